Background: an optimization exercise with open tools, aiming at small area and few clock cycles per item. Do not read the settings as production practice. Function was checked by simulation only, so behaviour that the tests miss may differ from the original. The runs stand in the order in which they began. Some may have run side by side, so a run need not build on the results above it, and the first need not be the original design. The series may have gaps, and a smaller design here may also do less where the tests do not look.

--- design/flow/design.v ---
`timescale 1ns / 1ps
module compression(
    input [31:0] Ki, Wi,
    input [31:0] ain, bin, cin, din, ein, fin, gin, hin,
    output [31:0] aout, bout, cout, dout, eout, fout, gout, hout
    );
    wire [31:0] S0, S1, T1, T2, Ch_efg, Maj_abc;
    assign S0 = ({ain[1:0],ain[31:2]}) ^ ({ain[12:0],ain[31:13]}) ^ ({ain[21:0],ain[31:22]});
    assign S1 = ({ein[5:0],ein[31:6]}) ^ ({ein[10:0],ein[31:11]}) ^ ({ein[24:0],ein[31:25]});
    assign Maj_abc = (ain & bin) ^ (ain & cin) ^ (bin & cin);
    assign Ch_efg = (ein & fin) ^ (~ein & gin);
    assign T1 = hin + S1 + Ch_efg + Ki + Wi;
    assign T2 = S0 + Maj_abc;
    assign aout = T1 + T2;
    assign bout = ain;
    assign cout = bin;
    assign dout = cin;
    assign eout = din + T1;
    assign fout = ein;
    assign gout = fin;
    assign hout = gin;
endmodule
`timescale 1ns / 1ps
module sigma0(
    input [31:0] X,
    output [31:0] Y
    );
    assign Y = {X[6:0], X[31:7]} ^ {X[17:0], X[31:18]} ^ {3'b000, X[31:3]};
endmodule
module sigma1(
    input [31:0] X,
    output [31:0] Y
    );
    assign Y = {X[16:0], X[31:17]} ^ {X[18:0], X[31:19]} ^ {10'b0000000000, X[31:10]};
endmodule
module expander(
    input [31:0] Wm16, Wm15, Wm7, Wm2,
    output [31:0] Wnext
    );
    wire [31:0] sigmaL0Out, sigmaL1Out;
    sigma0 s0(.X(Wm15), .Y(sigmaL0Out));
    sigma1 s1(.X(Wm2), .Y(sigmaL1Out));
    assign Wnext = sigmaL1Out + Wm7 + sigmaL0Out + Wm16;
endmodule
`timescale 1ns / 1ps
module sha256_core(
    input clk, rst_n,
    input start,                
    input init,                 
    input [511:0] block,        
    output reg ready,
    output reg done,
    output [255:0] hash
    );
    localparam
        H01 = 32'h6A09E667,
        H02 = 32'hBB67AE85,
        H03 = 32'h3C6EF372,
        H04 = 32'hA54FF53A,
        H05 = 32'h510E527F,
        H06 = 32'h9B05688C,
        H07 = 32'h1F83D9AB,
        H08 = 32'h5BE0CD19;
    reg [31:0] H0, H1, H2, H3, H4, H5, H6, H7;
    reg [31:0] a, b, c, d, e, f, g, h;
    reg [31:0] W [0:15];
    reg [6:0] counter;
    reg busy;
    reg [31:0] Ki;
    always @(*)
        begin
            case(counter[5:0])
            6'd0:  Ki = 32'h428a2f98; 6'd1:  Ki = 32'h71374491; 6'd2:  Ki = 32'hb5c0fbcf; 6'd3:  Ki = 32'he9b5dba5;
            6'd4:  Ki = 32'h3956c25b; 6'd5:  Ki = 32'h59f111f1; 6'd6:  Ki = 32'h923f82a4; 6'd7:  Ki = 32'hab1c5ed5;
            6'd8:  Ki = 32'hd807aa98; 6'd9:  Ki = 32'h12835b01; 6'd10: Ki = 32'h243185be; 6'd11: Ki = 32'h550c7dc3;
            6'd12: Ki = 32'h72be5d74; 6'd13: Ki = 32'h80deb1fe; 6'd14: Ki = 32'h9bdc06a7; 6'd15: Ki = 32'hc19bf174;
            6'd16: Ki = 32'he49b69c1; 6'd17: Ki = 32'hefbe4786; 6'd18: Ki = 32'h0fc19dc6; 6'd19: Ki = 32'h240ca1cc;
            6'd20: Ki = 32'h2de92c6f; 6'd21: Ki = 32'h4a7484aa; 6'd22: Ki = 32'h5cb0a9dc; 6'd23: Ki = 32'h76f988da;
            6'd24: Ki = 32'h983e5152; 6'd25: Ki = 32'ha831c66d; 6'd26: Ki = 32'hb00327c8; 6'd27: Ki = 32'hbf597fc7;
            6'd28: Ki = 32'hc6e00bf3; 6'd29: Ki = 32'hd5a79147; 6'd30: Ki = 32'h06ca6351; 6'd31: Ki = 32'h14292967;
            6'd32: Ki = 32'h27b70a85; 6'd33: Ki = 32'h2e1b2138; 6'd34: Ki = 32'h4d2c6dfc; 6'd35: Ki = 32'h53380d13;
            6'd36: Ki = 32'h650a7354; 6'd37: Ki = 32'h766a0abb; 6'd38: Ki = 32'h81c2c92e; 6'd39: Ki = 32'h92722c85;
            6'd40: Ki = 32'ha2bfe8a1; 6'd41: Ki = 32'ha81a664b; 6'd42: Ki = 32'hc24b8b70; 6'd43: Ki = 32'hc76c51a3;
            6'd44: Ki = 32'hd192e819; 6'd45: Ki = 32'hd6990624; 6'd46: Ki = 32'hf40e3585; 6'd47: Ki = 32'h106aa070;
            6'd48: Ki = 32'h19a4c116; 6'd49: Ki = 32'h1e376c08; 6'd50: Ki = 32'h2748774c; 6'd51: Ki = 32'h34b0bcb5;
            6'd52: Ki = 32'h391c0cb3; 6'd53: Ki = 32'h4ed8aa4a; 6'd54: Ki = 32'h5b9cca4f; 6'd55: Ki = 32'h682e6ff3;
            6'd56: Ki = 32'h748f82ee; 6'd57: Ki = 32'h78a5636f; 6'd58: Ki = 32'h84c87814; 6'd59: Ki = 32'h8cc70208;
            6'd60: Ki = 32'h90befffa; 6'd61: Ki = 32'ha4506ceb; 6'd62: Ki = 32'hbef9a3f7; default: Ki = 32'hc67178f2;
            endcase
        end
    wire [31:0] an, bn, cn, dn, en, fn, gn, hn;
    wire [31:0] Wnext;
    compression u_compression(
        .Ki(Ki), .Wi(W[0]),
        .ain(a), .bin(b), .cin(c), .din(d), .ein(e), .fin(f), .gin(g), .hin(h),
        .aout(an), .bout(bn), .cout(cn), .dout(dn), .eout(en), .fout(fn), .gout(gn), .hout(hn)
        );
    expander u_expander(
        .Wm16(W[0]), .Wm15(W[1]), .Wm7(W[9]), .Wm2(W[14]),
        .Wnext(Wnext)
        );
    assign hash = {H0, H1, H2, H3, H4, H5, H6, H7};
    integer i;
    always @(posedge clk)
        begin
            if (~rst_n)
                begin
                    H0 <= H01; H1 <= H02; H2 <= H03; H3 <= H04;
                    H4 <= H05; H5 <= H06; H6 <= H07; H7 <= H08;
                    counter <= 0;
                    busy <= 0;
                    ready <= 1;
                    done <= 0;
                end
            else
                begin
                    done <= 0;
                    if (ready && start)
                        begin
                            if (init)
                                begin
                                    H0 <= H01; H1 <= H02; H2 <= H03; H3 <= H04;
                                    H4 <= H05; H5 <= H06; H6 <= H07; H7 <= H08;
                                    a <= H01; b <= H02; c <= H03; d <= H04;
                                    e <= H05; f <= H06; g <= H07; h <= H08;
                                end
                            else
                                begin
                                    a <= H0; b <= H1; c <= H2; d <= H3;
                                    e <= H4; f <= H5; g <= H6; h <= H7;
                                end
                            for (i = 0; i < 16; i = i + 1)
                                W[i] <= block[511-32*i -: 32];
                            counter <= 0;
                            busy <= 1;
                            ready <= 0;
                        end
                    else if (busy)
                        begin
                            if (counter == 64)
                                begin
                                    H0 <= H0 + a; H1 <= H1 + b; H2 <= H2 + c; H3 <= H3 + d;
                                    H4 <= H4 + e; H5 <= H5 + f; H6 <= H6 + g; H7 <= H7 + h;
                                    busy <= 0;
                                    ready <= 1;
                                    done <= 1;
                                end
                            else
                                begin
                                    a <= an; b <= bn; c <= cn; d <= dn;
                                    e <= en; f <= fn; g <= gn; h <= hn;
                                    for (i = 0; i < 15; i = i + 1)
                                        W[i] <= W[i+1];
                                    W[15] <= Wnext;
                                    counter <= counter + 1;
                                end
                        end
                end
        end
endmodule
--- design/flow/run.sh ---
#!/bin/bash
# synth_recipe.tcl (not shown) runs the flow's synth.tcl, then flattens the netlist and writes it again
# the make line also repeats each setting of config.mk as NAME=value (left out here)
make -C /OpenROAD-flow-scripts/flow DESIGN_CONFIG=/design/flow/config.mk WORK_HOME=/design/flow/orfs CLKGATE_MAP_FILE= SYNTH_SCRIPT=/design/flow/synth_recipe.tcl finish
--- design/flow/config.mk ---
export PLATFORM = sky130hd
export DESIGN_NAME = sha256_core
export DESIGN_NICKNAME = sha256_core
export VERILOG_FILES = /design/flow/design.v
export SDC_FILE = /design/flow/constraint.sdc
export NUM_CORES = 4
export LEC_CHECK = 0
export CAP_MARGIN = 20
export CORE_MARGIN = 2
export CORE_UTILIZATION = 40
export PLACE_DENSITY = 0.6
export SLEW_MARGIN = 20
--- design/flow/constraint.sdc ---
create_clock -name core_clock -period 8.0 [get_ports {clk}]
set_input_delay 1.6000 -clock core_clock [delete_from_list [all_inputs] [get_ports {clk}]]
set_output_delay 1.6000 -clock core_clock [all_outputs]
set_load 0.01 [all_outputs]
==> results of run 1 <==
-- stage by stage --
stage | TNS, ns | instance area (sq um) | setup slack [ns] | instances
after floorplan | -5451.96 | 71600 | -7.10 | 8226
after global placement | 0 | 81600 | 0.432 | 11000
after global routing | 0 | 86100 | 0.00657 | 11300
final | 0 | 86100 | 0.455 | 11300
after CTS | 0 | 86000 | 0.343 | 11300
after detailed placement | 0 | 81600 | 0.335 | 11000
-- synth_stat cells, drive strengths merged, types with 10 or more instances --
cell / instances / share of area, %
nand2: 2107 / 11
o22ai: 16 / 0.14
o221ai: 17 / 0.21
a2111oi: 11 / 0.15
or3: 43 / 0.38
and3: 31 / 0.27
o21ai: 599 / 4.2
xnor2: 363 / 4.5
o211ai: 51 / 0.54
nand3b: 120 / 1.3
fa: 195 / 5.5
o21bai: 40 / 0.42
edfxtp: 768 / 32
mux2: 13 / 0.20
a211oi: 57 / 0.61
nor2: 374 / 2.0
nor3: 175 / 1.2
buf: 26 / 0.16
inv: 526 / 2.8
or2: 15 / 0.13
xor2: 198 / 2.4
ha: 390 / 6.8
a31o: 10 / 0.12
dfxtp: 298 / 8.3
nor2b: 44 / 0.39
nand4: 27 / 0.24
o41ai: 10 / 0.15
o31ai: 24 / 0.27
a31oi: 62 / 0.55
o21a: 69 / 0.72
nand3: 152 / 1.1
nand2b: 44 / 0.39
o311ai: 26 / 0.32
a21o: 194 / 2.0
and2: 23 / 0.20
clkbuf: 415 / 2.2
mux2i: 29 / 0.41
a221oi: 14 / 0.18
a21boi: 14 / 0.15
a21oi: 497 / 3.5
-- layout make-up --
class	instances	area, sq um
tap	2355	2950
antenna	16	40.0
timing repair buffer	890	8780
inverter	528	1980
fill	17200	92000
clock inverter	70	742
clock buffer	173	3630
multi-input combinational	6191	38900
sequential	1066	29000
-- sequential cells by signal, summed over array words and instances, names as in the netlist, 32 cells and up --
| name | count |
|---|---|
| u_compression.Ki | 32 |
| H6 | 32 |
| H4 | 32 |
| e | 32 |
| h | 32 |
| a | 32 |
| c | 32 |
| H0 | 32 |
| b | 32 |
| H2 | 32 |
| g | 32 |
| d | 32 |
| H3 | 32 |
| W | 512 |
| f | 32 |
| H7 | 32 |
| H1 | 32 |
| H5 | 32 |
-- routing by layer --
metal | share of wire, % | wire, um | vias up | track usage (%)
met3 | 8.7 | 27400 | 476 | 6.25
met5 | 0.018 | 57 | - | 0
met4 | 4.2 | 13100 | 10 | 12.7
li1 | - | - | 29400 | -
met1 | 43 | 137000 | 31300 | 47.7
met2 | 44 | 137000 | 3136 | 49.4
-- cells by family after synthesis --
logic type               count (synthesis)  share of synthesized area, %
flip-flops                            1066                          40.6
adder cells (fa/ha/maj)                588                          12.3
buffers and inverters                  969                          5.11
AND/OR/NAND/NOR                       3191                          19.0
multiplexers                            42                         0.611
XOR/XNOR                               561                          6.88
AO/OA/AOI/OAI                         1809                          15.5
-- worst max-delay path, delay by kind of cell (launching register included) --
kind | cells | cell delay [ns]
AO/OA/AOI/OAI | 11 | 2.11
buffers and inverters | 5 | 0.47
XOR/XNOR | 2 | 0.70
adder cells (fa/ha/maj) | 7 | 2.87
AND/OR/NAND/NOR | 2 | 0.29
flip-flops | 1 | 0.46
multiplexers | 1 | 0.34
-- how the worst min path moves through the flow --
stage	cells past startpoint	slack, ns	end
2_1_floorplan	2	0.48	counter[6]$_SDFFE_PP0P_
3_3_place_gp	2	0.49	W[6][22]$_DFFE_PP_
3_5_place_dp	2	0.50	W[7][17]$_DFFE_PP_
4_1_cts	2	0.50	W[14][17]$_DFFE_PP_
5_1_grt	2	0.53	W[1][27]$_DFFE_PP_
6_report	2	0.50	W[14][17]$_DFFE_PP_
-- what timing repair did --
action                     in CTS  in global routing
resized for setup               0                  2
setup endpoints to repair       0                  5
buffers inserted                0                  0
==> run_summary.xml, run 1 <==
<?xml version="1.0" encoding="UTF-8"?>
<metrics>
  <group name="synth">
    <metric name="synth_top_flop_cell" unit="">sky130_fd_sc_hd__edfxtp_1</metric>
    <metric name="synth-seq-cells" unit="">1066</metric>
    <metric name="postSynthNetCount" unit="">9327</metric>
    <metric name="ys_types" unit="">90</metric>
    <metric name="synth_cells" unit="">8226</metric>
    <metric name="yosys_warnings" unit="">3</metric>
    <metric name="sequential_element_share_of_the_synthesized_area" unit="%">40.6</metric>
    <metric name="share_of_synthesized_registers_carrying_an_async_set_or_reset" unit="%">0</metric>
    <metric name="synth_edf_count" unit="">768</metric>
    <metric name="netlist_area" unit="sq um">71500</metric>
    <metric name="syn_area_per_cell" unit="sq um">8.69</metric>
  </group>
  <group name="floorplan">
    <metric name="die-area" unit="sq um">182000</metric>
    <metric name="ioPinCount" unit="">774</metric>
    <metric name="die_x" unit="um">427</metric>
    <metric name="floorplan.core_area" unit="sq um">178000</metric>
    <metric name="die_height" unit="um">427</metric>
    <metric name="initial_core_util" unit="%">40.2</metric>
    <metric name="row_count" unit="">155</metric>
  </group>
  <group name="critical_path">
    <metric name="end_kind" unit="">flip-flop</metric>
    <metric name="cpMaxStageDelayCell" unit="">sky130_fd_sc_hd__xor2_1</metric>
    <metric name="slowest_delay" unit="ns">0.54</metric>
    <metric name="critPathLaunch" unit="">g[1]$_DFFE_PP_</metric>
    <metric name="worst_r2r_path_depth" unit="">28</metric>
    <metric name="rr_endpoint" unit="">a[29]$_DFFE_PP_</metric>
    <metric name="worst-r2r-setup-slack" unit="ns">0.45</metric>
    <metric name="critical-path-top-cell-by-count" unit="">sky130_fd_sc_hd__fa_1</metric>
    <metric name="timing.critical_path.arrival" unit="ns">8.06</metric>
    <metric name="classification_of_the_worst_setup_path" unit="">reg2reg</metric>
    <metric name="critical_path.max_fanout" unit="">4</metric>
    <metric name="worst_ep_required_time" unit="ns">8.51</metric>
    <metric name="worstSetupEndpoint" unit="">a[29]$_DFFE_PP_</metric>
    <metric name="regToRegStartpoint" unit="">g[1]$_DFFE_PP_</metric>
    <metric name="cp-start-kind" unit="">flip-flop</metric>
  </group>
  <group name="timing">
    <metric name="finalCritPeriodShare" unit="%">94.3</metric>
    <metric name="hold_violations" unit="">0</metric>
    <metric name="finalHoldWorstSlack" unit="ns">0.504</metric>
    <metric name="unrepaired_setup_endpoints_after_global_routing" unit="">no</metric>
    <metric name="slew_violations" unit="">0</metric>
    <metric name="finalWorstPathRequiredPeriod" unit="ns">7.55</metric>
    <metric name="timing_worst_slew_pin_value" unit="ns">1.21</metric>
    <metric name="max_clock_freq" unit="MHz">133</metric>
    <metric name="final-setup-viol-count" unit="">0</metric>
    <metric name="fin_skew" unit="ns">0.0437</metric>
    <metric name="slew_headroom" unit="%">18.2</metric>
  </group>
  <group name="global_routing">
    <metric name="antenna_found_initial" unit="">22</metric>
    <metric name="grt_max_degree" unit="">247</metric>
    <metric name="grt_pass1_wl" unit="um">436000</metric>
    <metric name="number_of_global_route_vias_before_repair" unit="">59200</metric>
    <metric name="grt.total_usage" unit="%">33.2</metric>
    <metric name="global_route.overflow_total" unit="">0</metric>
  </group>
  <group name="min_path">
    <metric name="worst_hold_startpoint" unit="">W[15][17]$_DFFE_PP_</metric>
    <metric name="holdCritPathClass" unit="">reg2reg</metric>
  </group>
  <group name="placement">
    <metric name="io_buffers" unit="">773</metric>
    <metric name="detailed_place_hpwl" unit="um">240000</metric>
    <metric name="gp_routability_congestion" unit="">0.981</metric>
  </group>
  <group name="final_layout">
    <metric name="finish.net_count" unit="">9909</metric>
    <metric name="most_common_cell_after_layout_fill_and_taps_aside" unit="">sky130_fd_sc_hd__nand2_1</metric>
    <metric name="layout_common_cells" unit="">sky130_fd_sc_hd__nand2_1 (2,103), sky130_fd_sc_hd__clkdlybuf4s50_1 (771), sky130_fd_sc_hd__edfxtp_1 (768)</metric>
    <metric name="areaGrowthSynthToFinish" unit="%">20.4</metric>
    <metric name="postLayoutCoreUtil" unit="%">48.3</metric>
    <metric name="final_layout_size_suffix_gt1_share" unit="%">4.35</metric>
  </group>
  <group name="routing">
    <metric name="post-route-drc-count" unit="">0</metric>
    <metric name="drt_pass1_iterations" unit="">6</metric>
    <metric name="detail-route-antenna-nets" unit="">0</metric>
    <metric name="routedWlPerCell" unit="um">27.9</metric>
    <metric name="drt-vias-per-instance" unit="">5.70</metric>
    <metric name="drt-total-wl" unit="um">315000</metric>
    <metric name="detail_route.iter0.violations" unit="">8585</metric>
    <metric name="dr_total_vias" unit="">64400</metric>
  </group>
  <group name="job">
    <metric name="timing.max_cap.violations" unit="">0</metric>
  </group>
  <group name="clock_tree">
    <metric name="cts.hold.buffers_added" unit="">0</metric>
    <metric name="cts.root.buffer_cell" unit="">sky130_fd_sc_hd__clkbuf_16</metric>
    <metric name="cts_tree" unit="">yes</metric>
    <metric name="cts_buffers" unit="">131</metric>
    <metric name="clk-insertion-delay-late" unit="ns">0.83</metric>
    <metric name="cts.clk_slew.worst_paths" unit="ns">0.07</metric>
    <metric name="clock_tree.buffer_depth" unit="">3</metric>
    <metric name="cts_sinks" unit="">1066</metric>
    <metric name="h-tree-depth" unit="">4</metric>
  </group>
  <group name="run_status">
    <metric name="run_status" unit="">complete, no violations</metric>
  </group>
</metrics>
Testbench counts, summed over its fixed seeds: cycles 15,378, blocks 233.
Power of run 1 is left out: the tool's default activity adds up to more than one toggle a clock period on the data nets, which glitch-free logic cannot reach.
==> run 2, diff against run 1 <==
==> design/flow/design.v (replaced) <==
`timescale 1ns / 1ps
module csa32(
    input [31:0] x, y, z,
    input cin,
    output [31:0] s, c
    );
    assign s = x ^ y ^ z;
    assign c = {(x[30:0] & y[30:0]) | (x[30:0] & z[30:0]) | (y[30:0] & z[30:0]), cin};
endmodule
module bsig0(input [31:0] x, output [31:0] y);
    assign y = {x[1:0], x[31:2]} ^ {x[12:0], x[31:13]} ^ {x[21:0], x[31:22]};
endmodule
module bsig1(input [31:0] x, output [31:0] y);
    assign y = {x[5:0], x[31:6]} ^ {x[10:0], x[31:11]} ^ {x[24:0], x[31:25]};
endmodule
module eround(
    input [31:0] p, e, f, g,
    output [31:0] y
    );
    wire [31:0] s1, ch, s, c;
    bsig1 u_s1(.x(e), .y(s1));
    assign ch = (e & f) | (~e & g);
    csa32 u_c(.x(p), .y(ch), .z(s1), .cin(1'b0), .s(s), .c(c));
    assign y = s + c;
endmodule
module around(
    input [31:0] t, a, b, c,
    output [31:0] y
    );
    wire [31:0] s0, mj, s, cy;
    bsig0 u_s0(.x(a), .y(s0));
    assign mj = (a & b) | (a & c) | (b & c);
    csa32 u_c(.x(t), .y(mj), .z(s0), .cin(1'b0), .s(s), .c(cy));
    assign y = s + cy;
endmodule
module around0(
    input [31:0] e, d, a, b, c,
    output [31:0] y
    );
    wire [31:0] s0, mj, s1, c1, s2, c2;
    bsig0 u_s0(.x(a), .y(s0));
    assign mj = (a & b) | (a & c) | (b & c);
    csa32 u_c1(.x(e), .y(~d), .z(mj), .cin(1'b1), .s(s1), .c(c1));
    csa32 u_c2(.x(s1), .y(c1), .z(s0), .cin(1'b0), .s(s2), .c(c2));
    assign y = s2 + c2;
endmodule
module compression(
    input [31:0] ain, bin, cin, din, ein, fin, gin,
    input [31:0] dd, pp, d2,
    input pro,
    input [31:0] x, y, z,
    output [31:0] a1, a2, e2, e3
    );
    wire [31:0] t1;
    around0 u_a1(.e(ein), .d(din), .a(ain), .b(bin), .c(cin), .y(a1));
    eround  u_e2(.p(dd), .e(ein), .f(fin), .g(gin), .y(e2));
    eround  u_t1(.p(pp), .e(ein), .f(fin), .g(gin), .y(t1));
    around  u_a2(.t(t1), .a(a1), .b(ain), .c(bin), .y(a2));
    wire [31:0] ex = pro ? x : e2;
    wire [31:0] ey = pro ? y : ein;
    wire [31:0] ez = pro ? z : fin;
    eround  u_e3(.p(d2), .e(ex), .f(ey), .g(ez), .y(e3));
endmodule
`timescale 1ns / 1ps
module sigma0(
    input [31:0] X,
    output [31:0] Y
    );
    assign Y = {X[6:0], X[31:7]} ^ {X[17:0], X[31:18]} ^ {3'b000, X[31:3]};
endmodule
module sigma1(
    input [31:0] X,
    output [31:0] Y
    );
    assign Y = {X[16:0], X[31:17]} ^ {X[18:0], X[31:19]} ^ {10'b0000000000, X[31:10]};
endmodule
module expander(
    input [31:0] Wm16, Wm15, Wm7, Wm2,
    output [31:0] Wnext
    );
    wire [31:0] sigmaL0Out, sigmaL1Out, s1, c1, s2, c2;
    sigma0 s0(.X(Wm15), .Y(sigmaL0Out));
    sigma1 s1m(.X(Wm2), .Y(sigmaL1Out));
    csa32 ca(.x(sigmaL1Out), .y(Wm7), .z(Wm16), .cin(1'b0), .s(s1), .c(c1));
    csa32 cb(.x(s1), .y(c1), .z(sigmaL0Out), .cin(1'b0), .s(s2), .c(c2));
    assign Wnext = s2 + c2;
endmodule
`timescale 1ns / 1ps
module sha256_core(
    input clk, rst_n,
    input start,                
    input init,                 
    input [511:0] block,        
    output ready,
    output reg done,
    output [255:0] hash
    );
    localparam
        H01 = 32'h6A09E667,
        H02 = 32'hBB67AE85,
        H03 = 32'h3C6EF372,
        H04 = 32'hA54FF53A,
        H05 = 32'h510E527F,
        H06 = 32'h9B05688C,
        H07 = 32'h1F83D9AB,
        H08 = 32'h5BE0CD19,
        K00 = 32'h428a2f98,
        K01 = 32'h71374491,
        C0  = 32'h43baf1eb;    
    reg [31:0] a, b, c, d, e, f, g;
    reg [31:0] dd, pp;
    reg [31:0] hx, hy, hu, hv, gx, gy, gu, gv;
    reg [31:0] W [0:15];
    reg [4:0] cnt;
    reg busy;
    reg hvalid;                 
    reg [31:0] KA, KB;          
    assign ready = ~busy;
    wire accept = start & ~busy;
    wire last = busy & (cnt == 5'd31);
    wire init_eff = init | ~hvalid;
    always @(*)
        case (cnt)
        5'd0: KA = 32'hb5c0fbcf;
        5'd1: KA = 32'h3956c25b;
        5'd2: KA = 32'h923f82a4;
        5'd3: KA = 32'hd807aa98;
        5'd4: KA = 32'h243185be;
        5'd5: KA = 32'h72be5d74;
        5'd6: KA = 32'h9bdc06a7;
        5'd7: KA = 32'he49b69c1;
        5'd8: KA = 32'h0fc19dc6;
        5'd9: KA = 32'h2de92c6f;
        5'd10: KA = 32'h5cb0a9dc;
        5'd11: KA = 32'h983e5152;
        5'd12: KA = 32'hb00327c8;
        5'd13: KA = 32'hc6e00bf3;
        5'd14: KA = 32'h06ca6351;
        5'd15: KA = 32'h27b70a85;
        5'd16: KA = 32'h4d2c6dfc;
        5'd17: KA = 32'h650a7354;
        5'd18: KA = 32'h81c2c92e;
        5'd19: KA = 32'ha2bfe8a1;
        5'd20: KA = 32'hc24b8b70;
        5'd21: KA = 32'hd192e819;
        5'd22: KA = 32'hf40e3585;
        5'd23: KA = 32'h19a4c116;
        5'd24: KA = 32'h2748774c;
        5'd25: KA = 32'h391c0cb3;
        5'd26: KA = 32'h5b9cca4f;
        5'd27: KA = 32'h748f82ee;
        5'd28: KA = 32'h84c87814;
        5'd29: KA = 32'h90befffa;
        5'd30: KA = 32'hbef9a3f7;
        default: KA = 32'hbef9a3f7;
        endcase
    always @(*)
        case (cnt)
        5'd0: KB = 32'he9b5dba5;
        5'd1: KB = 32'h59f111f1;
        5'd2: KB = 32'hab1c5ed5;
        5'd3: KB = 32'h12835b01;
        5'd4: KB = 32'h550c7dc3;
        5'd5: KB = 32'h80deb1fe;
        5'd6: KB = 32'hc19bf174;
        5'd7: KB = 32'hefbe4786;
        5'd8: KB = 32'h240ca1cc;
        5'd9: KB = 32'h4a7484aa;
        5'd10: KB = 32'h76f988da;
        5'd11: KB = 32'ha831c66d;
        5'd12: KB = 32'hbf597fc7;
        5'd13: KB = 32'hd5a79147;
        5'd14: KB = 32'h14292967;
        5'd15: KB = 32'h2e1b2138;
        5'd16: KB = 32'h53380d13;
        5'd17: KB = 32'h766a0abb;
        5'd18: KB = 32'h92722c85;
        5'd19: KB = 32'ha81a664b;
        5'd20: KB = 32'hc76c51a3;
        5'd21: KB = 32'hd6990624;
        5'd22: KB = 32'h106aa070;
        5'd23: KB = 32'h1e376c08;
        5'd24: KB = 32'h34b0bcb5;
        5'd25: KB = 32'h4ed8aa4a;
        5'd26: KB = 32'h682e6ff3;
        5'd27: KB = 32'h78a5636f;
        5'd28: KB = 32'h8cc70208;
        5'd29: KB = 32'ha4506ceb;
        5'd30: KB = 32'hc67178f2;
        default: KB = 32'hc67178f2;
        endcase
    wire [31:0] fa0 = hx + a, fa1 = hy + b, fe0 = gx + f, fe1 = gy + g;
    assign hash = {fa0, fa1, hu, hv, fe0, fe1, gu, gv};
    wire [31:0] n0 = init_eff ? H01 : fa0;
    wire [31:0] n1 = init_eff ? H02 : fa1;
    wire [31:0] n2 = init_eff ? H03 : hu;
    wire [31:0] n3 = init_eff ? H04 : hv;
    wire [31:0] n4 = init_eff ? H05 : fe0;
    wire [31:0] n5 = init_eff ? H06 : fe1;
    wire [31:0] n6 = init_eff ? H07 : gu;
    wire [31:0] w0 = block[511:480], w1 = block[479:448];
    wire [31:0] l1s, l1c, m1s, m1c, l2s, l2c, d2;
    csa32 c_d2a(.x(busy ? b : hv), .y(busy ? g : gv), .z(busy ? KA : K00), .cin(1'b0), .s(l1s), .c(l1c));
    assign m1s = (~busy & init_eff) ? C0 : l1s;
    assign m1c = (~busy & init_eff) ? 32'd0 : l1c;
    csa32 c_d2b(.x(m1s), .y(m1c), .z(busy ? W[2] : w0), .cin(1'b0), .s(l2s), .c(l2c));
    assign d2 = l2s + l2c;
    wire [31:0] q1s, q1c, q2s, q2c, dd_n, pp_n;
    csa32 c_pa(.x(busy ? f : n6), .y(busy ? KB : K01), .z(busy ? W[3] : w1), .cin(1'b0), .s(q1s), .c(q1c));
    csa32 c_pb(.x(q1s), .y(q1c), .z(busy ? a : n2), .cin(1'b0), .s(q2s), .c(q2c));
    assign pp_n = q1s + q1c;
    assign dd_n = q2s + q2c;
    wire [31:0] a1, a2, e2, e3;
    compression u_compression(
        .ain(a), .bin(b), .cin(c), .din(d), .ein(e), .fin(f), .gin(g),
        .dd(dd), .pp(pp), .d2(d2),
        .pro(~busy), .x(n4), .y(n5), .z(n6),
        .a1(a1), .a2(a2), .e2(e2), .e3(e3)
        );
    wire [31:0] Wn0, Wn1;
    expander u_exp0(.Wm16(W[0]), .Wm15(W[1]), .Wm7(W[9]), .Wm2(W[14]), .Wnext(Wn0));
    expander u_exp1(.Wm16(W[1]), .Wm15(W[2]), .Wm7(W[10]), .Wm2(W[15]), .Wnext(Wn1));
    integer i;
    always @(posedge clk)
        begin
            if (~rst_n)
                begin
                    cnt <= 0;
                    busy <= 0;
                    done <= 0;
                    hvalid <= 0;
                end
            else
                begin
                    done <= last;
                    if (accept)
                        begin
                            busy <= 1;
                            hvalid <= 1;
                        end
                    else if (last)
                        busy <= 0;
                    if (accept)
                        cnt <= 0;
                    else
                        cnt <= cnt + 1'b1;
                end
        end
    always @(posedge clk)
        begin
            if (accept)
                begin
                    for (i = 0; i < 16; i = i + 1)
                        W[i] <= block[511-32*i -: 32];
                end
            else
                begin
                    for (i = 0; i < 14; i = i + 1)
                        W[i] <= W[i+2];
                    W[14] <= Wn0;
                    W[15] <= Wn1;
                end
            e <= e3;
            dd <= dd_n;
            pp <= pp_n;
            if (accept)
                begin
                    a <= n0; b <= n1; c <= n2; d <= n3;
                    f <= n4; g <= n5;
                end
            else
                begin
                    c <= a; d <= b;
                    if (busy)
                        begin
                            a <= a2; b <= a1; f <= e2; g <= e;
                        end
                end
            if (accept && init_eff)
                begin
                    hx <= H03; hy <= H04; hu <= H01; hv <= H02;
                    gx <= H07; gy <= H08; gu <= H05; gv <= H06;
                end
            else if (accept || last)
                begin
                    hx <= hu; hy <= hv; hu <= fa0; hv <= fa1;
                    gx <= gu; gy <= gv; gu <= fe0; gv <= fe1;
                end
        end
endmodule
==> run 2 against run 1 <==
First-iteration DRC count down 3.0%; synthesized cell count rose by 14%; via count increased by 18%; utilization increased by 4.3 points; setup slack got worse by 0.32 ns; flip-flop and latch count grew 62; register-to-register slack worse by 0.32 ns; clock skew is 0.015 ns higher; critical path type unchanged.
==> run_summary.xml, run 2 <==
<?xml version="1.0" encoding="UTF-8"?>
<metrics>
  <group name="timing">
    <metric name="finalCritPeriodShare" unit="%">98.3</metric>
    <metric name="hold_violations" unit="">0</metric>
    <metric name="final-setup-viol-count" unit="">0</metric>
    <metric name="slew_violations" unit="">0</metric>
    <metric name="slew_headroom" unit="%">20.8</metric>
    <metric name="fin_skew" unit="ns">0.0592</metric>
    <metric name="unrepaired_setup_endpoints_after_global_routing" unit="">yes</metric>
    <metric name="finalWorstPathRequiredPeriod" unit="ns">7.86</metric>
    <metric name="timing_worst_slew_pin_value" unit="ns">1.18</metric>
    <metric name="max_clock_freq" unit="MHz">127</metric>
    <metric name="finalHoldWorstSlack" unit="ns">0.404</metric>
  </group>
  <group name="routing">
    <metric name="routedWlPerCell" unit="um">31.4</metric>
    <metric name="drt-total-wl" unit="um">431000</metric>
    <metric name="post-route-drc-count" unit="">0</metric>
    <metric name="drt-vias-per-instance" unit="">5.56</metric>
    <metric name="dr_total_vias" unit="">76300</metric>
    <metric name="detail-route-antenna-nets" unit="">0</metric>
    <metric name="detail_route.iter0.violations" unit="">8327</metric>
    <metric name="drt_pass1_iterations" unit="">8</metric>
  </group>
  <group name="placement">
    <metric name="gp_routability_congestion" unit="">1.09</metric>
    <metric name="detailed_place_hpwl" unit="um">358000</metric>
    <metric name="io_buffers" unit="">773</metric>
  </group>
  <group name="final_layout">
    <metric name="layout_common_cells" unit="">sky130_fd_sc_hd__nand2_1 (2,031), sky130_fd_sc_hd__buf_4 (1,093), sky130_fd_sc_hd__dfxtp_1 (992)</metric>
    <metric name="finish.net_count" unit="">12400</metric>
    <metric name="top_register" unit="">W</metric>
    <metric name="most_common_cell_after_layout_fill_and_taps_aside" unit="">sky130_fd_sc_hd__nand2_1</metric>
    <metric name="areaGrowthSynthToFinish" unit="%">31.2</metric>
    <metric name="final_layout_size_suffix_gt1_share" unit="%">14.9</metric>
    <metric name="largest_register_ff_count" unit="">512</metric>
  </group>
  <group name="synth">
    <metric name="netlist_top_cells_area" unit="">sky130_fd_sc_hd__dfxtp_1 (26%), sky130_fd_sc_hd__fa_1 (11%), sky130_fd_sc_hd__nand2_1 (9.8%)</metric>
    <metric name="synthDominantCellAreaShare" unit="%">25.6</metric>
    <metric name="syn_area_per_cell" unit="sq um">8.32</metric>
    <metric name="postSynthNetCount" unit="">10800</metric>
    <metric name="netlist_area" unit="sq um">78100</metric>
    <metric name="synth_xor_area_share" unit="%">10.1</metric>
    <metric name="yosys_warnings" unit="">3</metric>
    <metric name="synth_top_flop_cell" unit="">sky130_fd_sc_hd__dfxtp_1</metric>
    <metric name="ys_types" unit="">107</metric>
    <metric name="post_synth_most_frequent_cells" unit="">sky130_fd_sc_hd__nand2_1 (2,037), sky130_fd_sc_hd__dfxtp_1 (1,000), sky130_fd_sc_hd__inv_1 (830)</metric>
    <metric name="synth_compound_area_share" unit="%">15.6</metric>
    <metric name="synth-seq-cells" unit="">1128</metric>
    <metric name="post_synth_and_or_nand_nor_area_fraction" unit="%">16.3</metric>
    <metric name="yosysTopAreaCell" unit="">sky130_fd_sc_hd__dfxtp_1</metric>
    <metric name="yosysMostFrequentCell" unit="">sky130_fd_sc_hd__nand2_1</metric>
    <metric name="share_of_synthesized_registers_carrying_an_async_set_or_reset" unit="%">0</metric>
    <metric name="synth_cells" unit="">9389</metric>
    <metric name="synth.mux.area_fraction" unit="%">2.48</metric>
    <metric name="post_synth_fa_ha_maj_area_fraction" unit="%">18.9</metric>
    <metric name="sequential_element_share_of_the_synthesized_area" unit="%">30.5</metric>
    <metric name="synth_edf_count" unit="">128</metric>
    <metric name="synth_top_family_by_area" unit="">adder cells</metric>
  </group>
  <group name="clock_tree">
    <metric name="clk-insertion-delay-late" unit="ns">0.84</metric>
    <metric name="cts_buffers" unit="">138</metric>
    <metric name="cts_sinks" unit="">1128</metric>
    <metric name="clock_tree.buffer_depth" unit="">3</metric>
    <metric name="cts.clk_slew.worst_paths" unit="ns">0.06</metric>
    <metric name="h-tree-depth" unit="">4</metric>
    <metric name="cts_tree" unit="">yes</metric>
    <metric name="cts.root.buffer_cell" unit="">sky130_fd_sc_hd__clkbuf_16</metric>
  </group>
  <group name="floorplan">
    <metric name="die-area" unit="sq um">199000</metric>
    <metric name="die_x" unit="um">446</metric>
    <metric name="floorplan.core_area" unit="sq um">195000</metric>
    <metric name="row_count" unit="">162</metric>
    <metric name="die_height" unit="um">446</metric>
    <metric name="ioPinCount" unit="">774</metric>
    <metric name="initial_core_util" unit="%">40.2</metric>
  </group>
  <group name="critical_path">
    <metric name="classification_of_the_worst_setup_path" unit="">reg2reg</metric>
    <metric name="worst_ep_required_time" unit="ns">8.57</metric>
    <metric name="cpMaxStageDelayCell" unit="">sky130_fd_sc_hd__fa_1</metric>
    <metric name="end_kind" unit="">flip-flop</metric>
    <metric name="critical-path-top-cell-by-count" unit="">sky130_fd_sc_hd__buf_4</metric>
    <metric name="timing.critical_path.arrival" unit="ns">8.44</metric>
    <metric name="cp-start-kind" unit="">flip-flop</metric>
    <metric name="slowest_delay" unit="ns">0.56</metric>
    <metric name="critPathTopFamily" unit="">compound AO/OA/AOI/OAI gates</metric>
    <metric name="critical_path.max_fanout" unit="">4</metric>
    <metric name="critical_path.n_buffers_inverters" unit="">8</metric>
  </group>
  <group name="global_routing">
    <metric name="grt_max_degree" unit="">178</metric>
    <metric name="grt.total_usage" unit="%">42.1</metric>
    <metric name="grt_pass1_wl" unit="um">582000</metric>
    <metric name="global_route.overflow_total" unit="">0</metric>
    <metric name="antenna_found_initial" unit="">43</metric>
    <metric name="number_of_global_route_vias_before_repair" unit="">74100</metric>
  </group>
  <group name="job">
    <metric name="timing.max_cap.violations" unit="">0</metric>
  </group>
  <group name="run_status">
    <metric name="run_status" unit="">complete, no violations</metric>
  </group>
  <group name="min_path">
    <metric name="holdCritPathClass" unit="">reg2reg</metric>
  </group>
</metrics>
-- run 2: layer usage --
metal	global-route usage (%)	wire [um]
met5	0	107
met4	28.3	34400
met3	8.50	34600
met2	66.4	193000
met1	51.9	169000
-- run 2: worst min-delay path, cell delays in order (launching register included) --
cell and delay (ns):
sky130_fd_sc_hd__dfxtp_1 0.31, sky130_fd_sc_hd__nand2_1 0.04, sky130_fd_sc_hd__nand2_1 0.05
-- run 2: final cells by class --
class	count	area, sq um
diodes	29	72.6
well taps	2542	3180
flip-flops and latches	1128	23900
repair buffers	1918	16900
multi-input cells	6996	50400
clock buffers	197	4000
inverters	834	3130
clock inverters	60	937
fillers	18400	92000
-- run 2: logic make-up after synthesis --
group | after synthesis
and+or+nand+nor | 3053
AOI/OAI and AO/OA | 1941
buffers and inverters | 1265
DFF | 1128
adders and majority gates | 920
xor gates and xnor gates | 901
muxes | 181
-- run 2: worst paths after layout --
check | startpoint | end | slack [ns] | depth (start not counted)
max | a[14]$_DFFE_PP_ | a[27]$_DFFE_PP_ | 0.14 | 36
min | W[4][26]$_DFF_P_ | W[2][26]$_DFF_P_ | 0.40 | 2
max reg2reg | a[14]$_DFFE_PP_ | a[27]$_DFFE_PP_ | 0.14 | 36
min reg2reg | W[4][26]$_DFF_P_ | W[2][26]$_DFF_P_ | 0.40 | 2
-- run 2: what timing repair did --
action / CTS / global route
setup endpoints to repair: 16 / 22
hold buffers: 0 / 0
setup buffers: 4 / 25
endpoints found under the hold margin: 0 / 0
pin swaps: 10 / 70
resized for setup: 33 / 125
-- run 2: per-stage QoR --
step	util [%]	TNS, ns	std cells	setup WS, ns	cell area (sq um)
finish	52.7	0	13700	0.136	103000
global route	52.7	-0.394	13700	-0.103	103000
CTS	52.3	0	13700	0.000306	102000
detailed placement	49.6	-4.76	13400	-0.670	96600
global placement	49.6	-4.01	13400	-0.744	96600
floorplan	-	0	9389	0.00313	78200
Testbench counts for the RTL of run 2, summed over its fixed seeds: cycles 7,689, blocks 233.
Power of run 2 is left out for the same reason.
==> run 3, diff against run 2 <==
--- a/design/flow/design.v
+++ b/design/flow/design.v
@@ -46,7 +46,7 @@
 endmodule
 module compression(
     input [31:0] ain, bin, cin, din, ein, fin, gin,
-    input [31:0] dd, pp, d2,
+    input [31:0] dd, d2,
     input pro,
     input [31:0] x, y, z,
     output [31:0] a1, a2, e2, e3
@@ -54,13 +54,45 @@
     wire [31:0] t1;
     around0 u_a1(.e(ein), .d(din), .a(ain), .b(bin), .c(cin), .y(a1));
     eround  u_e2(.p(dd), .e(ein), .f(fin), .g(gin), .y(e2));
-    eround  u_t1(.p(pp), .e(ein), .f(fin), .g(gin), .y(t1));
+    wire [31:0] s1e, che, t1s, t1c, t2s, t2c;
+    bsig1 u_s1e(.x(ein), .y(s1e));
+    assign che = (ein & fin) | (~ein & gin);
+    csa32 u_t1a(.x(dd), .y(che), .z(s1e), .cin(1'b0), .s(t1s), .c(t1c));
+    csa32 u_t1b(.x(t1s), .y(t1c), .z(~cin), .cin(1'b1), .s(t2s), .c(t2c));
+    assign t1 = t2s + t2c;
     around  u_a2(.t(t1), .a(a1), .b(ain), .c(bin), .y(a2));
     wire [31:0] ex = pro ? x : e2;
     wire [31:0] ey = pro ? y : ein;
     wire [31:0] ez = pro ? z : fin;
     eround  u_e3(.p(d2), .e(ex), .f(ey), .g(ez), .y(e3));
 endmodule
+module add32_bk(
+    input [31:0] x, y,
+    output [31:0] s
+    );
+    wire [31:0] g0 = x & y, p0 = x ^ y;
+    reg [31:0] G, P;
+    integer l, i;
+    always @(*)
+        begin
+            G = g0; P = p0;
+            for (l = 0; l < 5; l = l + 1)
+                for (i = 0; i < 32; i = i + 1)
+                    if ((i % (2 << l)) == (2 << l) - 1)
+                        begin
+                            G[i] = G[i] | (P[i] & G[i - (1 << l)]);
+                            P[i] = P[i] & P[i - (1 << l)];
+                        end
+            for (l = 3; l >= 0; l = l - 1)
+                for (i = 0; i < 32; i = i + 1)
+                    if ((i % (2 << l)) == (1 << l) - 1 && i >= (2 << l))
+                        begin
+                            G[i] = G[i] | (P[i] & G[i - (1 << l)]);
+                            P[i] = P[i] & P[i - (1 << l)];
+                        end
+        end
+    assign s = p0 ^ {G[30:0], 1'b0};
+endmodule
 `timescale 1ns / 1ps
 module sigma0(
     input [31:0] X,
@@ -83,7 +115,7 @@
     sigma1 s1m(.X(Wm2), .Y(sigmaL1Out));
     csa32 ca(.x(sigmaL1Out), .y(Wm7), .z(Wm16), .cin(1'b0), .s(s1), .c(c1));
     csa32 cb(.x(s1), .y(c1), .z(sigmaL0Out), .cin(1'b0), .s(s2), .c(c2));
-    assign Wnext = s2 + c2;
+    add32_bk u_add(.x(s2), .y(c2), .s(Wnext));
 endmodule
 `timescale 1ns / 1ps
 module sha256_core(
@@ -108,11 +140,12 @@
         K01 = 32'h71374491,
         C0  = 32'h43baf1eb;    
     reg [31:0] a, b, c, d, e, f, g;
-    reg [31:0] dd, pp;
+    reg [31:0] dd;
     reg [31:0] hx, hy, hu, hv, gx, gy, gu, gv;
     reg [31:0] W [0:15];
     reg [4:0] cnt;
     reg busy;
+    reg idle;                   
     reg hvalid;                 
     reg [31:0] KA, KB;          
     assign ready = ~busy;
@@ -189,7 +222,11 @@
         5'd30: KB = 32'hc67178f2;
         default: KB = 32'hc67178f2;
         endcase
-    wire [31:0] fa0 = hx + a, fa1 = hy + b, fe0 = gx + f, fe1 = gy + g;
+    wire [31:0] fa0, fa1, fe0, fe1;
+    add32_bk u_fa0(.x(hx), .y(a), .s(fa0));
+    add32_bk u_fa1(.x(hy), .y(b), .s(fa1));
+    add32_bk u_fe0(.x(gx), .y(f), .s(fe0));
+    add32_bk u_fe1(.x(gy), .y(g), .s(fe1));
     assign hash = {fa0, fa1, hu, hv, fe0, fe1, gu, gv};
     wire [31:0] n0 = init_eff ? H01 : fa0;
     wire [31:0] n1 = init_eff ? H02 : fa1;
@@ -198,22 +235,22 @@
     wire [31:0] n4 = init_eff ? H05 : fe0;
     wire [31:0] n5 = init_eff ? H06 : fe1;
     wire [31:0] n6 = init_eff ? H07 : gu;
-    wire [31:0] w0 = block[511:480], w1 = block[479:448];
+    wire [31:0] Wd0 = idle ? block[511:480] : W[2];
+    wire [31:0] Wd1 = busy ? W[3] : block[479:448];
     wire [31:0] l1s, l1c, m1s, m1c, l2s, l2c, d2;
-    csa32 c_d2a(.x(busy ? b : hv), .y(busy ? g : gv), .z(busy ? KA : K00), .cin(1'b0), .s(l1s), .c(l1c));
-    assign m1s = (~busy & init_eff) ? C0 : l1s;
-    assign m1c = (~busy & init_eff) ? 32'd0 : l1c;
-    csa32 c_d2b(.x(m1s), .y(m1c), .z(busy ? W[2] : w0), .cin(1'b0), .s(l2s), .c(l2c));
+    csa32 c_d2a(.x(idle ? hv : b), .y(idle ? gv : g), .z(idle ? K00 : KA), .cin(1'b0), .s(l1s), .c(l1c));
+    assign m1s = (idle & init_eff) ? C0 : l1s;
+    assign m1c = (idle & init_eff) ? 32'd0 : l1c;
+    csa32 c_d2b(.x(m1s), .y(m1c), .z(Wd0), .cin(1'b0), .s(l2s), .c(l2c));
     assign d2 = l2s + l2c;
-    wire [31:0] q1s, q1c, q2s, q2c, dd_n, pp_n;
-    csa32 c_pa(.x(busy ? f : n6), .y(busy ? KB : K01), .z(busy ? W[3] : w1), .cin(1'b0), .s(q1s), .c(q1c));
+    wire [31:0] q1s, q1c, q2s, q2c, dd_n;
+    csa32 c_pa(.x(busy ? f : n6), .y(busy ? KB : K01), .z(Wd1), .cin(1'b0), .s(q1s), .c(q1c));
     csa32 c_pb(.x(q1s), .y(q1c), .z(busy ? a : n2), .cin(1'b0), .s(q2s), .c(q2c));
-    assign pp_n = q1s + q1c;
-    assign dd_n = q2s + q2c;
+    add32_bk u_dd(.x(q2s), .y(q2c), .s(dd_n));
     wire [31:0] a1, a2, e2, e3;
     compression u_compression(
         .ain(a), .bin(b), .cin(c), .din(d), .ein(e), .fin(f), .gin(g),
-        .dd(dd), .pp(pp), .d2(d2),
+        .dd(dd), .d2(d2),
         .pro(~busy), .x(n4), .y(n5), .z(n6),
         .a1(a1), .a2(a2), .e2(e2), .e3(e3)
         );
@@ -221,12 +258,21 @@
     expander u_exp0(.Wm16(W[0]), .Wm15(W[1]), .Wm7(W[9]), .Wm2(W[14]), .Wnext(Wn0));
     expander u_exp1(.Wm16(W[1]), .Wm15(W[2]), .Wm7(W[10]), .Wm2(W[15]), .Wnext(Wn1));
     integer i;
+    reg [31:0] Wn [2:15];     
+    always @(*)
+        begin
+            for (i = 2; i < 14; i = i + 1)
+                Wn[i] = W[i+2];
+            Wn[14] = Wn0;
+            Wn[15] = Wn1;
+        end
     always @(posedge clk)
         begin
             if (~rst_n)
                 begin
                     cnt <= 0;
                     busy <= 0;
+                    idle <= 1;
                     done <= 0;
                     hvalid <= 0;
                 end
@@ -236,10 +282,14 @@
                     if (accept)
                         begin
                             busy <= 1;
+                            idle <= 0;
                             hvalid <= 1;
                         end
                     else if (last)
-                        busy <= 0;
+                        begin
+                            busy <= 0;
+                            idle <= 1;
+                        end
                     if (accept)
                         cnt <= 0;
                     else
@@ -248,21 +298,12 @@
         end
     always @(posedge clk)
         begin
-            if (accept)
-                begin
-                    for (i = 0; i < 16; i = i + 1)
-                        W[i] <= block[511-32*i -: 32];
-                end
-            else
-                begin
-                    for (i = 0; i < 14; i = i + 1)
-                        W[i] <= W[i+2];
-                    W[14] <= Wn0;
-                    W[15] <= Wn1;
-                end
+            W[0] <= Wd0;
+            W[1] <= Wd1;
+            for (i = 2; i < 16; i = i + 1)
+                W[i] <= busy ? Wn[i] : block[511-32*i -: 32];
             e <= e3;
             dd <= dd_n;
-            pp <= pp_n;
             if (accept)
                 begin
                     a <= n0; b <= n1; c <= n2; d <= n3;
--- a/design/flow/config.mk
+++ b/design/flow/config.mk
@@ -8,5 +8,6 @@
 export CAP_MARGIN = 20
 export CORE_MARGIN = 2
 export CORE_UTILIZATION = 40
+export CTS_BUF_LIST = sky130_fd_sc_hd__clkbuf_4 sky130_fd_sc_hd__clkbuf_8
 export PLACE_DENSITY = 0.6
 export SLEW_MARGIN = 20
==> run 3 against run 2 <==
Now fails the layout checks on negative setup slack; critical endpoint is now a[31]$_DFFE_PP_; hold slack gained 0.038 ns; die area shrank 5.1%; via count fell by 9.8%; clock skew increased by 0.023 ns; utilization grew 1.5 points; largest cell class unchanged; critical path type unchanged; setup slack got worse by 0.14 ns; fmax is 1.7% lower.
==> run_summary.xml, run 3 <==
<?xml version="1.0" encoding="UTF-8"?>
<metrics>
  <group name="critical_path">
    <metric name="worst_ep_required_time" unit="ns">8.74</metric>
    <metric name="critical_path.n_buffers_inverters" unit="">6</metric>
    <metric name="worst-r2r-setup-slack" unit="ns">-0.0002</metric>
    <metric name="timing.critical_path.arrival" unit="ns">8.74</metric>
    <metric name="slowest_delay" unit="ns">0.52</metric>
    <metric name="worst_r2r_path_depth" unit="">35</metric>
    <metric name="regToRegStartpoint" unit="">e[27]$_DFF_P_</metric>
    <metric name="critical_path.max_fanout" unit="">2</metric>
    <metric name="end_kind" unit="">flip-flop</metric>
    <metric name="critical-path-top-cell-by-count" unit="">sky130_fd_sc_hd__buf_4</metric>
    <metric name="critPathTopFamily" unit="">compound AO/OA/AOI/OAI gates</metric>
    <metric name="classification_of_the_worst_setup_path" unit="">reg2reg</metric>
    <metric name="cp-start-kind" unit="">flip-flop</metric>
    <metric name="rr_endpoint" unit="">a[31]$_DFFE_PP_</metric>
    <metric name="cpMaxStageDelayCell" unit="">sky130_fd_sc_hd__fa_1</metric>
  </group>
  <group name="synth">
    <metric name="netlist_area" unit="sq um">74100</metric>
    <metric name="yosysTopAreaCell" unit="">sky130_fd_sc_hd__dfxtp_1</metric>
    <metric name="synth_xor_area_share" unit="%">9.45</metric>
    <metric name="synth_top_flop_cell" unit="">sky130_fd_sc_hd__dfxtp_1</metric>
    <metric name="synth.mux.area_fraction" unit="%">8.69</metric>
    <metric name="postSynthNetCount" unit="">9195</metric>
    <metric name="yosysMostFrequentCell" unit="">sky130_fd_sc_hd__dfxtp_1</metric>
    <metric name="post_synth_most_frequent_cells" unit="">sky130_fd_sc_hd__dfxtp_1 (969), sky130_fd_sc_hd__inv_1 (844), sky130_fd_sc_hd__nand2_1 (649)</metric>
    <metric name="netlist_top_cells_area" unit="">sky130_fd_sc_hd__dfxtp_1 (26%), sky130_fd_sc_hd__fa_1 (15%), sky130_fd_sc_hd__mux2_2 (7.5%)</metric>
    <metric name="post_synth_and_or_nand_nor_area_fraction" unit="%">8.76</metric>
    <metric name="synth-seq-cells" unit="">1097</metric>
    <metric name="syn_area_per_cell" unit="sq um">9.59</metric>
    <metric name="ys_types" unit="">87</metric>
    <metric name="post_synth_fa_ha_maj_area_fraction" unit="%">22.0</metric>
    <metric name="synth_cells" unit="">7732</metric>
    <metric name="yosys_warnings" unit="">6</metric>
    <metric name="synth_compound_area_share" unit="%">13.6</metric>
    <metric name="synthDominantCellAreaShare" unit="%">26.2</metric>
    <metric name="synth_edf_count" unit="">128</metric>
    <metric name="synth_top_family_by_area" unit="">adder cells</metric>
    <metric name="share_of_synthesized_registers_carrying_an_async_set_or_reset" unit="%">0</metric>
    <metric name="sequential_element_share_of_the_synthesized_area" unit="%">31.4</metric>
  </group>
  <group name="floorplan">
    <metric name="row_count" unit="">158</metric>
    <metric name="die_x" unit="um">435</metric>
    <metric name="floorplan.core_area" unit="sq um">185000</metric>
    <metric name="ioPinCount" unit="">774</metric>
    <metric name="die_height" unit="um">435</metric>
    <metric name="initial_core_util" unit="%">40.1</metric>
    <metric name="die-area" unit="sq um">189000</metric>
  </group>
  <group name="final_layout">
    <metric name="largest_register_ff_count" unit="">512</metric>
    <metric name="final_layout_size_suffix_gt1_share" unit="%">24.3</metric>
    <metric name="most_common_cell_after_layout_fill_and_taps_aside" unit="">sky130_fd_sc_hd__buf_4</metric>
    <metric name="finish.net_count" unit="">11100</metric>
    <metric name="final.fill_count" unit="">17100</metric>
    <metric name="areaGrowthSynthToFinish" unit="%">35.0</metric>
    <metric name="layout_common_cells" unit="">sky130_fd_sc_hd__buf_4 (1,209), sky130_fd_sc_hd__dfxtp_1 (964), sky130_fd_sc_hd__inv_1 (835)</metric>
    <metric name="top_register" unit="">W</metric>
    <metric name="fin_cells" unit="">12300</metric>
  </group>
  <group name="routing">
    <metric name="drt_pass1_iterations" unit="">7</metric>
    <metric name="dr_total_vias" unit="">68700</metric>
    <metric name="routedWlPerCell" unit="um">34.9</metric>
    <metric name="drt-total-wl" unit="um">430000</metric>
    <metric name="highest-signal-layer" unit="">met5</metric>
    <metric name="route.met3.wl" unit="um">35000</metric>
    <metric name="post-route-drc-count" unit="">0</metric>
    <metric name="detail_route.iter0.violations" unit="">7053</metric>
    <metric name="routed_length_on_met1" unit="um">149000</metric>
    <metric name="dr_wl_met2" unit="um">190000</metric>
    <metric name="detail-route-antenna-nets" unit="">0</metric>
    <metric name="drt-vias-per-instance" unit="">5.58</metric>
  </group>
  <group name="clock_tree">
    <metric name="cts.root.buffer_cell" unit="">sky130_fd_sc_hd__clkbuf_8</metric>
    <metric name="clk-insertion-delay-late" unit="ns">1.02</metric>
    <metric name="cts_sinks" unit="">1097</metric>
    <metric name="h-tree-depth" unit="">4</metric>
    <metric name="cts.clk_slew.worst_paths" unit="ns">0.06</metric>
    <metric name="cts_buffers" unit="">202</metric>
    <metric name="cts.hold.buffers_added" unit="">0</metric>
    <metric name="cts_tree" unit="">yes</metric>
    <metric name="clock_tree.buffer_depth" unit="">3</metric>
  </group>
  <group name="timing">
    <metric name="finalCritPeriodShare" unit="%">100</metric>
    <metric name="timing_worst_slew_pin_value" unit="ns">1.34</metric>
    <metric name="fin_skew" unit="ns">0.0817</metric>
    <metric name="finalWorstPathRequiredPeriod" unit="ns">8.00</metric>
    <metric name="unrepaired_setup_endpoints_after_global_routing" unit="">yes</metric>
    <metric name="max_clock_freq" unit="MHz">125</metric>
    <metric name="hold_violations" unit="">0</metric>
    <metric name="slew_headroom" unit="%">9.53</metric>
    <metric name="final-setup-viol-count" unit="">1</metric>
    <metric name="slew_violations" unit="">0</metric>
    <metric name="timing.final.ws_setup" unit="ns">-0.000208</metric>
  </group>
  <group name="run_status">
    <metric name="layout.failed_checks" unit="">negative setup slack</metric>
    <metric name="run_status" unit="">complete, but fails checks</metric>
  </group>
  <group name="placement">
    <metric name="io_buffers" unit="">773</metric>
    <metric name="gp_routability_congestion" unit="">1.12</metric>
    <metric name="detailed_place_hpwl" unit="um">358000</metric>
    <metric name="placed_cells" unit="">11900</metric>
  </group>
  <group name="global_routing">
    <metric name="grt_pass1_wl" unit="um">571000</metric>
    <metric name="number_of_global_route_vias_before_repair" unit="">68700</metric>
    <metric name="global_route.overflow_total" unit="">0</metric>
    <metric name="antenna_found_initial" unit="">60</metric>
    <metric name="grt.total_usage" unit="%">44.7</metric>
    <metric name="grt_max_degree" unit="">159</metric>
  </group>
  <group name="job">
    <metric name="timing.max_cap.violations" unit="">0</metric>
  </group>
  <group name="min_path">
    <metric name="hold_depth" unit="">1</metric>
    <metric name="holdCritPathClass" unit="">reg2reg</metric>
    <metric name="holdPathEnd" unit="">W[3][27]$_DFF_P_</metric>
    <metric name="worst_hold_startpoint" unit="">W[5][27]$_DFF_P_</metric>
  </group>
</metrics>
## run 3: cell count changes after synthesis, sizes merged, moves of 40 or more
cell and delta:
a21oi -82, fa +100, a22o -50, o21ai -213, nand2 -1388, nand3 -82
mux2 +401, xnor2 -65, xor2 -41, o22a +46, clkbuf -50, ha -40
## run 3: worst max-delay path by stage
stage / from / end / slack (ns) / cells past startpoint
floorplan: init / e[31]$_DFF_P_ / 0.09 / 33
global placement: e[28]$_DFF_P_ / e[31]$_DFF_P_ / -0.91 / 35
detailed placement: e[14]$_DFF_P_ / e[28]$_DFF_P_ / -0.95 / 37
CTS: a[7]$_DFFE_PP_ / hash[255] / 0.0006 / 20
global route: e[27]$_DFF_P_ / e[31]$_DFF_P_ / -0.14 / 36
finish: e[27]$_DFF_P_ / a[31]$_DFFE_PP_ / -0.0002 / 35
## run 3: logic make-up after synthesis
| group | Yosys count |
|---|---|
| AOI/OAI and AO/OA | 1576 |
| xor gates and xnor gates | 796 |
| adders and majority gates | 989 |
| buffers and inverters | 1211 |
| DFF | 1097 |
| muxes | 582 |
| and+or+nand+nor | 1481 |
## run 3: cell type report
type / instances / area, sq um / area share, %
flip-flops and latches: 1097 / 23300 / 23.2
multi-input cells: 5424 / 47700 / 47.7
well taps: 2480 / 3100 / 3.10
clock buffers: 304 / 3880 / 3.88
repair buffers: 2045 / 18000 / 17.9
clock inverters: 71 / 882 / 0.881
inverters: 850 / 3200 / 3.19
diodes: 44 / 110 / 0.110
## run 3: through the flow
stage	utilization, %	setup slack, ns	TNS [ns]	hold WS (ns)	cell area, sq um
3_3_place_gp	50.7	-0.914	-15.82	0.435	93600
5_1_grt	54.1	-0.140	-0.290	0.459	100000
6_report	54.2	-0.000208	-0.000208	0.442	100000
3_5_place_dp	50.7	-0.948	-17.45	0.439	93600
2_1_floorplan	-	0.0852	0	0.432	74100
4_1_cts	53.7	0.000589	0	0.451	99200
## run 3: routing by layer
| metal | track usage, % | up-vias |
|---|---|---|
| li1 | - | 29800 |
| met1 | 48.5 | 33700 |
| met2 | 69.6 | 3812 |
| met3 | 10.6 | 1427 |
| met4 | 46.7 | 32 |
| met5 | 0.538 | - |
## run 3: what timing repair did
item | in CTS | in global routing
gates cloned | 0 | 0
setup endpoints to repair | 45 | 23
pin swaps | 57 | 123
buffers inserted | 28 | 20
gates resized for setup | 105 | 129
Testbench counts for the RTL of run 3, summed over its fixed seeds: cycles 7,689, blocks 233.
Power of run 3 is left out for the same reason.
==> run 4, diff against run 3 <==
--- a/design/flow/design.v
+++ b/design/flow/design.v
@@ -33,26 +33,15 @@
     csa32 u_c(.x(t), .y(mj), .z(s0), .cin(1'b0), .s(s), .c(cy));
     assign y = s + cy;
 endmodule
-module around0(
-    input [31:0] e, d, a, b, c,
-    output [31:0] y
-    );
-    wire [31:0] s0, mj, s1, c1, s2, c2;
-    bsig0 u_s0(.x(a), .y(s0));
-    assign mj = (a & b) | (a & c) | (b & c);
-    csa32 u_c1(.x(e), .y(~d), .z(mj), .cin(1'b1), .s(s1), .c(c1));
-    csa32 u_c2(.x(s1), .y(c1), .z(s0), .cin(1'b0), .s(s2), .c(c2));
-    assign y = s2 + c2;
-endmodule
 module compression(
-    input [31:0] ain, bin, cin, din, ein, fin, gin,
-    input [31:0] dd, d2,
+    input [31:0] ain, bin, cin, ein, fin, gin, tt,
+    input [31:0] dd, d2, p2,
     input pro,
     input [31:0] x, y, z,
-    output [31:0] a1, a2, e2, e3
+    output [31:0] a1, a2, e2, e3, t3
     );
     wire [31:0] t1;
-    around0 u_a1(.e(ein), .d(din), .a(ain), .b(bin), .c(cin), .y(a1));
+    around  u_a1(.t(tt), .a(ain), .b(bin), .c(cin), .y(a1));
     eround  u_e2(.p(dd), .e(ein), .f(fin), .g(gin), .y(e2));
     wire [31:0] s1e, che, t1s, t1c, t2s, t2c;
     bsig1 u_s1e(.x(ein), .y(s1e));
@@ -65,6 +54,7 @@
     wire [31:0] ey = pro ? y : ein;
     wire [31:0] ez = pro ? z : fin;
     eround  u_e3(.p(d2), .e(ex), .f(ey), .g(ez), .y(e3));
+    eround  u_t3(.p(p2), .e(ex), .f(ey), .g(ez), .y(t3));
 endmodule
 module add32_bk(
     input [31:0] x, y,
@@ -137,10 +127,10 @@
         H07 = 32'h1F83D9AB,
         H08 = 32'h5BE0CD19,
         K00 = 32'h428a2f98,
-        K01 = 32'h71374491,
-        C0  = 32'h43baf1eb;    
-    reg [31:0] a, b, c, d, e, f, g;
+        K01 = 32'h71374491;
+    reg [31:0] a, b, c, e, f, g;
     reg [31:0] dd;
+    reg [31:0] tt;              
     reg [31:0] hx, hy, hu, hv, gx, gy, gu, gv;
     reg [31:0] W [0:15];
     reg [4:0] cnt;
@@ -235,24 +225,24 @@
     wire [31:0] n4 = init_eff ? H05 : fe0;
     wire [31:0] n5 = init_eff ? H06 : fe1;
     wire [31:0] n6 = init_eff ? H07 : gu;
+    wire [31:0] n7 = init_eff ? H08 : gv;
     wire [31:0] Wd0 = idle ? block[511:480] : W[2];
     wire [31:0] Wd1 = busy ? W[3] : block[479:448];
-    wire [31:0] l1s, l1c, m1s, m1c, l2s, l2c, d2;
-    csa32 c_d2a(.x(idle ? hv : b), .y(idle ? gv : g), .z(idle ? K00 : KA), .cin(1'b0), .s(l1s), .c(l1c));
-    assign m1s = (idle & init_eff) ? C0 : l1s;
-    assign m1c = (idle & init_eff) ? 32'd0 : l1c;
-    csa32 c_d2b(.x(m1s), .y(m1c), .z(Wd0), .cin(1'b0), .s(l2s), .c(l2c));
+    wire [31:0] l1s, l1c, l2s, l2c, p2, d2;
+    csa32 c_d2a(.x(idle ? n7 : g), .y(idle ? K00 : KA), .z(Wd0), .cin(1'b0), .s(l1s), .c(l1c));
+    csa32 c_d2b(.x(l1s), .y(l1c), .z(idle ? n3 : b), .cin(1'b0), .s(l2s), .c(l2c));
+    assign p2 = l1s + l1c;
     assign d2 = l2s + l2c;
     wire [31:0] q1s, q1c, q2s, q2c, dd_n;
     csa32 c_pa(.x(busy ? f : n6), .y(busy ? KB : K01), .z(Wd1), .cin(1'b0), .s(q1s), .c(q1c));
     csa32 c_pb(.x(q1s), .y(q1c), .z(busy ? a : n2), .cin(1'b0), .s(q2s), .c(q2c));
     add32_bk u_dd(.x(q2s), .y(q2c), .s(dd_n));
-    wire [31:0] a1, a2, e2, e3;
+    wire [31:0] a1, a2, e2, e3, t3;
     compression u_compression(
-        .ain(a), .bin(b), .cin(c), .din(d), .ein(e), .fin(f), .gin(g),
-        .dd(dd), .d2(d2),
+        .ain(a), .bin(b), .cin(c), .ein(e), .fin(f), .gin(g), .tt(tt),
+        .dd(dd), .d2(d2), .p2(p2),
         .pro(~busy), .x(n4), .y(n5), .z(n6),
-        .a1(a1), .a2(a2), .e2(e2), .e3(e3)
+        .a1(a1), .a2(a2), .e2(e2), .e3(e3), .t3(t3)
         );
     wire [31:0] Wn0, Wn1;
     expander u_exp0(.Wm16(W[0]), .Wm15(W[1]), .Wm7(W[9]), .Wm2(W[14]), .Wnext(Wn0));
@@ -303,15 +293,16 @@
             for (i = 2; i < 16; i = i + 1)
                 W[i] <= busy ? Wn[i] : block[511-32*i -: 32];
             e <= e3;
+            tt <= t3;
             dd <= dd_n;
             if (accept)
                 begin
-                    a <= n0; b <= n1; c <= n2; d <= n3;
+                    a <= n0; b <= n1; c <= n2;
                     f <= n4; g <= n5;
                 end
             else
                 begin
-                    c <= a; d <= b;
+                    c <= a;
                     if (busy)
                         begin
                             a <= a2; b <= a1; f <= e2; g <= e;
==> design/flow/flow/run.sh (new file) <==
#!/bin/bash
# The standard layout (standard.sh), with plain buf_1 cells as the port buffers
# instead of the delay buffers buffer_ports picks by default.
set -euo pipefail
bash standard.sh "BUFFER_PORTS_ARGS=-buffer_cell sky130_fd_sc_hd__buf_1" finish > flow_make.log 2>&1
==> design/flow/standard.sh (new file) <==
#!/bin/bash
# synth_recipe.tcl (not shown) runs the flow's synth.tcl, then flattens the netlist and writes it again
# the make line also repeats each setting of config.mk as NAME=value (left out here)
make -C /OpenROAD-flow-scripts/flow DESIGN_CONFIG=/design/flow/config.mk WORK_HOME=/design/flow/orfs CLKGATE_MAP_FILE= SYNTH_SCRIPT=/design/flow/synth_recipe.tcl "${@:-finish}"
--- a/design/flow/config.mk
+++ b/design/flow/config.mk
@@ -10,4 +10,5 @@
 export CORE_UTILIZATION = 40
 export CTS_BUF_LIST = sky130_fd_sc_hd__clkbuf_4 sky130_fd_sc_hd__clkbuf_8
 export PLACE_DENSITY = 0.6
+export SETUP_SLACK_MARGIN = 0.1
 export SLEW_MARGIN = 20
removed: design/flow/run.sh
==> run 4 against run 3 <==
Flip-flop and latch count unchanged; the run now finishes clean; synthesized cell count grew 4.7%; utilization fell by 3.6 points; via count rose by 4.2%; area after synthesis up 3.1%.
==> run_summary.xml, run 4 <==
<?xml version="1.0" encoding="UTF-8"?>
<metrics>
  <group name="critical_path">
    <metric name="critical_path.max_fanout" unit="">3</metric>
    <metric name="critical-path-top-cell-by-count" unit="">sky130_fd_sc_hd__a21oi_2</metric>
    <metric name="classification_of_the_worst_setup_path" unit="">reg2reg</metric>
    <metric name="slowest_delay" unit="ns">0.52</metric>
    <metric name="timing.critical_path.arrival" unit="ns">8.75</metric>
    <metric name="worst_ep_required_time" unit="ns">8.89</metric>
    <metric name="end_kind" unit="">flip-flop</metric>
    <metric name="cpMaxStageDelayCell" unit="">sky130_fd_sc_hd__fa_1</metric>
    <metric name="cp-start-kind" unit="">flip-flop</metric>
  </group>
  <group name="global_routing">
    <metric name="grt_pass1_wl" unit="um">559000</metric>
    <metric name="grt.total_usage" unit="%">41.9</metric>
    <metric name="number_of_global_route_vias_before_repair" unit="">67900</metric>
    <metric name="grt_max_degree" unit="">172</metric>
    <metric name="global_route.overflow_total" unit="">0</metric>
    <metric name="antenna_found_initial" unit="">63</metric>
  </group>
  <group name="floorplan">
    <metric name="initial_core_util" unit="%">40.2</metric>
    <metric name="ioPinCount" unit="">774</metric>
    <metric name="die_height" unit="um">441</metric>
    <metric name="die_x" unit="um">441</metric>
    <metric name="row_count" unit="">160</metric>
    <metric name="floorplan.core_area" unit="sq um">190000</metric>
    <metric name="die-area" unit="sq um">195000</metric>
  </group>
  <group name="placement">
    <metric name="io_buffers" unit="">773</metric>
    <metric name="detailed_place_hpwl" unit="um">352000</metric>
    <metric name="gp_routability_congestion" unit="">1.10</metric>
  </group>
  <group name="timing">
    <metric name="slew_violations" unit="">0</metric>
    <metric name="tns" unit="ns">0</metric>
    <metric name="fin_skew" unit="ns">0.123</metric>
    <metric name="slew_headroom" unit="%">11.8</metric>
    <metric name="finalWorstPathRequiredPeriod" unit="ns">7.86</metric>
    <metric name="finalCritPeriodShare" unit="%">98.2</metric>
    <metric name="timing_worst_slew_pin_value" unit="ns">1.31</metric>
    <metric name="hold_violations" unit="">0</metric>
    <metric name="unrepaired_setup_endpoints_after_global_routing" unit="">yes</metric>
    <metric name="max_clock_freq" unit="MHz">127</metric>
    <metric name="final-setup-viol-count" unit="">0</metric>
  </group>
  <group name="run_status">
    <metric name="run_status" unit="">complete, no violations</metric>
  </group>
  <group name="routing">
    <metric name="drt-vias-per-instance" unit="">5.72</metric>
    <metric name="detail-route-antenna-nets" unit="">0</metric>
    <metric name="dr_total_vias" unit="">71600</metric>
    <metric name="drt-total-wl" unit="um">421000</metric>
    <metric name="routedWlPerCell" unit="um">33.6</metric>
    <metric name="post-route-drc-count" unit="">0</metric>
    <metric name="detail_route.iter0.violations" unit="">8992</metric>
    <metric name="drt_pass1_iterations" unit="">6</metric>
  </group>
  <group name="synth">
    <metric name="yosysTopAreaCell" unit="">sky130_fd_sc_hd__dfxtp_1</metric>
    <metric name="ys_types" unit="">84</metric>
    <metric name="netlist_area" unit="sq um">76400</metric>
    <metric name="synth_cells" unit="">8096</metric>
    <metric name="yosys_warnings" unit="">6</metric>
    <metric name="synth-seq-cells" unit="">1097</metric>
    <metric name="syn_area_per_cell" unit="sq um">9.44</metric>
    <metric name="synthDominantCellAreaShare" unit="%">25.4</metric>
    <metric name="share_of_synthesized_registers_carrying_an_async_set_or_reset" unit="%">0</metric>
    <metric name="post_synth_most_frequent_cells" unit="">sky130_fd_sc_hd__dfxtp_1 (969), sky130_fd_sc_hd__inv_1 (798), sky130_fd_sc_hd__nand2_1 (638)</metric>
    <metric name="postSynthNetCount" unit="">9621</metric>
    <metric name="netlist_top_cells_area" unit="">sky130_fd_sc_hd__dfxtp_1 (25%), sky130_fd_sc_hd__fa_1 (14%), sky130_fd_sc_hd__ha_1 (7.6%)</metric>
    <metric name="synth_top_flop_cell" unit="">sky130_fd_sc_hd__dfxtp_1</metric>
    <metric name="sequential_element_share_of_the_synthesized_area" unit="%">30.4</metric>
    <metric name="synth_edf_count" unit="">128</metric>
    <metric name="yosysMostFrequentCell" unit="">sky130_fd_sc_hd__dfxtp_1</metric>
  </group>
  <group name="clock_tree">
    <metric name="cts_buffers" unit="">197</metric>
    <metric name="clock_tree.buffer_depth" unit="">3</metric>
    <metric name="cts_tree" unit="">yes</metric>
    <metric name="cts.root.buffer_cell" unit="">sky130_fd_sc_hd__clkbuf_8</metric>
    <metric name="cts_sinks" unit="">1097</metric>
    <metric name="clk-insertion-delay-late" unit="ns">1.06</metric>
    <metric name="h-tree-depth" unit="">4</metric>
    <metric name="cts.clk_slew.worst_paths" unit="ns">0.07</metric>
    <metric name="cts.hold.buffers_added" unit="">0</metric>
  </group>
  <group name="min_path">
    <metric name="holdCritPathClass" unit="">reg2reg</metric>
  </group>
  <group name="final_layout">
    <metric name="final_layout_size_suffix_gt1_share" unit="%">21.9</metric>
    <metric name="final.fill_count" unit="">18100</metric>
    <metric name="largest_register_ff_count" unit="">512</metric>
    <metric name="top_register" unit="">W</metric>
    <metric name="layout_common_cells" unit="">sky130_fd_sc_hd__buf_4 (1,051), sky130_fd_sc_hd__dfxtp_1 (965), sky130_fd_sc_hd__inv_1 (794)</metric>
    <metric name="most_common_cell_after_layout_fill_and_taps_aside" unit="">sky130_fd_sc_hd__buf_4</metric>
    <metric name="finish.net_count" unit="">11300</metric>
    <metric name="layout.area.seq" unit="sq um">23300</metric>
    <metric name="multi_input_area" unit="sq um">50000</metric>
    <metric name="areaGrowthSynthToFinish" unit="%">25.8</metric>
    <metric name="postLayoutCoreUtil" unit="%">50.6</metric>
  </group>
  <group name="job">
    <metric name="timing.max_cap.violations" unit="">0</metric>
  </group>
</metrics>
[run 4: timing repair]
item                                    4_1_cts  5_1_grt
setup buffers                                11       28
gates cloned                                  0        0
endpoints found under the setup margin       28       30
gates resized for setup                      41      127
pin swaps                                    16       71
[run 4: critical path: cells and delay by family (launching register included)]
family / cells / cell delay [ns]
simple gates: 5 / 0.86
compound gates: 19 / 3.23
fa+ha+maj: 5 / 1.73
buf+inv: 5 / 0.75
flops: 1 / 0.39
xor+xnor: 4 / 0.74
[run 4: layout make-up]
cell class	count	share of cell area, %
diodes	31	0.0807
flip-flops and latches	1097	24.2
repair buffers	1896	12.7
multi-input cells	5825	52.0
well taps	2511	3.27
clock inverters	56	0.729
clock buffers	308	3.97
inverters	800	3.12
[run 4: per-layer routing]
| metal | vias up | part of all wire (%) | global-route usage (%) |
|---|---|---|---|
| li1 | 30900 | - | - |
| met2 | 4249 | 42 | 61.5 |
| met3 | 955 | 11 | 12.0 |
| met4 | 40 | 7.0 | 24.5 |
| met1 | 35500 | 40 | 54.7 |
| met5 | - | 0.065 | 0 |
[run 4: cell families (layout without fill, tap and decap cells)]
kind of cell,count (synthesis),after routing,synth area share [%]
DFF,1097,1097,30.4
AOI/OAI and AO/OA,1718,1718,14.2
and+or+nand+nor,1668,1668,9.61
adders and majority gates,1052,1052,22.4
other,0,31,0
buffers and inverters,1174,3060,5.77
muxes,540,540,7.84
xor gates and xnor gates,847,847,9.76
[run 4: path summary, 6_finish.rpt]
path,from,end,slack (ns),cells past startpoint
max,f[0]$_DFFE_PP_,e[31]$_DFF_P_,0.14,38
max reg2reg,f[0]$_DFFE_PP_,e[31]$_DFF_P_,0.14,38
min reg2reg,W[7][9]$_DFF_P_,W[5][9]$_DFF_P_,0.43,1
min,W[7][9]$_DFF_P_,W[5][9]$_DFF_P_,0.43,1
[run 4: stage by stage]
stage | area, sq um | worst slack (ns) | hold WS [ns] | instances
2_1_floorplan | 76600 | 0.0160 | 0.432 | 8096
3_3_place_gp | 90300 | -0.620 | 0.435 | 12100
3_5_place_dp | 90300 | -0.708 | 0.440 | 12100
4_1_cts | 95100 | 0.0451 | 0.426 | 12500
5_1_grt | 96100 | -0.0512 | 0.442 | 12500
6_report | 96100 | 0.144 | 0.432 | 12500
Testbench counts for the RTL of run 4, summed over its fixed seeds: cycles 7,689, blocks 233.
Power of run 4 is left out for the same reason.
==> run 5, diff against run 4 <==
--- a/design/flow/config.mk
+++ b/design/flow/config.mk
@@ -10,5 +10,5 @@
 export CORE_UTILIZATION = 40
 export CTS_BUF_LIST = sky130_fd_sc_hd__clkbuf_4 sky130_fd_sc_hd__clkbuf_8
 export PLACE_DENSITY = 0.6
-export SETUP_SLACK_MARGIN = 0.1
+export SETUP_SLACK_MARGIN = 0.3
 export SLEW_MARGIN = 20
==> run 5 against run 4 <==
Flip-flop and latch count stayed put; non-clock buffer count is 79 lower; critical endpoint unchanged; hold slack worse by 0.012 ns; first-iteration DRC count is 1.2% lower; setup slack better by 0.11 ns.
==> run_summary.xml, run 5 <==
<?xml version="1.0" encoding="UTF-8"?>
<metrics>
  <group name="run_status">
    <metric name="run_status" unit="">complete, no violations</metric>
  </group>
  <group name="floorplan">
    <metric name="row_count" unit="">160</metric>
    <metric name="ioPinCount" unit="">774</metric>
    <metric name="initial_core_util" unit="%">40.2</metric>
    <metric name="die_height" unit="um">441</metric>
    <metric name="floorplan.core_area" unit="sq um">190000</metric>
    <metric name="die_x" unit="um">441</metric>
    <metric name="die-area" unit="sq um">195000</metric>
  </group>
  <group name="global_routing">
    <metric name="grt_max_degree" unit="">126</metric>
    <metric name="grt_pass1_wl" unit="um">547000</metric>
    <metric name="global_route.overflow_total" unit="">0</metric>
    <metric name="grt.total_usage" unit="%">40.9</metric>
    <metric name="number_of_global_route_vias_before_repair" unit="">68000</metric>
    <metric name="antenna_found_initial" unit="">39</metric>
  </group>
  <group name="critical_path">
    <metric name="cp-start-kind" unit="">flip-flop</metric>
    <metric name="classification_of_the_worst_setup_path" unit="">reg2reg</metric>
    <metric name="timing.critical_path.arrival" unit="ns">8.64</metric>
    <metric name="slowest_delay" unit="ns">0.67</metric>
    <metric name="worst_ep_required_time" unit="ns">8.89</metric>
    <metric name="cpMaxStageDelayCell" unit="">sky130_fd_sc_hd__dfxtp_1</metric>
    <metric name="worst-r2r-setup-slack" unit="ns">0.25</metric>
    <metric name="critical_path.max_fanout" unit="">4</metric>
    <metric name="end_kind" unit="">flip-flop</metric>
  </group>
  <group name="synth">
    <metric name="synth_cells" unit="">8096</metric>
    <metric name="sequential_element_share_of_the_synthesized_area" unit="%">30.4</metric>
    <metric name="netlist_area" unit="sq um">76400</metric>
    <metric name="ys_types" unit="">84</metric>
    <metric name="synth_top_flop_cell" unit="">sky130_fd_sc_hd__dfxtp_1</metric>
    <metric name="postSynthNetCount" unit="">9621</metric>
    <metric name="post_synth_most_frequent_cells" unit="">sky130_fd_sc_hd__dfxtp_1 (969), sky130_fd_sc_hd__inv_1 (798), sky130_fd_sc_hd__nand2_1 (638)</metric>
    <metric name="syn_area_per_cell" unit="sq um">9.44</metric>
    <metric name="netlist_top_cells_area" unit="">sky130_fd_sc_hd__dfxtp_1 (25%), sky130_fd_sc_hd__fa_1 (14%), sky130_fd_sc_hd__ha_1 (7.6%)</metric>
    <metric name="yosys_warnings" unit="">6</metric>
    <metric name="synthDominantCellAreaShare" unit="%">25.4</metric>
    <metric name="synth-seq-cells" unit="">1097</metric>
    <metric name="yosysTopAreaCell" unit="">sky130_fd_sc_hd__dfxtp_1</metric>
    <metric name="share_of_synthesized_registers_carrying_an_async_set_or_reset" unit="%">0</metric>
    <metric name="yosysMostFrequentCell" unit="">sky130_fd_sc_hd__dfxtp_1</metric>
    <metric name="synth_edf_count" unit="">128</metric>
  </group>
  <group name="final_layout">
    <metric name="layout.cell_area.non_filler" unit="sq um">95900</metric>
    <metric name="areaGrowthSynthToFinish" unit="%">25.5</metric>
    <metric name="top_register" unit="">W</metric>
    <metric name="finish.net_count" unit="">11300</metric>
    <metric name="final_layout_size_suffix_gt1_share" unit="%">22.0</metric>
    <metric name="layout_common_cells" unit="">sky130_fd_sc_hd__buf_4 (988), sky130_fd_sc_hd__dfxtp_1 (959), sky130_fd_sc_hd__inv_1 (791)</metric>
    <metric name="most_common_cell_after_layout_fill_and_taps_aside" unit="">sky130_fd_sc_hd__buf_4</metric>
    <metric name="largest_register_ff_count" unit="">512</metric>
  </group>
  <group name="job">
    <metric name="timing.max_cap.violations" unit="">0</metric>
  </group>
  <group name="timing">
    <metric name="timing_worst_slew_pin_value" unit="ns">1.25</metric>
    <metric name="finalWorstPathRequiredPeriod" unit="ns">7.75</metric>
    <metric name="fin_skew" unit="ns">0.0910</metric>
    <metric name="finalHoldWorstSlack" unit="ns">0.420</metric>
    <metric name="max_clock_freq" unit="MHz">129</metric>
    <metric name="tns" unit="ns">0</metric>
    <metric name="slew_violations" unit="">0</metric>
    <metric name="slew_headroom" unit="%">15.7</metric>
    <metric name="finalCritPeriodShare" unit="%">96.8</metric>
    <metric name="hold_violations" unit="">0</metric>
    <metric name="unrepaired_setup_endpoints_after_global_routing" unit="">yes</metric>
    <metric name="final-setup-viol-count" unit="">0</metric>
  </group>
  <group name="routing">
    <metric name="dr_total_vias" unit="">71700</metric>
    <metric name="drt_pass1_iterations" unit="">10</metric>
    <metric name="drt-total-wl" unit="um">411000</metric>
    <metric name="routedWlPerCell" unit="um">33.0</metric>
    <metric name="detail_route.iter0.violations" unit="">8882</metric>
    <metric name="drt-vias-per-instance" unit="">5.76</metric>
    <metric name="detail-route-antenna-nets" unit="">0</metric>
    <metric name="post-route-drc-count" unit="">0</metric>
  </group>
  <group name="clock_tree">
    <metric name="cts_tree" unit="">yes</metric>
    <metric name="cts.clk_slew.worst_paths" unit="ns">0.06</metric>
    <metric name="clock_tree.buffer_depth" unit="">3</metric>
    <metric name="cts.root.buffer_cell" unit="">sky130_fd_sc_hd__clkbuf_8</metric>
    <metric name="h-tree-depth" unit="">4</metric>
    <metric name="cts.hold.buffers_added" unit="">0</metric>
    <metric name="cts_sinks" unit="">1097</metric>
    <metric name="cts_buffers" unit="">197</metric>
    <metric name="clk-insertion-delay-late" unit="ns">1.06</metric>
  </group>
  <group name="min_path">
    <metric name="holdCritPathClass" unit="">reg2reg</metric>
  </group>
  <group name="placement">
    <metric name="io_buffers" unit="">773</metric>
    <metric name="gp_routability_congestion" unit="">1.10</metric>
    <metric name="dpl_cell_area" unit="sq um">89300</metric>
    <metric name="detailed_place_hpwl" unit="um">340000</metric>
  </group>
</metrics>
## run 5: cell count changes in the layout (fill, tap and decap cells not counted), moves of 7 or more
cell	change
sky130_fd_sc_hd__buf_4	-63
sky130_fd_sc_hd__buf_12	-23
sky130_fd_sc_hd__clkbuf_4	-20
sky130_fd_sc_hd__a21oi_1	-15
sky130_fd_sc_hd__a21oi_2	+14
sky130_fd_sc_hd__xor2_2	+14
sky130_fd_sc_hd__xor2_1	-12
sky130_fd_sc_hd__buf_6	+8
sky130_fd_sc_hd__bufinv_16	+8
sky130_fd_sc_hd__ha_4	+8
sky130_fd_sc_hd__xnor2_2	+7
## run 5: worst paths after layout
path | startpoint | to | cells past startpoint
setup reg to reg | e[31]$_DFF_P_ | e[31]$_DFF_P_ | 31
hold / removal | W[6][16]$_DFF_P_ | W[4][16]$_DFF_P_ | 1
hold reg to reg | W[6][16]$_DFF_P_ | W[4][16]$_DFF_P_ | 1
setup / recovery | e[31]$_DFF_P_ | e[31]$_DFF_P_ | 31
## run 5: kinds of logic after synthesis
group / Yosys count / share of synthesized area [%]
compound gates: 1718 / 14.2
simple gates: 1668 / 9.61
buf+inv: 1174 / 5.77
flops: 1097 / 30.4
fa+ha+maj: 1052 / 22.4
xor+xnor: 847 / 9.76
mux: 540 / 7.84
## run 5: metrics by stage
stage	instances	util (%)	worst slack [ns]
floorplan	8096	-	0.0160
global placement	12000	47.0	-0.348
detailed placement	12000	47.0	-0.271
CTS	12400	49.8	0.231
global route	12400	50.5	0.0968
finish	12400	50.5	0.252
## run 5: what timing repair did
| item | CTS | global route |
|---|---|---|
| endpoints found under the setup margin | 38 | 48 |
| buffers inserted | 13 | 36 |
| pin swaps | 33 | 130 |
| gates resized for setup | 75 | 190 |
## run 5: worst max-delay path: cells and delay by family, from the launching register on
family | cells | cell delay, ns
AO/OA/AOI/OAI | 14 | 2.51
XOR/XNOR | 5 | 1.14
adder cells (fa/ha/maj) | 4 | 1.65
buffers and inverters | 4 | 0.61
flip-flops | 1 | 0.67
AND/OR/NAND/NOR | 4 | 0.99
## run 5: layout make-up
type	instances	area, sq um
Fill cell	18000	94100
Multi-Input combinational cell	5825	50400
Sequential cell	1097	23300
Timing Repair Buffer	1817	11300
Clock buffer	292	3720
Tap cell	2511	3140
Inverter	800	3000
Clock inverter	78	992
Antenna cell	26	65.1
## run 5: layer usage
metal / vias up / global-route usage [%] / share of wire [%]
li1: 30700 / - / -
met1: 35400 / 53.5 / 39
met4: 22 / 26.3 / 7.8
met3: 1056 / 12.1 / 12
met5: - / 0 / 0.035
met2: 4573 / 58.4 / 41
Power of run 5 is left out for the same reason.
==> run 6, diff against run 5 <==
==> design/flow/flow/run.sh (replaced) <==
#!/bin/bash
# The standard layout (standard.sh) with two placement changes:
#  - plain buf_1 cells as the port buffers instead of the delay buffers
#    buffer_ports picks by default;
#  - timing-driven global placement keeps its net weights but not the buffers
#    its trial repair_design runs insert (GPL_KEEP_OVERFLOW=0); the regular
#    repair steps after placement still run.
set -euo pipefail
bash standard.sh "BUFFER_PORTS_ARGS=-buffer_cell sky130_fd_sc_hd__buf_1" GPL_KEEP_OVERFLOW=0 finish > flow_make.log 2>&1
--- a/design/flow/config.mk
+++ b/design/flow/config.mk
@@ -10,5 +10,5 @@
 export CORE_UTILIZATION = 40
 export CTS_BUF_LIST = sky130_fd_sc_hd__clkbuf_4 sky130_fd_sc_hd__clkbuf_8
 export PLACE_DENSITY = 0.6
-export SETUP_SLACK_MARGIN = 0.3
+export SETUP_SLACK_MARGIN = 0.2
 export SLEW_MARGIN = 20
==> run 6 against run 5 <==
Still clean on timing, DRC and antenna; non-clock buffer count down 766; setup slack got worse by 0.022 ns; clock skew grew 0.0020 ns; area after synthesis unchanged; fmax decreased by 0.28%; final cell count shrank 6.1%; utilization shrank 2.2 points; flip-flop and latch count is the same; die area stayed put; via count shrank 4.0%; clock-buffer cell count increased by 16; sequential share of layout area increased by 1.2 points; critical endpoint is now a[15]$_DFFE_PP_; highest routed layer unchanged.
==> run_summary.xml, run 6 <==
<?xml version="1.0" encoding="UTF-8"?>
<metrics>
  <group name="synth">
    <metric name="share_of_synthesized_registers_carrying_an_async_set_or_reset" unit="%">0</metric>
    <metric name="synthDominantCellAreaShare" unit="%">25.4</metric>
    <metric name="post_synth_most_frequent_cells" unit="">sky130_fd_sc_hd__dfxtp_1 (969), sky130_fd_sc_hd__inv_1 (798), sky130_fd_sc_hd__nand2_1 (638)</metric>
    <metric name="netlist_top_cells_area" unit="">sky130_fd_sc_hd__dfxtp_1 (25%), sky130_fd_sc_hd__fa_1 (14%), sky130_fd_sc_hd__ha_1 (7.6%)</metric>
    <metric name="sequential_element_share_of_the_synthesized_area" unit="%">30.4</metric>
    <metric name="yosysMostFrequentCell" unit="">sky130_fd_sc_hd__dfxtp_1</metric>
    <metric name="yosysTopAreaCell" unit="">sky130_fd_sc_hd__dfxtp_1</metric>
    <metric name="synth_top_flop_cell" unit="">sky130_fd_sc_hd__dfxtp_1</metric>
    <metric name="synth_edf_count" unit="">128</metric>
    <metric name="netlist_area" unit="sq um">76400</metric>
    <metric name="synth_cells" unit="">8096</metric>
    <metric name="synth-seq-cells" unit="">1097</metric>
    <metric name="postSynthNetCount" unit="">9621</metric>
    <metric name="yosys_warnings" unit="">6</metric>
    <metric name="ys_types" unit="">84</metric>
    <metric name="syn_area_per_cell" unit="sq um">9.44</metric>
  </group>
  <group name="floorplan">
    <metric name="die-area" unit="sq um">195000</metric>
    <metric name="die_x" unit="um">441</metric>
    <metric name="floorplan.core_area" unit="sq um">190000</metric>
    <metric name="initial_core_util" unit="%">40.2</metric>
    <metric name="die_height" unit="um">441</metric>
    <metric name="ioPinCount" unit="">774</metric>
    <metric name="row_count" unit="">160</metric>
  </group>
  <group name="critical_path">
    <metric name="worst_ep_required_time" unit="ns">8.80</metric>
    <metric name="critical_path.max_fanout" unit="">5</metric>
    <metric name="regToRegStartpoint" unit="">a[8]$_DFFE_PP_</metric>
    <metric name="critical_path.cell_chain" unit="">inv_1 -&gt; maj3_1 -&gt; fa_1 -&gt; inv_1 -&gt; ha_1 -&gt; a21oi_1 -&gt; o21ai_0 -&gt; o41a_1 -&gt; a21oi_2 -&gt; o21a_2 -&gt; nand2_2 -&gt; a31oi_4 -&gt; xnor2_4 -&gt; xnor2_1 -&gt; fa_1 -&gt; ha_1 -&gt; and2_1 -&gt; a22o_1 -&gt; or2_2 -&gt; a211o_1 -&gt; a21o_1 -&gt; a21oi_1 -&gt; xor2_2 -&gt; a21oi_1</metric>
    <metric name="classification_of_the_worst_setup_path" unit="">reg2reg</metric>
    <metric name="end_kind" unit="">flip-flop</metric>
    <metric name="rr_endpoint" unit="">a[15]$_DFFE_PP_</metric>
    <metric name="cpMaxStageDelayCell" unit="">sky130_fd_sc_hd__fa_1</metric>
    <metric name="timing.critical_path.arrival" unit="ns">8.57</metric>
    <metric name="worst-r2r-setup-slack" unit="ns">0.23</metric>
    <metric name="critical-path-top-cell-by-count" unit="">sky130_fd_sc_hd__a21oi_1</metric>
    <metric name="cp-start-kind" unit="">flip-flop</metric>
    <metric name="slowest_delay" unit="ns">0.51</metric>
    <metric name="worst_r2r_path_depth" unit="">24</metric>
  </group>
  <group name="timing">
    <metric name="timing_worst_slew_pin_value" unit="ns">1.25</metric>
    <metric name="slew_violations" unit="">0</metric>
    <metric name="fin_skew" unit="ns">0.0930</metric>
    <metric name="slew_headroom" unit="%">16.1</metric>
    <metric name="hold_violations" unit="">0</metric>
    <metric name="final-setup-viol-count" unit="">0</metric>
    <metric name="finalWorstPathRequiredPeriod" unit="ns">7.77</metric>
    <metric name="max_clock_freq" unit="MHz">129</metric>
    <metric name="finalCritPeriodShare" unit="%">97.1</metric>
    <metric name="unrepaired_setup_endpoints_after_global_routing" unit="">yes</metric>
    <metric name="tns" unit="ns">0</metric>
  </group>
  <group name="clock_tree">
    <metric name="cts.root.buffer_cell" unit="">sky130_fd_sc_hd__clkbuf_8</metric>
    <metric name="h-tree-depth" unit="">4</metric>
    <metric name="cts.hold.buffers_added" unit="">0</metric>
    <metric name="cts_sinks" unit="">1097</metric>
    <metric name="clk-insertion-delay-late" unit="ns">1.08</metric>
    <metric name="cts_tree" unit="">yes</metric>
    <metric name="cts_buffers" unit="">198</metric>
    <metric name="cts.clk_slew.worst_paths" unit="ns">0.07</metric>
    <metric name="clock_tree.buffer_depth" unit="">3</metric>
  </group>
  <group name="global_routing">
    <metric name="grt_pass1_wl" unit="um">533000</metric>
    <metric name="grt.total_usage" unit="%">40.2</metric>
    <metric name="grt_max_degree" unit="">65</metric>
    <metric name="number_of_global_route_vias_before_repair" unit="">64000</metric>
    <metric name="global_route.overflow_total" unit="">0</metric>
    <metric name="antenna_found_initial" unit="">45</metric>
  </group>
  <group name="final_layout">
    <metric name="layout_common_cells" unit="">sky130_fd_sc_hd__dfxtp_1 (935), sky130_fd_sc_hd__inv_1 (778), sky130_fd_sc_hd__buf_1 (771)</metric>
    <metric name="finish.net_count" unit="">10500</metric>
    <metric name="largest_register_ff_count" unit="">512</metric>
    <metric name="final_layout_size_suffix_gt1_share" unit="%">16.5</metric>
    <metric name="postLayoutCoreUtil" unit="%">48.3</metric>
    <metric name="areaGrowthSynthToFinish" unit="%">20.1</metric>
    <metric name="final.fill_count" unit="">18100</metric>
    <metric name="top_register" unit="">W</metric>
    <metric name="most_common_cell_after_layout_fill_and_taps_aside" unit="">sky130_fd_sc_hd__dfxtp_1</metric>
  </group>
  <group name="min_path">
    <metric name="holdPathEnd" unit="">W[4][4]$_DFF_P_</metric>
    <metric name="worst_hold_startpoint" unit="">W[6][4]$_DFF_P_</metric>
    <metric name="holdCritPathClass" unit="">reg2reg</metric>
    <metric name="hold_depth" unit="">1</metric>
  </group>
  <group name="routing">
    <metric name="drt_pass1_iterations" unit="">8</metric>
    <metric name="routedWlPerCell" unit="um">34.8</metric>
    <metric name="post-route-drc-count" unit="">0</metric>
    <metric name="drt-vias-per-instance" unit="">5.89</metric>
    <metric name="detail-route-antenna-nets" unit="">0</metric>
    <metric name="detail_route.iter0.violations" unit="">9039</metric>
    <metric name="drt-total-wl" unit="um">407000</metric>
    <metric name="dr_total_vias" unit="">68900</metric>
  </group>
  <group name="placement">
    <metric name="gp_routability_congestion" unit="">1.07</metric>
    <metric name="detailed_place_hpwl" unit="um">330000</metric>
    <metric name="io_buffers" unit="">773</metric>
  </group>
  <group name="run_status">
    <metric name="run_status" unit="">complete, no violations</metric>
  </group>
  <group name="job">
    <metric name="timing.max_cap.violations" unit="">0</metric>
  </group>
</metrics>
-- run 6: cell count changes in the layout (fill, tap and decap cells not counted), moves of 12 or more --
| cell | previous run | this run |
|---|---|---|
| sky130_fd_sc_hd__xnor2_2 | 33 | 55 |
| sky130_fd_sc_hd__clkinv_2 | 36 | 20 |
| sky130_fd_sc_hd__dfxtp_4 | 2 | 25 |
| sky130_fd_sc_hd__xnor2_1 | 534 | 507 |
| sky130_fd_sc_hd__buf_4 | 988 | 182 |
| sky130_fd_sc_hd__buf_16 | 0 | 45 |
| sky130_fd_sc_hd__dfxtp_1 | 959 | 935 |
| sky130_fd_sc_hd__mux2i_1 | 73 | 61 |
| sky130_fd_sc_hd__inv_1 | 791 | 778 |
-- run 6: worst max-delay path by stage --
stage | from | endpoint | slack [ns] | cells past startpoint
CTS | a[23]$_DFFE_PP_ | a[25]$_DFFE_PP_ | 0.14 | 28
detailed placement | f[0]$_DFFE_PP_ | e[31]$_DFF_P_ | -1.20 | 34
global placement | busy$_SDFFE_PN0P_ | hv[7]$_SDFFE_PP1P_ | -97.72 | 2
finish | a[8]$_DFFE_PP_ | a[15]$_DFFE_PP_ | 0.23 | 24
global route | f[11]$_DFFE_PP_ | e[31]$_DFF_P_ | 0.11 | 29
floorplan | init | e[31]$_DFF_P_ | 0.02 | 32
-- run 6: layer usage --
metal  track usage, %  part of all wire (%)  vias to the layer above  wire, um
met5            0.199                 0.060                        -       243
met4             23.1                   7.1                       30     28700
met3             11.1                    11                      998     46100
met2             58.6                    42                     4411    171000
met1             53.1                    40                    34200    161000
li1                 -                     -                    29200         -
-- run 6: area by class of cell --
class                      instances  area, sq um  share of cell area, %
antenna                           27         67.6                 0.0736
clock buffer                     308         3900                   4.25
clock inverter                    61          805                  0.877
inverter                         800         3020                   3.29
multi-input combinational       5826        51000                   55.5
sequential                      1097        23300                   25.5
tap                             2511         3140                   3.42
timing repair buffer            1051         6500                   7.09
-- run 6: through the flow --
| step | area [sq um] | std cells | hold slack, ns | setup WS, ns |
|---|---|---|---|---|
| 6_report | 91700 | 11700 | 0.421 | 0.230 |
| 5_1_grt | 91700 | 11700 | 0.428 | 0.114 |
| 4_1_cts | 89900 | 11600 | 0.410 | 0.140 |
| 3_5_place_dp | 83400 | 11100 | 0.439 | -1.20 |
| 3_3_place_gp | 81200 | 11000 | 0.436 | -97.72 |
| 2_1_floorplan | 76600 | 8096 | 0.432 | 0.0160 |
-- run 6: cell families after synthesis --
family	count (synthesis)	share of synthesized area [%]
multiplexers	540	7.84
AND/OR/NAND/NOR	1668	9.61
buffers and inverters	1174	5.77
flip-flops	1097	30.4
XOR/XNOR	847	9.76
adder cells (fa/ha/maj)	1052	22.4
AO/OA/AOI/OAI	1718	14.2
-- run 6: worst max-delay path: cells and delay by family, from the launching register on --
family,cells,cell delay (ns)
AOI/OAI and AO/OA,11,2.96
adders and majority gates,5,2.21
xor gates and xnor gates,3,0.89
and+or+nand+nor,3,0.68
DFF,1,0.48
buffers and inverters,2,0.31
-- run 6: timing repair --
action                     in CTS  in global routing
setup endpoints to repair      77                 35
gates resized for setup       169                179
pin swaps                      31                 95
buffers inserted              101                 89
cloned                          2                  6
Power of run 6 is left out for the same reason.
==> run 7, diff against run 6 <==
--- a/design/flow/config.mk
+++ b/design/flow/config.mk
@@ -10,5 +10,5 @@
 export CORE_UTILIZATION = 40
 export CTS_BUF_LIST = sky130_fd_sc_hd__clkbuf_4 sky130_fd_sc_hd__clkbuf_8
 export PLACE_DENSITY = 0.6
-export SETUP_SLACK_MARGIN = 0.2
+export SETUP_SLACK_MARGIN = 0.1
 export SLEW_MARGIN = 20
==> run 7 against run 6 <==
Utilization shrank 0.40 points; die area unchanged; via count decreased by 0.18%; critical endpoint is now e[31]$_DFF_P_; highest routed layer unchanged.
==> run_summary.xml, run 7 <==
<?xml version="1.0" encoding="UTF-8"?>
<metrics>
  <group name="synth">
    <metric name="yosysTopAreaCell" unit="">sky130_fd_sc_hd__dfxtp_1</metric>
    <metric name="synth_top_flop_cell" unit="">sky130_fd_sc_hd__dfxtp_1</metric>
    <metric name="netlist_top_cells_area" unit="">sky130_fd_sc_hd__dfxtp_1 (25%), sky130_fd_sc_hd__fa_1 (14%), sky130_fd_sc_hd__ha_1 (7.6%)</metric>
    <metric name="postSynthNetCount" unit="">9621</metric>
    <metric name="synthDominantCellAreaShare" unit="%">25.4</metric>
    <metric name="syn_area_per_cell" unit="sq um">9.44</metric>
    <metric name="post_synth_and_or_nand_nor_area_fraction" unit="%">9.61</metric>
    <metric name="netlist_area" unit="sq um">76400</metric>
    <metric name="synth_cells" unit="">8096</metric>
    <metric name="sequential_element_share_of_the_synthesized_area" unit="%">30.4</metric>
    <metric name="synth_compound_area_share" unit="%">14.2</metric>
    <metric name="yosys_warnings" unit="">6</metric>
    <metric name="synth_top_family_by_area" unit="">adder cells</metric>
    <metric name="synth_edf_count" unit="">128</metric>
    <metric name="share_of_synthesized_registers_carrying_an_async_set_or_reset" unit="%">0</metric>
    <metric name="post_synth_fa_ha_maj_area_fraction" unit="%">22.4</metric>
    <metric name="post_synth_most_frequent_cells" unit="">sky130_fd_sc_hd__dfxtp_1 (969), sky130_fd_sc_hd__inv_1 (798), sky130_fd_sc_hd__nand2_1 (638)</metric>
    <metric name="synth-seq-cells" unit="">1097</metric>
    <metric name="ys_types" unit="">84</metric>
    <metric name="synth_xor_area_share" unit="%">9.76</metric>
    <metric name="yosysMostFrequentCell" unit="">sky130_fd_sc_hd__dfxtp_1</metric>
    <metric name="synth.mux.area_fraction" unit="%">7.84</metric>
  </group>
  <group name="clock_tree">
    <metric name="cts.hold.buffers_added" unit="">0</metric>
    <metric name="clk-insertion-delay-late" unit="ns">1.06</metric>
    <metric name="cts.clk_slew.worst_paths" unit="ns">0.07</metric>
    <metric name="cts_tree" unit="">yes</metric>
    <metric name="h-tree-depth" unit="">4</metric>
    <metric name="cts_sinks" unit="">1097</metric>
    <metric name="clock_tree.buffer_depth" unit="">3</metric>
    <metric name="cts_buffers" unit="">198</metric>
    <metric name="cts.root.buffer_cell" unit="">sky130_fd_sc_hd__clkbuf_8</metric>
  </group>
  <group name="final_layout">
    <metric name="final_layout_size_suffix_gt1_share" unit="%">15.5</metric>
    <metric name="layout_common_cells" unit="">sky130_fd_sc_hd__dfxtp_1 (935), sky130_fd_sc_hd__inv_1 (784), sky130_fd_sc_hd__buf_1 (773)</metric>
    <metric name="areaGrowthSynthToFinish" unit="%">19.1</metric>
    <metric name="finish.net_count" unit="">10500</metric>
    <metric name="fin_cells" unit="">11600</metric>
    <metric name="final.fill_count" unit="">18100</metric>
    <metric name="postLayoutCoreUtil" unit="%">47.9</metric>
    <metric name="layout.cell_area.non_filler" unit="sq um">91000</metric>
    <metric name="largest_register_ff_count" unit="">512</metric>
    <metric name="top_register" unit="">W</metric>
    <metric name="most_common_cell_after_layout_fill_and_taps_aside" unit="">sky130_fd_sc_hd__dfxtp_1</metric>
  </group>
  <group name="routing">
    <metric name="dr_total_vias" unit="">68700</metric>
    <metric name="drt_pass1_iterations" unit="">8</metric>
    <metric name="drt-total-wl" unit="um">405000</metric>
    <metric name="post-route-drc-count" unit="">0</metric>
    <metric name="routedWlPerCell" unit="um">34.8</metric>
    <metric name="drt-vias-per-instance" unit="">5.90</metric>
    <metric name="detail-route-antenna-nets" unit="">0</metric>
    <metric name="detail_route.iter0.violations" unit="">8836</metric>
  </group>
  <group name="floorplan">
    <metric name="die_height" unit="um">441</metric>
    <metric name="die_x" unit="um">441</metric>
    <metric name="die-area" unit="sq um">195000</metric>
    <metric name="floorplan.core_area" unit="sq um">190000</metric>
    <metric name="ioPinCount" unit="">774</metric>
    <metric name="row_count" unit="">160</metric>
    <metric name="initial_core_util" unit="%">40.2</metric>
  </group>
  <group name="min_path">
    <metric name="holdCritPathClass" unit="">reg2reg</metric>
    <metric name="hold_depth" unit="">1</metric>
  </group>
  <group name="critical_path">
    <metric name="critical_path.max_fanout" unit="">5</metric>
    <metric name="classification_of_the_worst_setup_path" unit="">reg2reg</metric>
    <metric name="end_kind" unit="">flip-flop</metric>
    <metric name="worst_r2r_path_depth" unit="">26</metric>
    <metric name="worst_ep_required_time" unit="ns">8.90</metric>
    <metric name="cp-start-kind" unit="">flip-flop</metric>
    <metric name="timing.critical_path.arrival" unit="ns">8.78</metric>
  </group>
  <group name="timing">
    <metric name="finalHoldWorstSlack" unit="ns">0.425</metric>
    <metric name="fin_skew" unit="ns">0.0960</metric>
    <metric name="timing_worst_slew_pin_value" unit="ns">1.34</metric>
    <metric name="finalCritPeriodShare" unit="%">98.5</metric>
    <metric name="max_clock_freq" unit="MHz">127</metric>
    <metric name="finalWorstPathRequiredPeriod" unit="ns">7.88</metric>
    <metric name="final-setup-viol-count" unit="">0</metric>
    <metric name="slew_headroom" unit="%">9.54</metric>
    <metric name="unrepaired_setup_endpoints_after_global_routing" unit="">yes</metric>
    <metric name="slew_violations" unit="">0</metric>
    <metric name="hold_violations" unit="">0</metric>
  </group>
  <group name="run_status">
    <metric name="run_status" unit="">complete, no violations</metric>
  </group>
  <group name="global_routing">
    <metric name="grt.total_usage" unit="%">40.0</metric>
    <metric name="grt_max_degree" unit="">65</metric>
    <metric name="global_route.overflow_total" unit="">0</metric>
    <metric name="grt_pass1_wl" unit="um">531000</metric>
    <metric name="antenna_found_initial" unit="">42</metric>
    <metric name="number_of_global_route_vias_before_repair" unit="">63900</metric>
  </group>
  <group name="placement">
    <metric name="detailed_place_hpwl" unit="um">330000</metric>
    <metric name="dpl_cell_area" unit="sq um">83400</metric>
    <metric name="gp_routability_congestion" unit="">1.07</metric>
    <metric name="io_buffers" unit="">773</metric>
    <metric name="placed_cells" unit="">11100</metric>
  </group>
  <group name="job">
    <metric name="timing.max_cap.violations" unit="">0</metric>
  </group>
</metrics>
## run 7: cell types whose count changed in the layout (fill, tap and decap cells not counted), sizes merged
cell    before  now
buf       1040  996
diode       27   35
clkbuf     316  313
bufbuf       2    1
## run 7: path summary, 6_finish.rpt
kind | from | endpoint | slack, ns
max | g[1]$_DFFE_PP_ | e[31]$_DFF_P_ | 0.12
min | W[6][4]$_DFF_P_ | W[4][4]$_DFF_P_ | 0.42
max reg2reg | g[1]$_DFFE_PP_ | e[31]$_DFF_P_ | 0.12
min reg2reg | W[6][4]$_DFF_P_ | W[4][4]$_DFF_P_ | 0.42
## run 7: cell families after synthesis
group,count (synthesis)
multiplexers,540
buffers and inverters,1174
AND/OR/NAND/NOR,1668
XOR/XNOR,847
flip-flops,1097
adder cells (fa/ha/maj),1052
AO/OA/AOI/OAI,1718
## run 7: metal layers
layer | track usage, % | routed length (um)
met5 | 0 | 223
met1 | 53.2 | 161000
met4 | 22.3 | 27600
met2 | 58.7 | 171000
met3 | 10.8 | 44900
## run 7: final cells by class
class / count / area [sq um] / area share (%)
Multi-Input combinational cell: 5826 / 50600 / 55.6
Sequential cell: 1097 / 23300 / 25.7
Timing Repair Buffer: 1003 / 6080 / 6.68
Clock buffer: 308 / 3900 / 4.29
Tap cell: 2511 / 3140 / 3.45
Inverter: 800 / 3020 / 3.32
Clock inverter: 61 / 805 / 0.884
Antenna cell: 35 / 87.6 / 0.0963
## run 7: stage by stage
step	worst slack (ns)	TNS, ns
global route	0.00949	0
CTS	0.101	0
finish	0.117	0
floorplan	0.0160	0
detailed placement	-1.20	-36.69
global placement	-97.72	-
## run 7: timing repair
item / in CTS / in global routing
buffers inserted: 84 / 60
resized for setup: 133 / 152
endpoints found under the setup margin: 73 / 38
cloned: 1 / 5
pin swaps: 20 / 62
## run 7: critical path, cell delays in order (launching register included)
cell	delay, ns
sky130_fd_sc_hd__edfxtp_1	0.39
sky130_fd_sc_hd__inv_1	0.22
sky130_fd_sc_hd__fa_1	0.53
sky130_fd_sc_hd__nor2b_1	0.12
sky130_fd_sc_hd__o21ai_0	0.12
sky130_fd_sc_hd__a21boi_1	0.23
sky130_fd_sc_hd__o31a_1	0.19
sky130_fd_sc_hd__a41o_1	0.28
sky130_fd_sc_hd__a21oi_1	0.26
sky130_fd_sc_hd__a211o_1	0.41
sky130_fd_sc_hd__o21bai_1	0.15
sky130_fd_sc_hd__a21oi_1	0.11
sky130_fd_sc_hd__fa_1	0.40
sky130_fd_sc_hd__xnor2_1	0.93
sky130_fd_sc_hd__nand2_1	0.15
sky130_fd_sc_hd__nor2_1	0.15
sky130_fd_sc_hd__a211oi_1	0.06
sky130_fd_sc_hd__a21oi_1	0.63
sky130_fd_sc_hd__fa_1	0.55
sky130_fd_sc_hd__ha_1	0.37
sky130_fd_sc_hd__and3_1	0.21
sky130_fd_sc_hd__o211a_1	0.13
sky130_fd_sc_hd__or3_1	0.33
sky130_fd_sc_hd__a21oi_2	0.18
sky130_fd_sc_hd__o21bai_2	0.11
sky130_fd_sc_hd__a221oi_2	0.29
sky130_fd_sc_hd__xnor3_1	0.25
Power of run 7 is left out for the same reason.
==> run 8, diff against run 7 <==
--- a/design/flow/config.mk
+++ b/design/flow/config.mk
@@ -10,5 +10,5 @@
 export CORE_UTILIZATION = 40
 export CTS_BUF_LIST = sky130_fd_sc_hd__clkbuf_4 sky130_fd_sc_hd__clkbuf_8
 export PLACE_DENSITY = 0.6
-export SETUP_SLACK_MARGIN = 0.1
+export SETUP_SLACK_MARGIN = 0.15
 export SLEW_MARGIN = 20
==> run 8 against run 7 <==
Routed wire length increased by 0.26%; register-to-register slack gained 0.03 ns; clock skew is 0.00073 ns higher; global-route usage hardly changed; area after synthesis unchanged; critical endpoint is now a[25]$_DFFE_PP_.
==> run_summary.xml, run 8 <==
<?xml version="1.0" encoding="UTF-8"?>
<metrics>
  <group name="floorplan">
    <metric name="die_height" unit="um">441</metric>
    <metric name="die_x" unit="um">441</metric>
    <metric name="ioPinCount" unit="">774</metric>
    <metric name="die-area" unit="sq um">195000</metric>
    <metric name="row_count" unit="">160</metric>
    <metric name="floorplan.core_area" unit="sq um">190000</metric>
    <metric name="initial_core_util" unit="%">40.2</metric>
  </group>
  <group name="run_status">
    <metric name="run_status" unit="">complete, no violations</metric>
  </group>
  <group name="critical_path">
    <metric name="critPathTopFamily" unit="">compound AO/OA/AOI/OAI gates</metric>
    <metric name="worst_r2r_path_depth" unit="">26</metric>
    <metric name="critical_path.n_buffers_inverters" unit="">2</metric>
    <metric name="critical_path.max_fanout" unit="">5</metric>
    <metric name="worst_ep_required_time" unit="ns">8.75</metric>
    <metric name="timing.critical_path.arrival" unit="ns">8.61</metric>
    <metric name="crit_cells" unit="">26</metric>
    <metric name="cp-start-kind" unit="">flip-flop</metric>
    <metric name="cpMaxStageDelayCell" unit="">sky130_fd_sc_hd__fa_1</metric>
    <metric name="end_kind" unit="">flip-flop</metric>
    <metric name="slowest_delay" unit="ns">0.52</metric>
    <metric name="classification_of_the_worst_setup_path" unit="">reg2reg</metric>
  </group>
  <group name="routing">
    <metric name="drt-vias-per-instance" unit="">5.93</metric>
    <metric name="drt_pass1_iterations" unit="">6</metric>
    <metric name="detail-route-antenna-nets" unit="">0</metric>
    <metric name="drt-total-wl" unit="um">406000</metric>
    <metric name="detail_route.iter0.violations" unit="">9216</metric>
    <metric name="dr_total_vias" unit="">69200</metric>
    <metric name="post-route-drc-count" unit="">0</metric>
    <metric name="routedWlPerCell" unit="um">34.8</metric>
  </group>
  <group name="clock_tree">
    <metric name="cts.clk_slew.worst_paths" unit="ns">0.06</metric>
    <metric name="h-tree-depth" unit="">4</metric>
    <metric name="clk-insertion-delay-late" unit="ns">1.06</metric>
    <metric name="cts_tree" unit="">yes</metric>
    <metric name="clock_tree.buffer_depth" unit="">3</metric>
    <metric name="cts_sinks" unit="">1097</metric>
    <metric name="cts.root.buffer_cell" unit="">sky130_fd_sc_hd__clkbuf_8</metric>
    <metric name="cts.hold.buffers_added" unit="">0</metric>
    <metric name="cts_buffers" unit="">198</metric>
  </group>
  <group name="timing">
    <metric name="unrepaired_setup_endpoints_after_global_routing" unit="">yes</metric>
    <metric name="slew_violations" unit="">0</metric>
    <metric name="timing_worst_slew_pin_value" unit="ns">1.32</metric>
    <metric name="max_clock_freq" unit="MHz">127</metric>
    <metric name="finalWorstPathRequiredPeriod" unit="ns">7.85</metric>
    <metric name="slew_headroom" unit="%">10.8</metric>
    <metric name="hold_violations" unit="">0</metric>
    <metric name="fin_skew" unit="ns">0.0967</metric>
    <metric name="final-setup-viol-count" unit="">0</metric>
    <metric name="finalCritPeriodShare" unit="%">98.1</metric>
  </group>
  <group name="synth">
    <metric name="syn_area_per_cell" unit="sq um">9.44</metric>
    <metric name="netlist_area" unit="sq um">76400</metric>
    <metric name="yosysMostFrequentCell" unit="">sky130_fd_sc_hd__dfxtp_1</metric>
    <metric name="synth_edf_count" unit="">128</metric>
    <metric name="yosysTopAreaCell" unit="">sky130_fd_sc_hd__dfxtp_1</metric>
    <metric name="postSynthNetCount" unit="">9621</metric>
    <metric name="yosys_warnings" unit="">6</metric>
    <metric name="post_synth_most_frequent_cells" unit="">sky130_fd_sc_hd__dfxtp_1 (969), sky130_fd_sc_hd__inv_1 (798), sky130_fd_sc_hd__nand2_1 (638)</metric>
    <metric name="synth_cells" unit="">8096</metric>
    <metric name="ys_types" unit="">84</metric>
    <metric name="netlist_top_cells_area" unit="">sky130_fd_sc_hd__dfxtp_1 (25%), sky130_fd_sc_hd__fa_1 (14%), sky130_fd_sc_hd__ha_1 (7.6%)</metric>
    <metric name="sequential_element_share_of_the_synthesized_area" unit="%">30.4</metric>
    <metric name="synth_top_flop_cell" unit="">sky130_fd_sc_hd__dfxtp_1</metric>
    <metric name="synth-seq-cells" unit="">1097</metric>
    <metric name="share_of_synthesized_registers_carrying_an_async_set_or_reset" unit="%">0</metric>
    <metric name="synthDominantCellAreaShare" unit="%">25.4</metric>
  </group>
  <group name="placement">
    <metric name="detailed_place_hpwl" unit="um">330000</metric>
    <metric name="placed_cells" unit="">11100</metric>
    <metric name="io_buffers" unit="">773</metric>
    <metric name="gp_routability_congestion" unit="">1.07</metric>
  </group>
  <group name="final_layout">
    <metric name="largest_register_ff_count" unit="">512</metric>
    <metric name="most_common_cell_after_layout_fill_and_taps_aside" unit="">sky130_fd_sc_hd__dfxtp_1</metric>
    <metric name="finish.net_count" unit="">10500</metric>
    <metric name="fin_cells" unit="">11700</metric>
    <metric name="top_register" unit="">W</metric>
    <metric name="layout_common_cells" unit="">sky130_fd_sc_hd__dfxtp_1 (935), sky130_fd_sc_hd__inv_1 (782), sky130_fd_sc_hd__buf_1 (772)</metric>
    <metric name="areaGrowthSynthToFinish" unit="%">19.6</metric>
    <metric name="final.fill_count" unit="">18100</metric>
    <metric name="final_layout_size_suffix_gt1_share" unit="%">16.1</metric>
  </group>
  <group name="global_routing">
    <metric name="number_of_global_route_vias_before_repair" unit="">63900</metric>
    <metric name="grt_max_degree" unit="">65</metric>
    <metric name="grt.total_usage" unit="%">40.0</metric>
    <metric name="grt_pass1_wl" unit="um">531000</metric>
    <metric name="antenna_found_initial" unit="">50</metric>
    <metric name="global_route.overflow_total" unit="">0</metric>
  </group>
  <group name="min_path">
    <metric name="holdCritPathClass" unit="">reg2reg</metric>
    <metric name="hold_depth" unit="">1</metric>
  </group>
  <group name="job">
    <metric name="timing.max_cap.violations" unit="">0</metric>
  </group>
</metrics>
==> run 8: changes by cell type in the layout (fill, tap and decap cells not counted), sizes merged <==
| cell | change |
|---|---|
| buf | +24 |
| diode | +4 |
| clkbuf | +3 |
==> run 8: area by class of cell <==
type | instances | area (sq um) | area share [%]
Sequential cell | 1097 | 23300 | 25.5
Antenna cell | 39 | 97.6 | 0.107
Tap cell | 2511 | 3140 | 3.44
Timing Repair Buffer | 1030 | 6320 | 6.91
Clock buffer | 308 | 3900 | 4.27
Inverter | 800 | 3020 | 3.30
Multi-Input combinational cell | 5826 | 50800 | 55.6
Clock inverter | 61 | 805 | 0.880
==> run 8: logic make-up (layout without fill, tap and decap cells) <==
group / after synthesis / in the layout / synth area share, %
AO/OA/AOI/OAI: 1718 / 1718 / 14.2
flip-flops: 1097 / 1097 / 30.4
other: 0 / 39 / 0
multiplexers: 540 / 540 / 7.84
XOR/XNOR: 847 / 847 / 9.76
buffers and inverters: 1174 / 2199 / 5.77
adder cells (fa/ha/maj): 1052 / 1052 / 22.4
AND/OR/NAND/NOR: 1668 / 1669 / 9.61
==> run 8: through the flow <==
stage	setup TNS [ns]	hold WS, ns	setup WS (ns)	cell area, sq um	util, %
after global routing	0	0.428	0.0676	91400	48.1
after detailed placement	-36.69	0.439	-1.20	83400	43.9
after floorplan	0	0.432	0.0160	76600	-
after global placement	-	0.436	-97.72	81200	42.7
after CTS	0	0.410	0.128	89700	47.2
final	0	0.418	0.149	91400	48.1
==> run 8: routing by layer <==
metal	part of all wire (%)	GRT usage, %
met2	42	58.0
met5	0.041	0.223
met1	40	53.2
met3	11	10.7
met4	7.1	23.9
==> run 8: path summary, 6_finish.rpt <==
kind | slack (ns) | from | endpoint
hold reg to reg | 0.42 | W[6][4]$_DFF_P_ | W[4][4]$_DFF_P_
hold / removal | 0.42 | W[6][4]$_DFF_P_ | W[4][4]$_DFF_P_
setup / recovery | 0.15 | a[8]$_DFFE_PP_ | a[25]$_DFFE_PP_
setup reg to reg | 0.15 | a[8]$_DFFE_PP_ | a[25]$_DFFE_PP_
==> run 8: timing repair <==
item,CTS,global route
hold endpoints to repair,0,0
endpoints found under the setup margin,76,35
cloned,1,7
pin swaps,29,74
resized for setup,154,161
setup buffers,89,80
Power of run 8 is left out for the same reason.

## static timing again, ports no longer ideal
The results above use ideal ports. As a check the final layouts listed here were re-extracted and re-timed, cells and wires unchanged. Step 1 (the two cells are an assumption about what drives the block):
set clk [get_ports {clk}]
set_driving_cell -lib_cell sky130_fd_sc_hd__clkbuf_16 $clk
set_driving_cell -lib_cell sky130_fd_sc_hd__buf_2 [delete_from_list [all_inputs] $clk]
Step 2 also shifts input and output timing later by t, the mid clock arrival at the registers, as if the neighbouring blocks saw the same clock. a / b / c = no drivers / after step 1 / after step 2; a / b = the first two.
run | shift t [ns] | setup slack, ns | hold slack, ns | slew at the worst register clock pin (ns) | cell pins on the clock port's net
run 1 | 0.907 | 0.455 / 0.455 / 0.455 | 0.504 / 0.504 / 0.504 | 0.07 / 0.07 | 1
run 2 | 0.907 | 0.136 / 0.136 / -0.499 | 0.404 / 0.404 / 0.404 | 0.07 / 0.07 | 1
run 3 | 1.078 | 0.000 / 0.000 / -0.607 | 0.442 / 0.442 / 0.442 | 0.07 / 0.07 | 1
run 4 | 1.101 | 0.144 / 0.115 / -0.771 | 0.432 / 0.432 / 0.432 | 0.07 / 0.07 | 1
run 5 | 1.098 | 0.252 / 0.252 / -0.376 | 0.420 / 0.420 / 0.420 | 0.08 / 0.08 | 1
run 6 | 1.131 | 0.230 / 0.203 / -0.614 | 0.421 / 0.421 / 0.421 | 0.08 / 0.08 | 1
run 7 | 1.101 | 0.117 / 0.117 / -0.821 | 0.425 / 0.425 / 0.425 | 0.07 / 0.07 | 1
run 8 | 1.107 | 0.149 / 0.149 / -0.686 | 0.418 / 0.418 / 0.418 | 0.08 / 0.08 | 1
The setup slack of run 7, which loses most, moves by 0.000 ns with the drivers and by -0.938 ns with both steps.
